From an optimization exercise on the open Yosys and OpenROAD flow, aimed at small area; shortcuts taken in it are not production practice.
In this exercise RTL edits were held to simulation tests only and were not proved equivalent to the original.
The runs stand in the order in which they began. Some may have run side by side, so a run need not build on the results above it, and the first need not be the original design.
Some runs may be left out. An edit can pass the tests and still lose a function that they never use.
No activity file was given, so power comes from the tool's default toggle rates.

## design/flow/design.v

```verilog
module fsm(
input logic clk,
input logic rst,
input logic put,
input logic right,
input logic left,
input logic col_full,
output logic turn
);
enum logic[2:0] {rec0=3'b000, rec1=3'b001, rec2=3'b010, rec3=3'b011, rec4=3'b100, rec5=3'b101, rec6=3'b110} state;
always_ff@(posedge clk or negedge rst) begin
 if(!rst) begin
     turn<=0;
     state<=rec0;
  end else begin
  case (state)
   rec0: begin
    if (put) begin
     if(col_full==0)begin
     if(turn)begin
       turn<=0;
     end else if(!turn) begin 
     turn<=1;
	  end
     end else if(col_full==1)begin
       turn<=turn;
     end 
       state<=rec0;
    end else if(right) begin
     state<=rec1;
    end else if (left) begin
     state<=rec6;
    end
   end 
   rec1: begin
     if (put) begin
      if(col_full==0)begin
       if(turn)begin
        turn<=0;
       end else if(!turn) begin 
        turn<=1;
		  end
      end else if(col_full==1)begin
       turn<=turn;
     end 
      state<=rec1;
    end else if(right) begin
     state<=rec2;
    end else if (left) begin
     state<=rec0;
    end
   end 
   rec2: begin
   if (put) begin
     if(col_full==0)begin
     if(turn)begin
       turn<=0;
     end else if(!turn) begin 
     turn<=1;
	  end
     end else if(col_full==1)begin
       turn<=turn;
     end 
     state<=rec2;
    end else if(right) begin
     state<=rec2;
    end else if (left) begin
     state<=rec1;
    end
   end 
   rec3: begin
    if (put) begin
  if(col_full==0)begin
     if(turn)begin
       turn<=0;
     end else if(!turn) begin 
     turn<=1;
	  end
     end else if(col_full==1)begin
       turn<=turn;
     end 
        state<=rec3;
    end else if(right) begin
     state<=rec4;
    end else if (left) begin
     state<=rec2;
    end
   end 
   rec4: begin
    if (put) begin
 if(col_full==0)begin
     if(turn)begin
       turn<=0;
     end else if(!turn) begin 
     turn<=1;
	  end
     end else if(col_full==1)begin
       turn<=turn;
     end 
     state<=rec4;
    end else if(right) begin
     state<=rec5;
    end else if (left) begin
     state<=rec3;
    end
   end 
   rec5: begin
    if (put) begin
 if(col_full==0)begin
     if(turn)begin
       turn<=0;
     end else if(!turn) begin 
     turn<=1;
	  end
     end else if(col_full==1)begin
       turn<=turn;
     end 
        state<=rec5;
    end else if(right) begin
     state<=rec6;
    end else if (left) begin
     state<=rec4;
    end
   end 
   rec6: begin
    if (put) begin
  if(col_full==0)begin
     if(turn)begin
       turn<=0;
     end else if(!turn) begin 
     turn<=1;
	  end
     end else if(col_full==1)begin
       turn<=turn;
     end 
     state<=rec6;
    end else if(right) begin
     state<=rec0;
    end else if (left) begin
     state<=rec5;
    end
   end 
endcase
end
end
endmodule
module win(
input logic clk,
input logic rst,
input logic turn,
input logic [0:5][0:6][1:0] panel,
output logic win_a,
output logic win_b
);
int i,j,k,l,m,n,o,p;
always_ff@(posedge clk or negedge rst)
begin 
if(!rst) begin
  win_a <= 0;
  win_b <= 0;
end else begin
 for(i=0; i<=5; i++) begin           
   for(j=0; j<=3; j++) begin   
      if(panel[i][j]==2'b01 && panel[i][j+1]==2'b01 && panel[i][j+2]==2'b01 && panel[i][j+3]==2'b01) begin
              win_a <= 1'b1;
              win_b <= 1'b0;
      end else if(panel[i][j]==2'b10 && panel[i][j+1]==2'b10 && panel[i][j+2]==2'b10 && panel[i][j+3]==2'b10) begin 
              win_a <= 1'b0;
              win_b <= 1'b1;
      end
   end
 end
 for(k=0; k<=2; k++) begin
   for(l=0; l<=6; l++) begin     
      if(panel[k][l]==2'b01 && panel[k+1][l]==2'b01 && panel[k+2][l]==2'b01 && panel[k+3][l]==2'b01) begin
                win_a <= 1'b1;
                win_b <= 1'b0;
      end else if(panel[k][l]==2'b10 && panel[k+1][l]==2'b10 && panel[k+2][l]==2'b10 && panel[k+3][l]==2'b10) begin 
                win_a <= 1'b0;
                win_b <= 1'b1;
      end
   end
 end 
 for(m=0; m<=2; m++) begin
   for(n=0; n<=3; n++) begin   
       if(panel[m+3][n]==2'b01 && panel[m+2][n+1]==2'b01 && panel[m+1][n+2]==2'b01 && panel[m][n+3]==2'b01) begin
                   win_a <= 1'b1;
                   win_b <= 1'b0;
       end else if(panel[m+3][n]==2'b10 && panel[m+2][n+1]==2'b10 && panel[m+1][n+2]==2'b10 && panel[m][n+3]==2'b10) begin 
                   win_a <= 1'b0;
                   win_b <= 1'b1;
       end
   end
 end 
 for(o=0; o<=2; o++) begin
   for(p=0; p<=3; p++) begin 
      if(panel[o][p]==2'b01 && panel[o+1][p+1]==2'b01 && panel[o+2][p+2]==2'b01 && panel[o+3][p+3]==2'b01) begin
                win_a <= 1'b1;
                win_b <= 1'b0;
      end else if(panel[o][p]==2'b10 && panel[o+1][p+1]==2'b10 && panel[o+2][p+2]==2'b10 && panel[o+3][p+3]==2'b10) begin 
                win_a <= 1'b0;
                win_b <= 1'b1;
   end
 end
end 
end
end
endmodule
module state_update(
input logic clk,
input logic rst,
input logic turn,
input logic put,
input logic right,
input logic left,
input logic win_a,
input logic win_b,
output logic [0:5][0:6][1:0] panel,
output logic [0:6] play,
output logic invalid_move,
output logic col_full
);
assign col_full = |(play & {panel[0][0]!=2'b00, panel[0][1]!=2'b00, panel[0][2]!=2'b00, panel[0][3]!=2'b00, panel[0][4]!=2'b00, panel[0][5]!=2'b00, panel[0][6]!=2'b00});
int i,z,j,k,w;
int f,g,c,l,m,n,o,p;
always_ff@(posedge clk or negedge rst)
begin 
  if(!rst) begin
	   for(z=0; z<=5; z++) begin
	     for(i=0; i<=6; i++) begin
		    panel[z][i]<=2'b00;
			 play[i]<=(i==0);
       invalid_move<=0;
			end
	    end
   end else if(put) begin
     invalid_move<=col_full;
     for(i=0; i<=6; i++) begin
       if(play[i]) begin
         if(panel[5][i]==2'b00 && turn==0) begin
            panel[5][i]<=2'b01;
          end else if(panel[5][i]==2'b00 && turn==1) begin
            panel[5][i]<=2'b10;
          end else if(panel[4][i]==2'b00 && turn==0) begin
            panel[4][i]<=2'b01;
          end else if(panel[4][i]==2'b00 && turn==1) begin
            panel[4][i]<=2'b10;       
          end else if(panel[3][i]==2'b00 && turn==0) begin
            panel[3][i]<=2'b01;
          end else if(panel[3][i]==2'b00 && turn==1) begin
            panel[3][i]<=2'b10;  
          end else if(panel[2][i]==2'b00 && turn==0) begin
            panel[2][i]<=2'b01;
          end else if(panel[2][i]==2'b00 && turn==1) begin
            panel[2][i]<=2'b10; 
          end else if(panel[1][i]==2'b00 && turn==0) begin
            panel[1][i]<=2'b01;
          end else if(panel[1][i]==2'b00 && turn==1) begin
            panel[1][i]<=2'b10;    
          end else if(panel[0][i]==2'b00 && turn==0) begin
            panel[0][i]<=2'b01;
          end else if(panel[0][i]==2'b00 && turn==1) begin
            panel[0][i]<=2'b10;
          end
        end
      end
    end else if(right) begin
   for(j=0; j<=5; j++) begin
    if(play[j]) begin
       play[j]<=0;
       play[j+1]<=1;
    end else if (play[6]) begin  
       play[6]<=0;
       play[0]<=1;
    end
  end
 end else if(left)begin
   for(k=1; k<=6; k++) begin
    if(play[k]) begin
       play[k]<=0;
       play[k-1]<=1;
    end else if(play[0]) begin
       play[0]<=0;
       play[6]<=1;
    end
   end
  end else begin
 for(f=0; f<=5; f++) begin           
        for(g=0; g<=3; g++) begin
                if(panel[f][g]==2'b01 && panel[f][g+1]==2'b01 && panel[f][g+2]==2'b01 && panel[f][g+3]==2'b01 && win_a) begin 
                               panel[f][g]<=2'b11;
                               panel[f][g+1]<=2'b11; 
                               panel[f][g+2]<=2'b11; 
                               panel[f][g+3]<=2'b11;                  
                 end else if(panel[f][g]==2'b10 && panel[f][g+1]==2'b10 && panel[f][g+2]==2'b10 && panel[f][g+3]==2'b10 && win_b) begin 
                               panel[f][g]<=2'b11;
                               panel[f][g+1]<=2'b11; 
                               panel[f][g+2]<=2'b11; 
                               panel[f][g+3]<=2'b11; 
                 end
            end
end
        for(c=0; c<=2; c++) begin
        for(l=0; l<=6; l++) begin     
                if(panel[c][l]==2'b01 && panel[c+1][l]==2'b01 && panel[c+2][l]==2'b01 && panel[c+3][l]==2'b01 && win_a) begin
                          panel[c][l]<=2'b11;
                          panel[c+1][l]<=2'b11;
                          panel[c+2][l]<=2'b11;
                          panel[c+3][l]<=2'b11;
                 end else if(panel[c][l]==2'b10 && panel[c+1][l]==2'b10 && panel[c+2][l]==2'b10 && panel[c+3][l]==2'b10 && win_b) begin 
                          panel[c][l]<=2'b11;
                          panel[c+1][l]<=2'b11;
                          panel[c+2][l]<=2'b11;
                          panel[c+3][l]<=2'b11;
                 end
            end
end 
   for(m=0; m<=2; m++) begin
        for(n=0; n<=3; n++) begin   
                if(panel[m+3][n]==2'b01 && panel[m+2][n+1]==2'b01 && panel[m+1][n+2]==2'b01 && panel[m][n+3]==2'b01 && win_a ) begin
                          panel[m+3][n]<=2'b11; 
                          panel[m+2][n+1]<=2'b11;
                          panel[m+1][n+2]<=2'b11;
                          panel[m][n+3]<=2'b11;
                 end else if(panel[m+3][n]==2'b10 && panel[m+2][n+1]==2'b10 && panel[m+1][n+2]==2'b10 && panel[m][n+3]==2'b10 && win_b) begin 
                          panel[m+3][n]<=2'b11; 
                          panel[m+2][n+1]<=2'b11;
                          panel[m+1][n+2]<=2'b11;
                          panel[m][n+3]<=2'b11;
                 end
            end
end 
        for(o=0; o<=2; o++) begin
        for(p=0; p<=3; p++) begin 
                if(panel[o][p]==2'b01 && panel[o+1][p+1]==2'b01 && panel[o+2][p+2]==2'b01 && panel[o+3][p+3]==2'b01 && win_a) begin
                          panel[o][p]<=2'b11;
                          panel[o+1][p+1]<=2'b11;
                          panel[o+2][p+2]<=2'b11;
                          panel[o+3][p+3]<=2'b11;
                 end else if(panel[o][p]==2'b10 && panel[o+1][p+1]==2'b10 && panel[o+2][p+2]==2'b10 && panel[o+3][p+3]==2'b10 && win_b) begin 
                          panel[o][p]<=2'b11;
                          panel[o+1][p+1]<=2'b11;
                          panel[o+2][p+2]<=2'b11;
                          panel[o+3][p+3]<=2'b11;
                 end
            end
end 
end
end
endmodule
module fullpanel(
input logic clk,
input logic rst,
input logic [0:5][0:6][1:0] panel,
output logic full_panel
);
always_ff @(posedge clk or negedge rst)
begin
  if(!rst) begin
     full_panel <= 0;
  end else begin
     if(panel[0][0]!=2'b00 && panel[0][1]!=2'b00 && panel[0][2]!=2'b00 && panel[0][3]!=2'b00 && panel[0][4]!=2'b00 && panel[0][5]!=2'b00 && panel[0][6]!=2'b00) 
     begin
     full_panel <= 1;
  end else full_panel <= 0;
 end
end
endmodule     
module display(
input logic clk,
input logic rst, 
input logic [0:5][0:6][1:0] panel,
input logic [0:6] play,
input logic turn,
output logic hsync,
output logic vsync,
output logic [3:0]red,
output logic [3:0]green,
output logic [3:0]blue
);
logic [9:0] x;                    
logic [9:0] y;                   
logic enable;
always_ff @(posedge clk or negedge rst) 
begin
  if(~rst)begin        
   enable<=0;
  end else enable<= ~enable;
end
  assign vsync = (y>=491 && y<=492) ? 1'b0 : 1'b1;           
  assign hsync = (x>=656 && x<=751) ? 1'b0 : 1'b1;          
always_ff@(posedge clk or negedge rst)
    begin 
      if(~rst)
     begin
      x <= 0;
      y <= 0;
       end else begin
      if(enable) begin 
        if(x==799) begin     
        if(y==523) begin    
          x<=0;
          y<=0;
        end else begin 
          y <= y+1;
          x <= 0; 
            end          
        end else begin 
          y <= y;
          x <= x+1; end
        end 
      end 
  end
int i;   
int j;   
always_ff@(posedge clk or negedge rst)
begin
  if(~rst)begin   
     red <= 0;
     green <= 0;
     blue <= 0;
  end else if(x<640 && y<480) begin    
       red <= 0;
       green <= 0;
       blue <= 0;
       for(i=0; i<=5; i++)begin
        for(j=0; j<=6; j++)begin
          if(panel[i][j]==2'b01 && x>=185+40*j && x<=215+40*j && y>=125+40*i && y<=155+40*i) begin  
               red <= 4'b1111;
               green <= 0;
               blue <= 0;
          end else if(panel[i][j]==2'b10 && x>=185+40*j && x<=215+40*j && y>=125+40*i && y<=155+40*i) begin
               red <= 0;
               green <= 4'b1111;
               blue <= 0;
          end else if(panel[i][j]==2'b11 && x>=185+40*j && x<=215+40*j && y>=125+40*i && y<=155+40*i) begin
               red <= 0;
               green <= 0;
               blue <= 4'b1111;
          end else if(play[j] && turn==0 && x>=185+40*j && x<=215+40*j && y>=400 && y<=420) begin
               red <= 4'b1111;
               green <= 0;
               blue <= 0;
          end else if(play[j] && turn==1 && x>=185+40*j && x<=215+40*j && y>=400 && y<=420) begin
               red <= 0;
               green <= 4'b1111;
               blue <= 0;
          end
        end
      end
    end
end
endmodule
module score4(
input logic clk,
input logic rst,
input logic left,
input logic right,
input logic put,
output logic player,
output logic invalid_move,
output logic win_a,
output logic win_b,
output logic full_panel,
output logic hsync,
output logic vsync,
output logic [3:0] red,  
output logic [3:0] green,
output logic [3:0] blue
);
logic [0:5][0:6][1:0] panel;
logic [0:6] play;
logic col_full;
fsm playing(clk, rst, put, right, left, col_full, player);
win winner(clk, rst, player, panel, win_a, win_b);
state_update up(clk, rst, player, put ,right, left, win_a, win_b, panel, play, invalid_move, col_full);
fullpanel fully(clk, rst, panel, full_panel);
display disp(clk, rst, panel, play, player, hsync, vsync, red, green, blue); 
endmodule
```

## design/flow/run.sh

```bash
#!/bin/bash
# synth_recipe.tcl (not shown) runs the flow's synth.tcl, then flattens the netlist and writes it again
# the make line also repeats each setting of config.mk as NAME=value (left out here)
make -C /OpenROAD-flow-scripts/flow DESIGN_CONFIG=/design/flow/config.mk WORK_HOME=/design/flow/orfs CLKGATE_MAP_FILE= SYNTH_SCRIPT=/design/flow/synth_recipe.tcl finish
```

## design/flow/config.mk

```make
export PLATFORM = sky130hd
export DESIGN_NAME = score4
export DESIGN_NICKNAME = score4
export VERILOG_FILES = /design/flow/design.v
export SDC_FILE = /design/flow/constraint.sdc
export NUM_CORES = 4
export LEC_CHECK = 0
export CAP_MARGIN = 20
export CORE_MARGIN = 2
export CORE_UTILIZATION = 40
export SLEW_MARGIN = 20
```

## design/flow/constraint.sdc

```tcl
create_clock -name core_clock -period 20.0 [get_ports {clk}]
set_input_delay 4.0000 -clock core_clock [delete_from_list [all_inputs] [get_ports {clk}]]
set_output_delay 4.0000 -clock core_clock [all_outputs]
set_load 0.01 [all_outputs]
```

==> results.sh, run 1 <==
export IMPL_ir_drop_mv=0.1235
export IMPL_synth_edf_count=0
export IMPL_finalMaxSlewViolations=0
export IMPL_slew_headroom_pct=6.982
export IMPL_netlist_area_mm2=0.01228
export IMPL_synth_net_count=1688
export IMPL_fin_ws_ns=13.51
export IMPL_synth_cells=1676
export IMPL_place_ws_ns=13.30
export IMPL_reg2reg_from="up.panel[47]"
export IMPL_cts_htree_levels=4
export IMPL_ctsHoldBuffers=0
export IMPL_postSynth_asyncResetShare_pct=100.0
export IMPL_first_global_vias=14950
export IMPL_cts_root_buf="clkbuf_16"
export IMPL_seq_area_frac_synth_pct=25.08
export IMPL_grt_max_degree=75
export IMPL_path_max_fanout=21
export IMPL_rsz0062_at_grt="false"
export IMPL_yosys_area_top_type_share_pct=24.87
export IMPL_fin_crit_sh_pct=32.47
export IMPL_insertion_delay_ns=0.46
export IMPL_drtIter0Drc=3201
export IMPL_maxCapViolCount=0
export IMPL_crit_type="input pin to register"
export IMPL_drcViolationCount=0
export IMPL_fin_tns_setup_ns=0
export IMPL_nets=1636
export IMPL_antenna_found_initial=9
export IMPL_cts_tree="yes"
export IMPL_cts_resized=0
export IMPL_synth_top_cell_by_area="dfrtp_1"
export IMPL_hold_path_class="register to register"
export IMPL_vias_per_cell=7.987
export IMPL_wire_per_inst_um=41.26
export IMPL_rows=64
export IMPL_grt_usage_pct=52.49
export IMPL_hold_violations=0
export IMPL_synth_most_common_cell="nor2_1"
export IMPL_drt_pass1_iterations=9
export IMPL_layout_drive_gt1_share_pct=7.941
export IMPL_worst_path_buf_inv=1
export IMPL_period_needed_ns=6.494
export IMPL_rr_worst_depth=7
export IMPL_max_freq_mhz=154.0
export IMPL_end_kind="register"
export IMPL_wirelength_um=84120
export IMPL_synth_avg_cell_area_um2=7.325
export IMPL_cp_cell_sequence="clkdlybuf4s50_1 > nor2_1 > nand2_1 > a22oi_1 > o21ai_0 > a41oi_1 > o311ai_1 > o21a_1"
export IMPL_timing_critical_path_from="right"
export IMPL_place_congestion=1.141
export IMPL_syn_to_final_growth_pct=9.376
export IMPL_die_area_mm2=0.03211
export IMPL_clk_pin_slew_ns=0.07
export IMPL_io_pins=24
export IMPL_critPathMaxStageDelay_ns=0.74
export IMPL_initial_core_util_pct=40.35
export IMPL_tightest_slew_ns=1.360
export IMPL_p_leak_uw=0.004643
export IMPL_yosys_cell_types_count=86
export IMPL_start_kind="input pin"
export IMPL_critPathTopFamily="compound AO/OA/AOI/OAI gates"
export IMPL_whs_path_depth=1
export IMPL_status="timing/DRC/antenna clean"
export IMPL_hold_end="up.panel[34]"
export IMPL_critPathRequiredTime_ns=20.35
export IMPL_cts_buffer_depth=2
export IMPL_cts_buffers=17
export IMPL_skew_ns=0.01390
export IMPL_ys_top_cells_by_area="dfrtp_1 25%, nand2b_1 5.4%, o21ai_0 5.4%, nor2_1 4.2%, nor2b_1 3.9%"
export IMPL_post_cts_setup_buffers=0
export IMPL_ys_flop_type="dfrtp_1"
export IMPL_ant_nets=0
export IMPL_hpwl_um=63720
export IMPL_die_w_um=179.2
export IMPL_yosysWarningCount=5
export IMPL_numPortBuffers=23
export IMPL_rrSetupSlack_ns=15.52
export IMPL_powerDensity_mw_per_mm2=100.7
export IMPL_synthTopCellsByCount="138 x nor2_1, 132 x o21ai_0, 122 x dfrtp_1"
export IMPL_fp_dieH_um=179.2
export IMPL_hp_start="up.panel[34]"
export IMPL_crit_slowest_cell="clkdlybuf4s50_1"
export IMPL_grt_overflow=0
export IMPL_setup_violations=0
export IMPL_core_area_mm2=0.03043
export IMPL_ys_ff_latch=123
export IMPL_vias=16290
export IMPL_crit_arrival_ns=6.85
export IMPL_grt_pass1_wl_um=115400
export IMPL_cts_sinks=123
export IMPL_r2r_end="winner.win_a"
placed cells by master, fill, tap and decap left out, types with 10 or more instances in the layout:
cell,n
a21oi_1,84
nor2_1,138
a31oi_1,29
o221ai_1,18
and3_1,21
a211oi_1,12
nand3_1,65
nor3_1,53
a211o_1,11
o21ai_0,131
or3_1,23
nand4_1,45
a2111oi_0,10
o31ai_1,24
o21ai_1,10
or4_1,12
a21o_1,32
clkbuf_16,17
clkdlybuf4s50_1,21
o22ai_1,43
buf_4,53
inv_1,26
a22oi_1,17
dfrtp_1,122
mux2_2,10
nand2b_1,106
nand2_1,120
nor4_1,48
nor2b_1,73
o21bai_1,17
nand3b_1,12
o211ai_1,12
logic make-up (layout without fill, tap and decap cells):
| logic type | Yosys count | after routing | synth area share, % |
|---|---|---|---|
| AND/OR/NAND/NOR | 767 | 767 | 33.69 |
| adder cells (fa/ha/maj) | 7 | 7 | 0.7134 |
| other | 0 | 6 | 0 |
| AO/OA/AOI/OAI | 584 | 584 | 32.81 |
| XOR/XNOR | 11 | 11 | 0.7847 |
| flip-flops | 123 | 123 | 25.08 |
| buffers and inverters | 173 | 134 | 5.911 |
| multiplexers | 11 | 11 | 1.009 |
how the worst max path moves through the flow:
stage	end	slack, ns	cells after the start
CTS	vsync	13.62	3
detailed placement	up.panel[78]	13.30	9
floorplan	up.panel[78]	14.24	8
finish	up.panel[46]	13.51	8
global placement	up.panel[78]	13.34	9
global route	up.panel[78]	13.42	9
flip-flops by register name, summed over array words and instances (netlist names):
name and count:
disp.red 1, playing.state 3, up.play 7, fully.full_panel 1, up.invalid_move 1, disp.blue 1, disp.x 10, playing.turn 1
disp.green 1, disp.y 10, winner.win_b 1, winner.win_a 1, up.panel 84, disp.enable 1
per-stage QoR:
| step | total power (µW) | util (%) | instances | hold WS [ns] | instance area [µm²] |
|---|---|---|---|---|---|
| floorplan | 684.4 | - | 1676 | 0.4726 | 12280 |
| CTS | 1275 | 44.02 | 2033 | 0.4814 | 13390 |
| global route | 1350 | 44.09 | 2034 | 0.5050 | 13420 |
| detailed placement | 970.7 | 42.15 | 2001 | 0.4662 | 12830 |
| global placement | 970.8 | 42.07 | 2001 | 0.4573 | 12800 |
| finish | 1353 | 44.13 | 2039 | 0.4886 | 13430 |
power breakdown:
group          internal (µW)  switching (µW)
Combinational            150             442
Clock                    174             140
Sequential               300             148
metal layers:
| metal | vias up | track usage [%] | wire length [µm] |
|---|---|---|---|
| met4 | 8 | 43.18 | 9814 |
| met5 | - | 0 | 54 |
| met3 | 618 | 25.08 | 13620 |
| li1 | 6320 | - | - |
| met2 | 1701 | 72.15 | 32030 |
| met1 | 7639 | 61.33 | 28600 |
worst reg2reg max path, cell delays in order, from the launching register on:
cell	delay (ns)
dfrtp_1	0.69
nand2b_1	0.71
nor4_1	0.31
a2111oi_1	1.20
o21ai_0	0.58
a211o_1	0.42
nor3_1	0.29
o32ai_1	0.14
layout make-up:
type                            instances  area (µm²)
Tap cell                              396       495.5
Timing Repair Buffer                   75       619.3
Fill cell                            3117       17000
Multi-Input combinational cell       1380        8551
Inverter                               27       101.3
Clock buffer                           19       432.9
Sequential cell                       123        3079
Clock inverter                         13       133.9
Antenna cell                            6       15.01
==> inputs of run 2 (changes only) <==
==> design/flow/design.v (replaced) <==
module score4(
input logic clk,
input logic rst,
input logic left,
input logic right,
input logic put,
output logic player,
output logic invalid_move,
output logic win_a,
output logic win_b,
output logic full_panel,
output logic hsync,
output logic vsync,
output logic [3:0] red,
output logic [3:0] green,
output logic [3:0] blue
);
logic [2:0] col;           
logic [1:0] pix;           
logic [1:0] s00, s01, s02, s03, s04, s05, s06;
logic [1:0] s10, s11, s12, s13, s14, s15, s16;
logic [1:0] s20, s21, s22, s23, s24, s25, s26;
logic [1:0] s30, s31, s32, s33, s34, s35, s36;
logic [1:0] s40, s41, s42, s43, s44, s45, s46;
logic [1:0] s50, s51, s52, s53, s54, s55, s56;
wire nz00 = s00[0] | s00[1]; wire a00 = s00[0] & ~s00[1]; wire b00 = s00[1] & ~s00[0];
wire nz01 = s01[0] | s01[1]; wire a01 = s01[0] & ~s01[1]; wire b01 = s01[1] & ~s01[0];
wire nz02 = s02[0] | s02[1]; wire a02 = s02[0] & ~s02[1]; wire b02 = s02[1] & ~s02[0];
wire nz03 = s03[0] | s03[1]; wire a03 = s03[0] & ~s03[1]; wire b03 = s03[1] & ~s03[0];
wire nz04 = s04[0] | s04[1]; wire a04 = s04[0] & ~s04[1]; wire b04 = s04[1] & ~s04[0];
wire nz05 = s05[0] | s05[1]; wire a05 = s05[0] & ~s05[1]; wire b05 = s05[1] & ~s05[0];
wire nz06 = s06[0] | s06[1]; wire a06 = s06[0] & ~s06[1]; wire b06 = s06[1] & ~s06[0];
wire nz10 = s10[0] | s10[1]; wire a10 = s10[0] & ~s10[1]; wire b10 = s10[1] & ~s10[0];
wire nz11 = s11[0] | s11[1]; wire a11 = s11[0] & ~s11[1]; wire b11 = s11[1] & ~s11[0];
wire nz12 = s12[0] | s12[1]; wire a12 = s12[0] & ~s12[1]; wire b12 = s12[1] & ~s12[0];
wire nz13 = s13[0] | s13[1]; wire a13 = s13[0] & ~s13[1]; wire b13 = s13[1] & ~s13[0];
wire nz14 = s14[0] | s14[1]; wire a14 = s14[0] & ~s14[1]; wire b14 = s14[1] & ~s14[0];
wire nz15 = s15[0] | s15[1]; wire a15 = s15[0] & ~s15[1]; wire b15 = s15[1] & ~s15[0];
wire nz16 = s16[0] | s16[1]; wire a16 = s16[0] & ~s16[1]; wire b16 = s16[1] & ~s16[0];
wire nz20 = s20[0] | s20[1]; wire a20 = s20[0] & ~s20[1]; wire b20 = s20[1] & ~s20[0];
wire nz21 = s21[0] | s21[1]; wire a21 = s21[0] & ~s21[1]; wire b21 = s21[1] & ~s21[0];
wire nz22 = s22[0] | s22[1]; wire a22 = s22[0] & ~s22[1]; wire b22 = s22[1] & ~s22[0];
wire nz23 = s23[0] | s23[1]; wire a23 = s23[0] & ~s23[1]; wire b23 = s23[1] & ~s23[0];
wire nz24 = s24[0] | s24[1]; wire a24 = s24[0] & ~s24[1]; wire b24 = s24[1] & ~s24[0];
wire nz25 = s25[0] | s25[1]; wire a25 = s25[0] & ~s25[1]; wire b25 = s25[1] & ~s25[0];
wire nz26 = s26[0] | s26[1]; wire a26 = s26[0] & ~s26[1]; wire b26 = s26[1] & ~s26[0];
wire nz30 = s30[0] | s30[1]; wire a30 = s30[0] & ~s30[1]; wire b30 = s30[1] & ~s30[0];
wire nz31 = s31[0] | s31[1]; wire a31 = s31[0] & ~s31[1]; wire b31 = s31[1] & ~s31[0];
wire nz32 = s32[0] | s32[1]; wire a32 = s32[0] & ~s32[1]; wire b32 = s32[1] & ~s32[0];
wire nz33 = s33[0] | s33[1]; wire a33 = s33[0] & ~s33[1]; wire b33 = s33[1] & ~s33[0];
wire nz34 = s34[0] | s34[1]; wire a34 = s34[0] & ~s34[1]; wire b34 = s34[1] & ~s34[0];
wire nz35 = s35[0] | s35[1]; wire a35 = s35[0] & ~s35[1]; wire b35 = s35[1] & ~s35[0];
wire nz36 = s36[0] | s36[1]; wire a36 = s36[0] & ~s36[1]; wire b36 = s36[1] & ~s36[0];
wire nz40 = s40[0] | s40[1]; wire a40 = s40[0] & ~s40[1]; wire b40 = s40[1] & ~s40[0];
wire nz41 = s41[0] | s41[1]; wire a41 = s41[0] & ~s41[1]; wire b41 = s41[1] & ~s41[0];
wire nz42 = s42[0] | s42[1]; wire a42 = s42[0] & ~s42[1]; wire b42 = s42[1] & ~s42[0];
wire nz43 = s43[0] | s43[1]; wire a43 = s43[0] & ~s43[1]; wire b43 = s43[1] & ~s43[0];
wire nz44 = s44[0] | s44[1]; wire a44 = s44[0] & ~s44[1]; wire b44 = s44[1] & ~s44[0];
wire nz45 = s45[0] | s45[1]; wire a45 = s45[0] & ~s45[1]; wire b45 = s45[1] & ~s45[0];
wire nz46 = s46[0] | s46[1]; wire a46 = s46[0] & ~s46[1]; wire b46 = s46[1] & ~s46[0];
wire nz50 = s50[0] | s50[1]; wire a50 = s50[0] & ~s50[1]; wire b50 = s50[1] & ~s50[0];
wire nz51 = s51[0] | s51[1]; wire a51 = s51[0] & ~s51[1]; wire b51 = s51[1] & ~s51[0];
wire nz52 = s52[0] | s52[1]; wire a52 = s52[0] & ~s52[1]; wire b52 = s52[1] & ~s52[0];
wire nz53 = s53[0] | s53[1]; wire a53 = s53[0] & ~s53[1]; wire b53 = s53[1] & ~s53[0];
wire nz54 = s54[0] | s54[1]; wire a54 = s54[0] & ~s54[1]; wire b54 = s54[1] & ~s54[0];
wire nz55 = s55[0] | s55[1]; wire a55 = s55[0] & ~s55[1]; wire b55 = s55[1] & ~s55[0];
wire nz56 = s56[0] | s56[1]; wire a56 = s56[0] & ~s56[1]; wire b56 = s56[1] & ~s56[0];
wire [6:0] cs;
assign cs[0] = (col == 3'd0);
assign cs[1] = (col == 3'd1);
assign cs[2] = (col == 3'd2);
assign cs[3] = (col == 3'd3);
assign cs[4] = (col == 3'd4);
assign cs[5] = (col == 3'd5);
assign cs[6] = (col == 3'd6);
wire col_full = (cs[0] & nz00) | (cs[1] & nz01) | (cs[2] & nz02) | (cs[3] & nz03) | (cs[4] & nz04) | (cs[5] & nz05) | (cs[6] & nz06);
wire nobtn = ~put & ~right & ~left;
wire hwa = win_a & nobtn;   
wire hwb = win_b & nobtn;
wire pa0 = put & cs[0] & ~player; wire pb0 = put & cs[0] & player;
wire pa1 = put & cs[1] & ~player; wire pb1 = put & cs[1] & player;
wire pa2 = put & cs[2] & ~player; wire pb2 = put & cs[2] & player;
wire pa3 = put & cs[3] & ~player; wire pb3 = put & cs[3] & player;
wire pa4 = put & cs[4] & ~player; wire pb4 = put & cs[4] & player;
wire pa5 = put & cs[5] & ~player; wire pb5 = put & cs[5] & player;
wire pa6 = put & cs[6] & ~player; wire pb6 = put & cs[6] & player;
wire ma0 = a00 & a01 & a02 & a03; wire mb0 = b00 & b01 & b02 & b03; wire q0 = (ma0 & win_a) | (mb0 & win_b);
wire ma1 = a01 & a02 & a03 & a04; wire mb1 = b01 & b02 & b03 & b04; wire q1 = (ma1 & win_a) | (mb1 & win_b);
wire ma2 = a02 & a03 & a04 & a05; wire mb2 = b02 & b03 & b04 & b05; wire q2 = (ma2 & win_a) | (mb2 & win_b);
wire ma3 = a03 & a04 & a05 & a06; wire mb3 = b03 & b04 & b05 & b06; wire q3 = (ma3 & win_a) | (mb3 & win_b);
wire ma4 = a10 & a11 & a12 & a13; wire mb4 = b10 & b11 & b12 & b13; wire q4 = (ma4 & win_a) | (mb4 & win_b);
wire ma5 = a11 & a12 & a13 & a14; wire mb5 = b11 & b12 & b13 & b14; wire q5 = (ma5 & win_a) | (mb5 & win_b);
wire ma6 = a12 & a13 & a14 & a15; wire mb6 = b12 & b13 & b14 & b15; wire q6 = (ma6 & win_a) | (mb6 & win_b);
wire ma7 = a13 & a14 & a15 & a16; wire mb7 = b13 & b14 & b15 & b16; wire q7 = (ma7 & win_a) | (mb7 & win_b);
wire ma8 = a20 & a21 & a22 & a23; wire mb8 = b20 & b21 & b22 & b23; wire q8 = (ma8 & win_a) | (mb8 & win_b);
wire ma9 = a21 & a22 & a23 & a24; wire mb9 = b21 & b22 & b23 & b24; wire q9 = (ma9 & win_a) | (mb9 & win_b);
wire ma10 = a22 & a23 & a24 & a25; wire mb10 = b22 & b23 & b24 & b25; wire q10 = (ma10 & win_a) | (mb10 & win_b);
wire ma11 = a23 & a24 & a25 & a26; wire mb11 = b23 & b24 & b25 & b26; wire q11 = (ma11 & win_a) | (mb11 & win_b);
wire ma12 = a30 & a31 & a32 & a33; wire mb12 = b30 & b31 & b32 & b33; wire q12 = (ma12 & win_a) | (mb12 & win_b);
wire ma13 = a31 & a32 & a33 & a34; wire mb13 = b31 & b32 & b33 & b34; wire q13 = (ma13 & win_a) | (mb13 & win_b);
wire ma14 = a32 & a33 & a34 & a35; wire mb14 = b32 & b33 & b34 & b35; wire q14 = (ma14 & win_a) | (mb14 & win_b);
wire ma15 = a33 & a34 & a35 & a36; wire mb15 = b33 & b34 & b35 & b36; wire q15 = (ma15 & win_a) | (mb15 & win_b);
wire ma16 = a40 & a41 & a42 & a43; wire mb16 = b40 & b41 & b42 & b43; wire q16 = (ma16 & win_a) | (mb16 & win_b);
wire ma17 = a41 & a42 & a43 & a44; wire mb17 = b41 & b42 & b43 & b44; wire q17 = (ma17 & win_a) | (mb17 & win_b);
wire ma18 = a42 & a43 & a44 & a45; wire mb18 = b42 & b43 & b44 & b45; wire q18 = (ma18 & win_a) | (mb18 & win_b);
wire ma19 = a43 & a44 & a45 & a46; wire mb19 = b43 & b44 & b45 & b46; wire q19 = (ma19 & win_a) | (mb19 & win_b);
wire ma20 = a50 & a51 & a52 & a53; wire mb20 = b50 & b51 & b52 & b53; wire q20 = (ma20 & win_a) | (mb20 & win_b);
wire ma21 = a51 & a52 & a53 & a54; wire mb21 = b51 & b52 & b53 & b54; wire q21 = (ma21 & win_a) | (mb21 & win_b);
wire ma22 = a52 & a53 & a54 & a55; wire mb22 = b52 & b53 & b54 & b55; wire q22 = (ma22 & win_a) | (mb22 & win_b);
wire ma23 = a53 & a54 & a55 & a56; wire mb23 = b53 & b54 & b55 & b56; wire q23 = (ma23 & win_a) | (mb23 & win_b);
wire ma24 = a00 & a10 & a20 & a30; wire mb24 = b00 & b10 & b20 & b30; wire q24 = (ma24 & win_a) | (mb24 & win_b);
wire ma25 = a01 & a11 & a21 & a31; wire mb25 = b01 & b11 & b21 & b31; wire q25 = (ma25 & win_a) | (mb25 & win_b);
wire ma26 = a02 & a12 & a22 & a32; wire mb26 = b02 & b12 & b22 & b32; wire q26 = (ma26 & win_a) | (mb26 & win_b);
wire ma27 = a03 & a13 & a23 & a33; wire mb27 = b03 & b13 & b23 & b33; wire q27 = (ma27 & win_a) | (mb27 & win_b);
wire ma28 = a04 & a14 & a24 & a34; wire mb28 = b04 & b14 & b24 & b34; wire q28 = (ma28 & win_a) | (mb28 & win_b);
wire ma29 = a05 & a15 & a25 & a35; wire mb29 = b05 & b15 & b25 & b35; wire q29 = (ma29 & win_a) | (mb29 & win_b);
wire ma30 = a06 & a16 & a26 & a36; wire mb30 = b06 & b16 & b26 & b36; wire q30 = (ma30 & win_a) | (mb30 & win_b);
wire ma31 = a10 & a20 & a30 & a40; wire mb31 = b10 & b20 & b30 & b40; wire q31 = (ma31 & win_a) | (mb31 & win_b);
wire ma32 = a11 & a21 & a31 & a41; wire mb32 = b11 & b21 & b31 & b41; wire q32 = (ma32 & win_a) | (mb32 & win_b);
wire ma33 = a12 & a22 & a32 & a42; wire mb33 = b12 & b22 & b32 & b42; wire q33 = (ma33 & win_a) | (mb33 & win_b);
wire ma34 = a13 & a23 & a33 & a43; wire mb34 = b13 & b23 & b33 & b43; wire q34 = (ma34 & win_a) | (mb34 & win_b);
wire ma35 = a14 & a24 & a34 & a44; wire mb35 = b14 & b24 & b34 & b44; wire q35 = (ma35 & win_a) | (mb35 & win_b);
wire ma36 = a15 & a25 & a35 & a45; wire mb36 = b15 & b25 & b35 & b45; wire q36 = (ma36 & win_a) | (mb36 & win_b);
wire ma37 = a16 & a26 & a36 & a46; wire mb37 = b16 & b26 & b36 & b46; wire q37 = (ma37 & win_a) | (mb37 & win_b);
wire ma38 = a20 & a30 & a40 & a50; wire mb38 = b20 & b30 & b40 & b50; wire q38 = (ma38 & win_a) | (mb38 & win_b);
wire ma39 = a21 & a31 & a41 & a51; wire mb39 = b21 & b31 & b41 & b51; wire q39 = (ma39 & win_a) | (mb39 & win_b);
wire ma40 = a22 & a32 & a42 & a52; wire mb40 = b22 & b32 & b42 & b52; wire q40 = (ma40 & win_a) | (mb40 & win_b);
wire ma41 = a23 & a33 & a43 & a53; wire mb41 = b23 & b33 & b43 & b53; wire q41 = (ma41 & win_a) | (mb41 & win_b);
wire ma42 = a24 & a34 & a44 & a54; wire mb42 = b24 & b34 & b44 & b54; wire q42 = (ma42 & win_a) | (mb42 & win_b);
wire ma43 = a25 & a35 & a45 & a55; wire mb43 = b25 & b35 & b45 & b55; wire q43 = (ma43 & win_a) | (mb43 & win_b);
wire ma44 = a26 & a36 & a46 & a56; wire mb44 = b26 & b36 & b46 & b56; wire q44 = (ma44 & win_a) | (mb44 & win_b);
wire ma45 = a30 & a21 & a12 & a03; wire mb45 = b30 & b21 & b12 & b03; wire q45 = (ma45 & win_a) | (mb45 & win_b);
wire ma46 = a31 & a22 & a13 & a04; wire mb46 = b31 & b22 & b13 & b04; wire q46 = (ma46 & win_a) | (mb46 & win_b);
wire ma47 = a32 & a23 & a14 & a05; wire mb47 = b32 & b23 & b14 & b05; wire q47 = (ma47 & win_a) | (mb47 & win_b);
wire ma48 = a33 & a24 & a15 & a06; wire mb48 = b33 & b24 & b15 & b06; wire q48 = (ma48 & win_a) | (mb48 & win_b);
wire ma49 = a40 & a31 & a22 & a13; wire mb49 = b40 & b31 & b22 & b13; wire q49 = (ma49 & win_a) | (mb49 & win_b);
wire ma50 = a41 & a32 & a23 & a14; wire mb50 = b41 & b32 & b23 & b14; wire q50 = (ma50 & win_a) | (mb50 & win_b);
wire ma51 = a42 & a33 & a24 & a15; wire mb51 = b42 & b33 & b24 & b15; wire q51 = (ma51 & win_a) | (mb51 & win_b);
wire ma52 = a43 & a34 & a25 & a16; wire mb52 = b43 & b34 & b25 & b16; wire q52 = (ma52 & win_a) | (mb52 & win_b);
wire ma53 = a50 & a41 & a32 & a23; wire mb53 = b50 & b41 & b32 & b23; wire q53 = (ma53 & win_a) | (mb53 & win_b);
wire ma54 = a51 & a42 & a33 & a24; wire mb54 = b51 & b42 & b33 & b24; wire q54 = (ma54 & win_a) | (mb54 & win_b);
wire ma55 = a52 & a43 & a34 & a25; wire mb55 = b52 & b43 & b34 & b25; wire q55 = (ma55 & win_a) | (mb55 & win_b);
wire ma56 = a53 & a44 & a35 & a26; wire mb56 = b53 & b44 & b35 & b26; wire q56 = (ma56 & win_a) | (mb56 & win_b);
wire ma57 = a00 & a11 & a22 & a33; wire mb57 = b00 & b11 & b22 & b33; wire q57 = (ma57 & win_a) | (mb57 & win_b);
wire ma58 = a01 & a12 & a23 & a34; wire mb58 = b01 & b12 & b23 & b34; wire q58 = (ma58 & win_a) | (mb58 & win_b);
wire ma59 = a02 & a13 & a24 & a35; wire mb59 = b02 & b13 & b24 & b35; wire q59 = (ma59 & win_a) | (mb59 & win_b);
wire ma60 = a03 & a14 & a25 & a36; wire mb60 = b03 & b14 & b25 & b36; wire q60 = (ma60 & win_a) | (mb60 & win_b);
wire ma61 = a10 & a21 & a32 & a43; wire mb61 = b10 & b21 & b32 & b43; wire q61 = (ma61 & win_a) | (mb61 & win_b);
wire ma62 = a11 & a22 & a33 & a44; wire mb62 = b11 & b22 & b33 & b44; wire q62 = (ma62 & win_a) | (mb62 & win_b);
wire ma63 = a12 & a23 & a34 & a45; wire mb63 = b12 & b23 & b34 & b45; wire q63 = (ma63 & win_a) | (mb63 & win_b);
wire ma64 = a13 & a24 & a35 & a46; wire mb64 = b13 & b24 & b35 & b46; wire q64 = (ma64 & win_a) | (mb64 & win_b);
wire ma65 = a20 & a31 & a42 & a53; wire mb65 = b20 & b31 & b42 & b53; wire q65 = (ma65 & win_a) | (mb65 & win_b);
wire ma66 = a21 & a32 & a43 & a54; wire mb66 = b21 & b32 & b43 & b54; wire q66 = (ma66 & win_a) | (mb66 & win_b);
wire ma67 = a22 & a33 & a44 & a55; wire mb67 = b22 & b33 & b44 & b55; wire q67 = (ma67 & win_a) | (mb67 & win_b);
wire ma68 = a23 & a34 & a45 & a56; wire mb68 = b23 & b34 & b45 & b56; wire q68 = (ma68 & win_a) | (mb68 & win_b);
wire hl00 = nobtn & (q0 | q24 | q57);
wire g00 = nz10 & ~nz00;   
wire hl01 = nobtn & (q0 | q1 | q25 | q58);
wire g01 = nz11 & ~nz01;   
wire hl02 = nobtn & (q0 | q1 | q2 | q26 | q59);
wire g02 = nz12 & ~nz02;   
wire hl03 = nobtn & (q0 | q1 | q2 | q3 | q27 | q45 | q60);
wire g03 = nz13 & ~nz03;   
wire hl04 = nobtn & (q1 | q2 | q3 | q28 | q46);
wire g04 = nz14 & ~nz04;   
wire hl05 = nobtn & (q2 | q3 | q29 | q47);
wire g05 = nz15 & ~nz05;   
wire hl06 = nobtn & (q3 | q30 | q48);
wire g06 = nz16 & ~nz06;   
wire hl10 = nobtn & (q4 | q24 | q31 | q61);
wire g10 = nz20 & ~nz10;   
wire hl11 = nobtn & (q4 | q5 | q25 | q32 | q57 | q62);
wire g11 = nz21 & ~nz11;   
wire hl12 = nobtn & (q4 | q5 | q6 | q26 | q33 | q45 | q58 | q63);
wire g12 = nz22 & ~nz12;   
wire hl13 = nobtn & (q4 | q5 | q6 | q7 | q27 | q34 | q46 | q49 | q59 | q64);
wire g13 = nz23 & ~nz13;   
wire hl14 = nobtn & (q5 | q6 | q7 | q28 | q35 | q47 | q50 | q60);
wire g14 = nz24 & ~nz14;   
wire hl15 = nobtn & (q6 | q7 | q29 | q36 | q48 | q51);
wire g15 = nz25 & ~nz15;   
wire hl16 = nobtn & (q7 | q30 | q37 | q52);
wire g16 = nz26 & ~nz16;   
wire hl20 = nobtn & (q8 | q24 | q31 | q38 | q65);
wire g20 = nz30 & ~nz20;   
wire hl21 = nobtn & (q8 | q9 | q25 | q32 | q39 | q45 | q61 | q66);
wire g21 = nz31 & ~nz21;   
wire hl22 = nobtn & (q8 | q9 | q10 | q26 | q33 | q40 | q46 | q49 | q57 | q62 | q67);
wire g22 = nz32 & ~nz22;   
wire hl23 = nobtn & (q8 | q9 | q10 | q11 | q27 | q34 | q41 | q47 | q50 | q53 | q58 | q63 | q68);
wire g23 = nz33 & ~nz23;   
wire hl24 = nobtn & (q9 | q10 | q11 | q28 | q35 | q42 | q48 | q51 | q54 | q59 | q64);
wire g24 = nz34 & ~nz24;   
wire hl25 = nobtn & (q10 | q11 | q29 | q36 | q43 | q52 | q55 | q60);
wire g25 = nz35 & ~nz25;   
wire hl26 = nobtn & (q11 | q30 | q37 | q44 | q56);
wire g26 = nz36 & ~nz26;   
wire hl30 = nobtn & (q12 | q24 | q31 | q38 | q45);
wire g30 = nz40 & ~nz30;   
wire hl31 = nobtn & (q12 | q13 | q25 | q32 | q39 | q46 | q49 | q65);
wire g31 = nz41 & ~nz31;   
wire hl32 = nobtn & (q12 | q13 | q14 | q26 | q33 | q40 | q47 | q50 | q53 | q61 | q66);
wire g32 = nz42 & ~nz32;   
wire hl33 = nobtn & (q12 | q13 | q14 | q15 | q27 | q34 | q41 | q48 | q51 | q54 | q57 | q62 | q67);
wire g33 = nz43 & ~nz33;   
wire hl34 = nobtn & (q13 | q14 | q15 | q28 | q35 | q42 | q52 | q55 | q58 | q63 | q68);
wire g34 = nz44 & ~nz34;   
wire hl35 = nobtn & (q14 | q15 | q29 | q36 | q43 | q56 | q59 | q64);
wire g35 = nz45 & ~nz35;   
wire hl36 = nobtn & (q15 | q30 | q37 | q44 | q60);
wire g36 = nz46 & ~nz36;   
wire hl40 = nobtn & (q16 | q31 | q38 | q49);
wire g40 = nz50 & ~nz40;   
wire hl41 = nobtn & (q16 | q17 | q32 | q39 | q50 | q53);
wire g41 = nz51 & ~nz41;   
wire hl42 = nobtn & (q16 | q17 | q18 | q33 | q40 | q51 | q54 | q65);
wire g42 = nz52 & ~nz42;   
wire hl43 = nobtn & (q16 | q17 | q18 | q19 | q34 | q41 | q52 | q55 | q61 | q66);
wire g43 = nz53 & ~nz43;   
wire hl44 = nobtn & (q17 | q18 | q19 | q35 | q42 | q56 | q62 | q67);
wire g44 = nz54 & ~nz44;   
wire hl45 = nobtn & (q18 | q19 | q36 | q43 | q63 | q68);
wire g45 = nz55 & ~nz45;   
wire hl46 = nobtn & (q19 | q37 | q44 | q64);
wire g46 = nz56 & ~nz46;   
wire hl50 = nobtn & (q20 | q38 | q53);
wire g50 = ~nz50;   
wire hl51 = nobtn & (q20 | q21 | q39 | q54);
wire g51 = ~nz51;   
wire hl52 = nobtn & (q20 | q21 | q22 | q40 | q55);
wire g52 = ~nz52;   
wire hl53 = nobtn & (q20 | q21 | q22 | q23 | q41 | q56 | q65);
wire g53 = ~nz53;   
wire hl54 = nobtn & (q21 | q22 | q23 | q42 | q66);
wire g54 = ~nz54;   
wire hl55 = nobtn & (q22 | q23 | q43 | q67);
wire g55 = ~nz55;   
wire hl56 = nobtn & (q23 | q44 | q68);
wire g56 = ~nz56;   
logic wa_n, wb_n;
always_comb begin
  wa_n = win_a; wb_n = win_b;
  if (ma0) begin wa_n = 1'b1; wb_n = 1'b0; end else if (mb0) begin wa_n = 1'b0; wb_n = 1'b1; end
  if (ma1) begin wa_n = 1'b1; wb_n = 1'b0; end else if (mb1) begin wa_n = 1'b0; wb_n = 1'b1; end
  if (ma2) begin wa_n = 1'b1; wb_n = 1'b0; end else if (mb2) begin wa_n = 1'b0; wb_n = 1'b1; end
  if (ma3) begin wa_n = 1'b1; wb_n = 1'b0; end else if (mb3) begin wa_n = 1'b0; wb_n = 1'b1; end
  if (ma4) begin wa_n = 1'b1; wb_n = 1'b0; end else if (mb4) begin wa_n = 1'b0; wb_n = 1'b1; end
  if (ma5) begin wa_n = 1'b1; wb_n = 1'b0; end else if (mb5) begin wa_n = 1'b0; wb_n = 1'b1; end
  if (ma6) begin wa_n = 1'b1; wb_n = 1'b0; end else if (mb6) begin wa_n = 1'b0; wb_n = 1'b1; end
  if (ma7) begin wa_n = 1'b1; wb_n = 1'b0; end else if (mb7) begin wa_n = 1'b0; wb_n = 1'b1; end
  if (ma8) begin wa_n = 1'b1; wb_n = 1'b0; end else if (mb8) begin wa_n = 1'b0; wb_n = 1'b1; end
  if (ma9) begin wa_n = 1'b1; wb_n = 1'b0; end else if (mb9) begin wa_n = 1'b0; wb_n = 1'b1; end
  if (ma10) begin wa_n = 1'b1; wb_n = 1'b0; end else if (mb10) begin wa_n = 1'b0; wb_n = 1'b1; end
  if (ma11) begin wa_n = 1'b1; wb_n = 1'b0; end else if (mb11) begin wa_n = 1'b0; wb_n = 1'b1; end
  if (ma12) begin wa_n = 1'b1; wb_n = 1'b0; end else if (mb12) begin wa_n = 1'b0; wb_n = 1'b1; end
  if (ma13) begin wa_n = 1'b1; wb_n = 1'b0; end else if (mb13) begin wa_n = 1'b0; wb_n = 1'b1; end
  if (ma14) begin wa_n = 1'b1; wb_n = 1'b0; end else if (mb14) begin wa_n = 1'b0; wb_n = 1'b1; end
  if (ma15) begin wa_n = 1'b1; wb_n = 1'b0; end else if (mb15) begin wa_n = 1'b0; wb_n = 1'b1; end
  if (ma16) begin wa_n = 1'b1; wb_n = 1'b0; end else if (mb16) begin wa_n = 1'b0; wb_n = 1'b1; end
  if (ma17) begin wa_n = 1'b1; wb_n = 1'b0; end else if (mb17) begin wa_n = 1'b0; wb_n = 1'b1; end
  if (ma18) begin wa_n = 1'b1; wb_n = 1'b0; end else if (mb18) begin wa_n = 1'b0; wb_n = 1'b1; end
  if (ma19) begin wa_n = 1'b1; wb_n = 1'b0; end else if (mb19) begin wa_n = 1'b0; wb_n = 1'b1; end
  if (ma20) begin wa_n = 1'b1; wb_n = 1'b0; end else if (mb20) begin wa_n = 1'b0; wb_n = 1'b1; end
  if (ma21) begin wa_n = 1'b1; wb_n = 1'b0; end else if (mb21) begin wa_n = 1'b0; wb_n = 1'b1; end
  if (ma22) begin wa_n = 1'b1; wb_n = 1'b0; end else if (mb22) begin wa_n = 1'b0; wb_n = 1'b1; end
  if (ma23) begin wa_n = 1'b1; wb_n = 1'b0; end else if (mb23) begin wa_n = 1'b0; wb_n = 1'b1; end
  if (ma24) begin wa_n = 1'b1; wb_n = 1'b0; end else if (mb24) begin wa_n = 1'b0; wb_n = 1'b1; end
  if (ma25) begin wa_n = 1'b1; wb_n = 1'b0; end else if (mb25) begin wa_n = 1'b0; wb_n = 1'b1; end
  if (ma26) begin wa_n = 1'b1; wb_n = 1'b0; end else if (mb26) begin wa_n = 1'b0; wb_n = 1'b1; end
  if (ma27) begin wa_n = 1'b1; wb_n = 1'b0; end else if (mb27) begin wa_n = 1'b0; wb_n = 1'b1; end
  if (ma28) begin wa_n = 1'b1; wb_n = 1'b0; end else if (mb28) begin wa_n = 1'b0; wb_n = 1'b1; end
  if (ma29) begin wa_n = 1'b1; wb_n = 1'b0; end else if (mb29) begin wa_n = 1'b0; wb_n = 1'b1; end
  if (ma30) begin wa_n = 1'b1; wb_n = 1'b0; end else if (mb30) begin wa_n = 1'b0; wb_n = 1'b1; end
  if (ma31) begin wa_n = 1'b1; wb_n = 1'b0; end else if (mb31) begin wa_n = 1'b0; wb_n = 1'b1; end
  if (ma32) begin wa_n = 1'b1; wb_n = 1'b0; end else if (mb32) begin wa_n = 1'b0; wb_n = 1'b1; end
  if (ma33) begin wa_n = 1'b1; wb_n = 1'b0; end else if (mb33) begin wa_n = 1'b0; wb_n = 1'b1; end
  if (ma34) begin wa_n = 1'b1; wb_n = 1'b0; end else if (mb34) begin wa_n = 1'b0; wb_n = 1'b1; end
  if (ma35) begin wa_n = 1'b1; wb_n = 1'b0; end else if (mb35) begin wa_n = 1'b0; wb_n = 1'b1; end
  if (ma36) begin wa_n = 1'b1; wb_n = 1'b0; end else if (mb36) begin wa_n = 1'b0; wb_n = 1'b1; end
  if (ma37) begin wa_n = 1'b1; wb_n = 1'b0; end else if (mb37) begin wa_n = 1'b0; wb_n = 1'b1; end
  if (ma38) begin wa_n = 1'b1; wb_n = 1'b0; end else if (mb38) begin wa_n = 1'b0; wb_n = 1'b1; end
  if (ma39) begin wa_n = 1'b1; wb_n = 1'b0; end else if (mb39) begin wa_n = 1'b0; wb_n = 1'b1; end
  if (ma40) begin wa_n = 1'b1; wb_n = 1'b0; end else if (mb40) begin wa_n = 1'b0; wb_n = 1'b1; end
  if (ma41) begin wa_n = 1'b1; wb_n = 1'b0; end else if (mb41) begin wa_n = 1'b0; wb_n = 1'b1; end
  if (ma42) begin wa_n = 1'b1; wb_n = 1'b0; end else if (mb42) begin wa_n = 1'b0; wb_n = 1'b1; end
  if (ma43) begin wa_n = 1'b1; wb_n = 1'b0; end else if (mb43) begin wa_n = 1'b0; wb_n = 1'b1; end
  if (ma44) begin wa_n = 1'b1; wb_n = 1'b0; end else if (mb44) begin wa_n = 1'b0; wb_n = 1'b1; end
  if (ma45) begin wa_n = 1'b1; wb_n = 1'b0; end else if (mb45) begin wa_n = 1'b0; wb_n = 1'b1; end
  if (ma46) begin wa_n = 1'b1; wb_n = 1'b0; end else if (mb46) begin wa_n = 1'b0; wb_n = 1'b1; end
  if (ma47) begin wa_n = 1'b1; wb_n = 1'b0; end else if (mb47) begin wa_n = 1'b0; wb_n = 1'b1; end
  if (ma48) begin wa_n = 1'b1; wb_n = 1'b0; end else if (mb48) begin wa_n = 1'b0; wb_n = 1'b1; end
  if (ma49) begin wa_n = 1'b1; wb_n = 1'b0; end else if (mb49) begin wa_n = 1'b0; wb_n = 1'b1; end
  if (ma50) begin wa_n = 1'b1; wb_n = 1'b0; end else if (mb50) begin wa_n = 1'b0; wb_n = 1'b1; end
  if (ma51) begin wa_n = 1'b1; wb_n = 1'b0; end else if (mb51) begin wa_n = 1'b0; wb_n = 1'b1; end
  if (ma52) begin wa_n = 1'b1; wb_n = 1'b0; end else if (mb52) begin wa_n = 1'b0; wb_n = 1'b1; end
  if (ma53) begin wa_n = 1'b1; wb_n = 1'b0; end else if (mb53) begin wa_n = 1'b0; wb_n = 1'b1; end
  if (ma54) begin wa_n = 1'b1; wb_n = 1'b0; end else if (mb54) begin wa_n = 1'b0; wb_n = 1'b1; end
  if (ma55) begin wa_n = 1'b1; wb_n = 1'b0; end else if (mb55) begin wa_n = 1'b0; wb_n = 1'b1; end
  if (ma56) begin wa_n = 1'b1; wb_n = 1'b0; end else if (mb56) begin wa_n = 1'b0; wb_n = 1'b1; end
  if (ma57) begin wa_n = 1'b1; wb_n = 1'b0; end else if (mb57) begin wa_n = 1'b0; wb_n = 1'b1; end
  if (ma58) begin wa_n = 1'b1; wb_n = 1'b0; end else if (mb58) begin wa_n = 1'b0; wb_n = 1'b1; end
  if (ma59) begin wa_n = 1'b1; wb_n = 1'b0; end else if (mb59) begin wa_n = 1'b0; wb_n = 1'b1; end
  if (ma60) begin wa_n = 1'b1; wb_n = 1'b0; end else if (mb60) begin wa_n = 1'b0; wb_n = 1'b1; end
  if (ma61) begin wa_n = 1'b1; wb_n = 1'b0; end else if (mb61) begin wa_n = 1'b0; wb_n = 1'b1; end
  if (ma62) begin wa_n = 1'b1; wb_n = 1'b0; end else if (mb62) begin wa_n = 1'b0; wb_n = 1'b1; end
  if (ma63) begin wa_n = 1'b1; wb_n = 1'b0; end else if (mb63) begin wa_n = 1'b0; wb_n = 1'b1; end
  if (ma64) begin wa_n = 1'b1; wb_n = 1'b0; end else if (mb64) begin wa_n = 1'b0; wb_n = 1'b1; end
  if (ma65) begin wa_n = 1'b1; wb_n = 1'b0; end else if (mb65) begin wa_n = 1'b0; wb_n = 1'b1; end
  if (ma66) begin wa_n = 1'b1; wb_n = 1'b0; end else if (mb66) begin wa_n = 1'b0; wb_n = 1'b1; end
  if (ma67) begin wa_n = 1'b1; wb_n = 1'b0; end else if (mb67) begin wa_n = 1'b0; wb_n = 1'b1; end
  if (ma68) begin wa_n = 1'b1; wb_n = 1'b0; end else if (mb68) begin wa_n = 1'b0; wb_n = 1'b1; end
end
always_ff @(posedge clk or negedge rst)
  if (!rst) begin
    s00 <= 2'b00; s01 <= 2'b00; s02 <= 2'b00; s03 <= 2'b00; s04 <= 2'b00; s05 <= 2'b00; s06 <= 2'b00;
    s10 <= 2'b00; s11 <= 2'b00; s12 <= 2'b00; s13 <= 2'b00; s14 <= 2'b00; s15 <= 2'b00; s16 <= 2'b00;
    s20 <= 2'b00; s21 <= 2'b00; s22 <= 2'b00; s23 <= 2'b00; s24 <= 2'b00; s25 <= 2'b00; s26 <= 2'b00;
    s30 <= 2'b00; s31 <= 2'b00; s32 <= 2'b00; s33 <= 2'b00; s34 <= 2'b00; s35 <= 2'b00; s36 <= 2'b00;
    s40 <= 2'b00; s41 <= 2'b00; s42 <= 2'b00; s43 <= 2'b00; s44 <= 2'b00; s45 <= 2'b00; s46 <= 2'b00;
    s50 <= 2'b00; s51 <= 2'b00; s52 <= 2'b00; s53 <= 2'b00; s54 <= 2'b00; s55 <= 2'b00; s56 <= 2'b00;
  end else begin
    s00 <= s00 | {2{hl00}} | {pb0 & g00, pa0 & g00};
    s01 <= s01 | {2{hl01}} | {pb1 & g01, pa1 & g01};
    s02 <= s02 | {2{hl02}} | {pb2 & g02, pa2 & g02};
    s03 <= s03 | {2{hl03}} | {pb3 & g03, pa3 & g03};
    s04 <= s04 | {2{hl04}} | {pb4 & g04, pa4 & g04};
    s05 <= s05 | {2{hl05}} | {pb5 & g05, pa5 & g05};
    s06 <= s06 | {2{hl06}} | {pb6 & g06, pa6 & g06};
    s10 <= s10 | {2{hl10}} | {pb0 & g10, pa0 & g10};
    s11 <= s11 | {2{hl11}} | {pb1 & g11, pa1 & g11};
    s12 <= s12 | {2{hl12}} | {pb2 & g12, pa2 & g12};
    s13 <= s13 | {2{hl13}} | {pb3 & g13, pa3 & g13};
    s14 <= s14 | {2{hl14}} | {pb4 & g14, pa4 & g14};
    s15 <= s15 | {2{hl15}} | {pb5 & g15, pa5 & g15};
    s16 <= s16 | {2{hl16}} | {pb6 & g16, pa6 & g16};
    s20 <= s20 | {2{hl20}} | {pb0 & g20, pa0 & g20};
    s21 <= s21 | {2{hl21}} | {pb1 & g21, pa1 & g21};
    s22 <= s22 | {2{hl22}} | {pb2 & g22, pa2 & g22};
    s23 <= s23 | {2{hl23}} | {pb3 & g23, pa3 & g23};
    s24 <= s24 | {2{hl24}} | {pb4 & g24, pa4 & g24};
    s25 <= s25 | {2{hl25}} | {pb5 & g25, pa5 & g25};
    s26 <= s26 | {2{hl26}} | {pb6 & g26, pa6 & g26};
    s30 <= s30 | {2{hl30}} | {pb0 & g30, pa0 & g30};
    s31 <= s31 | {2{hl31}} | {pb1 & g31, pa1 & g31};
    s32 <= s32 | {2{hl32}} | {pb2 & g32, pa2 & g32};
    s33 <= s33 | {2{hl33}} | {pb3 & g33, pa3 & g33};
    s34 <= s34 | {2{hl34}} | {pb4 & g34, pa4 & g34};
    s35 <= s35 | {2{hl35}} | {pb5 & g35, pa5 & g35};
    s36 <= s36 | {2{hl36}} | {pb6 & g36, pa6 & g36};
    s40 <= s40 | {2{hl40}} | {pb0 & g40, pa0 & g40};
    s41 <= s41 | {2{hl41}} | {pb1 & g41, pa1 & g41};
    s42 <= s42 | {2{hl42}} | {pb2 & g42, pa2 & g42};
    s43 <= s43 | {2{hl43}} | {pb3 & g43, pa3 & g43};
    s44 <= s44 | {2{hl44}} | {pb4 & g44, pa4 & g44};
    s45 <= s45 | {2{hl45}} | {pb5 & g45, pa5 & g45};
    s46 <= s46 | {2{hl46}} | {pb6 & g46, pa6 & g46};
    s50 <= s50 | {2{hl50}} | {pb0 & g50, pa0 & g50};
    s51 <= s51 | {2{hl51}} | {pb1 & g51, pa1 & g51};
    s52 <= s52 | {2{hl52}} | {pb2 & g52, pa2 & g52};
    s53 <= s53 | {2{hl53}} | {pb3 & g53, pa3 & g53};
    s54 <= s54 | {2{hl54}} | {pb4 & g54, pa4 & g54};
    s55 <= s55 | {2{hl55}} | {pb5 & g55, pa5 & g55};
    s56 <= s56 | {2{hl56}} | {pb6 & g56, pa6 & g56};
  end
always_ff @(posedge clk or negedge rst)
  if (!rst) begin
    col <= 3'd0;
    player <= 1'b0;
    invalid_move <= 1'b0;
    win_a <= 1'b0;
    win_b <= 1'b0;
    full_panel <= 1'b0;
  end else begin
    win_a <= wa_n;
    win_b <= wb_n;
    full_panel <= nz00 & nz01 & nz02 & nz03 & nz04 & nz05 & nz06;
    if (put) begin
      invalid_move <= col_full;
      if (!col_full) player <= ~player;
    end else if (right) begin
      col <= (col == 3'd6) ? 3'd0 : col + 3'd1;
    end else if (left) begin
      col <= (col == 3'd0) ? 3'd6 : col - 3'd1;
    end
  end
logic en;
logic [5:0] rx, ry;
logic [4:0] qx, qy;
wire rx_end = rx[5] & rx[2] & rx[1] & rx[0];                   
wire ry_end = ry[5] & ry[2] & ry[1] & ry[0];                   
wire x_end = qx[4] & qx[2] & qx[1] & qx[0] & (rx[4:0] == 5'd14);  
wire y_end = qy[4] & qy[0] & ry[5] & ry[2] & ry[1] & ~ry[0];      
always_ff @(posedge clk or negedge rst)
  if (!rst) begin
    en <= 1'b0;
    rx <= 6'd15; qx <= 5'd3;
    ry <= 6'd35; qy <= 5'd4;
  end else begin
    en <= ~en;
    if (en) begin
      if (x_end) begin
        rx <= 6'd15; qx <= 5'd3;
        if (y_end) begin
          ry <= 6'd35; qy <= 5'd4;
        end else if (ry_end) begin
          ry <= 6'd0; qy <= qy + 5'd1;
        end else
          ry <= ry + 6'd1;
      end else if (rx_end) begin
        rx <= 6'd0; qx <= qx + 5'd1;
      end else
        rx <= rx + 6'd1;
    end
  end
wire rx_ge31 = rx[5] | (&rx[4:0]);
wire ry_ge31 = ry[5] | (&ry[4:0]);
assign hsync = ~((qx == 5'd19 & rx_ge31) | qx == 5'd20 | qx == 5'd21 | (qx == 5'd22 & rx <= 6'd6));
assign vsync = ~(qy == 5'd17 & ry[5:1] == 5'd3);
wire incol = (qx[4:3] == 2'b01) & (qx[2:0] != 3'd7) & ~rx_ge31;
wire inrow = (qy[4:3] == 2'b01) & (qy[2:1] != 2'b11) & ~ry_ge31;
wire inbar = (qy == 5'd14 & ry >= 6'd35) | (qy == 5'd15 & ry <= 6'd15);
logic [1:0] sqv;
always_comb begin
  sqv = 2'b00;
  case (qy[2:0])
    3'd0: case (qx[2:0])
      3'd0: sqv = s00;
      3'd1: sqv = s01;
      3'd2: sqv = s02;
      3'd3: sqv = s03;
      3'd4: sqv = s04;
      3'd5: sqv = s05;
      3'd6: sqv = s06;
      default: sqv = 2'b00;
    endcase
    3'd1: case (qx[2:0])
      3'd0: sqv = s10;
      3'd1: sqv = s11;
      3'd2: sqv = s12;
      3'd3: sqv = s13;
      3'd4: sqv = s14;
      3'd5: sqv = s15;
      3'd6: sqv = s16;
      default: sqv = 2'b00;
    endcase
    3'd2: case (qx[2:0])
      3'd0: sqv = s20;
      3'd1: sqv = s21;
      3'd2: sqv = s22;
      3'd3: sqv = s23;
      3'd4: sqv = s24;
      3'd5: sqv = s25;
      3'd6: sqv = s26;
      default: sqv = 2'b00;
    endcase
    3'd3: case (qx[2:0])
      3'd0: sqv = s30;
      3'd1: sqv = s31;
      3'd2: sqv = s32;
      3'd3: sqv = s33;
      3'd4: sqv = s34;
      3'd5: sqv = s35;
      3'd6: sqv = s36;
      default: sqv = 2'b00;
    endcase
    3'd4: case (qx[2:0])
      3'd0: sqv = s40;
      3'd1: sqv = s41;
      3'd2: sqv = s42;
      3'd3: sqv = s43;
      3'd4: sqv = s44;
      3'd5: sqv = s45;
      3'd6: sqv = s46;
      default: sqv = 2'b00;
    endcase
    3'd5: case (qx[2:0])
      3'd0: sqv = s50;
      3'd1: sqv = s51;
      3'd2: sqv = s52;
      3'd3: sqv = s53;
      3'd4: sqv = s54;
      3'd5: sqv = s55;
      3'd6: sqv = s56;
      default: sqv = 2'b00;
    endcase
    default: sqv = 2'b00;
  endcase
end
wire [1:0] pix_n = (inrow & incol) ? sqv :
                   (inbar & incol & (qx[2:0] == col)) ? {player, ~player} : 2'b00;
always_ff @(posedge clk or negedge rst)
  if (!rst) pix <= 2'b00;
  else pix <= pix_n;
assign red   = {4{pix[0] & ~pix[1]}};
assign green = {4{pix[1] & ~pix[0]}};
assign blue  = {4{pix[1] & pix[0]}};
endmodule
==> design/flow/flow/run.sh (new file) <==
#!/bin/bash
# The standard layout (standard.sh) with three changes, all set through
# ORFS's own variables:
#  - ABC maps the logic with an area-oriented script (flow/abc_area.script),
#  - clock tree synthesis uses small clock buffers and no dummy loads,
#  - the port buffers are the smallest buffer cell.
set -e
rm -rf scripts_mod
cp -r "$FLOW_HOME/scripts" scripts_mod
cp flow/abc_area.script scripts_mod/abc_area.script
export SCRIPTS_DIR="$PWD/scripts_mod"
export CTS_ARGS="-sink_clustering_enable -repair_clock_nets -buf_list {sky130_fd_sc_hd__clkbuf_4 sky130_fd_sc_hd__clkbuf_8} -root_buf sky130_fd_sc_hd__clkbuf_8 -dont_use_dummy_load"
export BUFFER_PORTS_ARGS="-buffer_cell sky130_fd_sc_hd__buf_1"
bash standard.sh > standard.log 2>&1
==> design/flow/flow/abc_area.script (new file) <==
strash
&get -n
&st
&dc2
&dch -f
&nf -a
&put
topo
==> design/flow/standard.sh (new file) <==
#!/bin/bash
# synth_recipe.tcl (not shown) runs the flow's synth.tcl, then flattens the netlist and writes it again
# the make line also repeats each setting of config.mk as NAME=value (left out here)
make -C /OpenROAD-flow-scripts/flow DESIGN_CONFIG=/design/flow/config.mk WORK_HOME=/design/flow/orfs CLKGATE_MAP_FILE= SYNTH_SCRIPT=/design/flow/synth_recipe.tcl "${@:-finish}"
--- a/design/flow/config.mk
+++ b/design/flow/config.mk
@@ -5,6 +5,7 @@
 export SDC_FILE = /design/flow/constraint.sdc
 export NUM_CORES = 4
 export LEC_CHECK = 0
+export ABC_AREA = 1
 export CAP_MARGIN = 20
 export CORE_MARGIN = 2
 export CORE_UTILIZATION = 40
removed: design/flow/run.sh
==> run 2 against run 1 <==
  * First-iteration DRC count fell by 40%
  * Global-route usage fell by 13 points
  * Worst setup slack got worse by 3.7 ns
  * Largest cell class unchanged
==> results.sh, run 2 <==
export IMPL_ys_ff_latch=117
export IMPL_synth_most_common_cell="nor2_1"
export IMPL_tightest_slew_ns=1.146
export IMPL_grt_pass1_wl_um=70710
export IMPL_layout_drive_gt1_share_pct=3.383
export IMPL_initial_core_util_pct=40.89
export IMPL_maxCapViolCount=0
export IMPL_synth_top_cell_by_area="dfrtp_1"
export IMPL_fin_tns_setup_ns=0
export IMPL_skew_ns=0.03775
export IMPL_io_pins=24
export IMPL_clk_pin_slew_ns=0.08
export IMPL_yosys_area_top_type_share_pct=28.83
export IMPL_top_regs="rx: 6 flops, ry: 6 flops"
export IMPL_wirelength_um=48080
export IMPL_netlist_area_mm2=0.009286
export IMPL_core_area_mm2=0.02271
export IMPL_p_leak_uw=0.003561
export IMPL_max_freq_mhz=97.75
export IMPL_antenna_found_initial=2
export IMPL_start_kind="register"
export IMPL_hold_violations=0
export IMPL_critPathMaxStageDelay_ns=0.46
export IMPL_critPathTopFamily="compound AO/OA/AOI/OAI gates"
export IMPL_hpwl_um=37760
export IMPL_cts_root_buf="clkbuf_8"
export IMPL_crit_arrival_ns=10.56
export IMPL_synth_net_count=1255
export IMPL_cts_resized=0
export IMPL_rows=55
export IMPL_ctsHoldBuffers=0
export IMPL_ir_drop_mv=0.1019
export IMPL_cts_htree_levels=4
export IMPL_synth_avg_cell_area_um2=7.568
export IMPL_fp_dieH_um=156.4
export IMPL_grt_usage_pct=39.81
export IMPL_grt_max_degree=68
export IMPL_fin_crit_sh_pct=51.15
export IMPL_seq_area_frac_synth_pct=31.66
export IMPL_worst_path_buf_inv=0
export IMPL_synth_edf_count=0
export IMPL_nets=1301
export IMPL_place_congestion=1.129
export IMPL_cts_tree="yes"
export IMPL_finalMaxSlewViolations=0
export IMPL_critPathRequiredTime_ns=20.33
export IMPL_final_area_mm2=0.01001
export IMPL_numPortBuffers=23
export IMPL_postSynth_asyncResetShare_pct=100.0
export IMPL_status="timing/DRC/antenna clean"
export IMPL_setup_violations=0
export IMPL_most_common_layout_cells="168 x nor2_1, 123 x nor4_1, 108 x nand2_1, 107 x o21ai_0, 106 x dfrtp_1"
export IMPL_mostFrequentLayoutCell="nor2_1"
export IMPL_end_kind="register"
export IMPL_post_cts_setup_buffers=0
export IMPL_cts_sinks=117
export IMPL_syn_to_final_growth_pct=7.815
export IMPL_die_area_mm2=0.02445
export IMPL_crit_slowest_cell="a2111o_1"
export IMPL_placed_area_mm2=0.009776
export IMPL_vias_per_cell=7.206
export IMPL_crit_type="register to register"
export IMPL_cts_buffers=17
export IMPL_drcViolationCount=0
export IMPL_grt_overflow=0
export IMPL_vias=11220
export IMPL_drtIter0Drc=1921
export IMPL_synth_cells=1227
export IMPL_crit_top_cell="a21oi_1"
export IMPL_period_needed_ns=10.23
export IMPL_powerDensity_mw_per_mm2=117.7
export IMPL_ys_flop_type="dfrtp_1"
export IMPL_path_max_fanout=8
export IMPL_yosys_cell_types_count=53
export IMPL_wire_per_inst_um=30.88
export IMPL_die_w_um=156.4
export IMPL_synthTopCellsByCount="168 x nor2_1, 123 x nor4_1, 108 x nand2_1"
export IMPL_yosysWarningCount=1
export IMPL_slew_headroom_pct=22.81
export IMPL_cts_buffer_depth=2
export IMPL_rsz0062_at_grt="false"
export IMPL_ys_top_cells_by_area="dfrtp_1 29%, nor4_1 8.3%, nor2_1 6.8%, o21ai_0 5.8%, nand2b_1 5.1%"
export IMPL_drt_pass1_iterations=7
export IMPL_ant_nets=0
export IMPL_hold_path_class="register to register"
export IMPL_first_global_vias=10670
export IMPL_insertion_delay_ns=0.47
==> run 2: cell count changes in the layout (fill, tap and decap cells not counted), sizes merged, moves of 30 or more <==
cell    previous run  this run
inv               32         0
a21o              32         1
nand2b           106        76
clkinv             4        64
o21ai            141       107
nor2             138       168
nand3             65        27
nor2b             76        11
nor4              51       123
==> run 2: cells by family (layout without fill, tap and decap cells) <==
group                      after synthesis  in the layout  synth area share, %
other                                    0              1                    0
buffers and inverters                   73            117                3.314
muxes                                    2              2               0.2156
and+or+nand+nor                        636            636                34.86
DFF                                    117            117                31.66
xor gates and xnor gates                10             10               0.9431
adders and majority gates               23             23                3.099
AOI/OAI and AO/OA                      366            366                25.91
==> run 2: worst paths after layout <==
| kind | depth (start not counted) | startpoint | slack, ns | endpoint |
|---|---|---|---|---|
| max reg2reg | 66 | s03[1] | 9.77 | win_b |
| min | 2 | ry[1] | 0.50 | ry[1] |
| min reg2reg | 2 | ry[1] | 0.50 | ry[1] |
| max in group asynchronous | 2 | rst | 14.99 | s03[1] |
| min in group asynchronous | 1 | rst | 3.60 | s43[1] |
| max | 66 | s03[1] | 9.77 | win_b |
==> run 2: power breakdown <==
group / internal (µW) / leakage [µW] / switching, µW
Combinational: 147 / 0.00206 / 412
Clock: 74.6 / 0.000122 / 92.3
Sequential: 307 / 0.00138 / 147
Total: 528 / 0.00356 / 651
==> run 2: area by class of cell <==
class	count	area, µm²
flip-flops and latches	117	2942
well taps	285	356.6
fillers	2388	12700
repair buffers	36	187.7
inverters	64	240.2
multi-input cells	1037	6050
diodes	1	2.502
clock buffers	17	234.0
==> run 2: worst min-delay path, delay by kind of cell, from the launching register on <==
| kind | cells | cell delay [ns] |
|---|---|---|
| flops | 1 | 0.40 |
| simple gates | 2 | 0.11 |
==> run 2: through the flow <==
step	total power (µW)	hold WS (ns)	instances	utilization, %	setup slack (ns)
6_report	1178	0.4966	1557	44.09	9.770
2_1_floorplan	713.1	0.4612	1227	-	12.00
4_1_cts	1137	0.5033	1556	44.08	10.19
5_1_grt	1227	0.5193	1556	44.08	8.769
3_3_place_gp	978.4	0.4789	1539	43.05	10.53
3_5_place_dp	969.0	0.4834	1539	43.05	10.29
==> run 2: routing by layer <==
metal / vias to the layer above / routed length, µm / track usage (%)
met5: - / 12 / 0.4141
met4: 2 / 3125 / 21.89
met3: 219 / 6609 / 15.81
met2: 888 / 19830 / 57.27
met1: 5315 / 18500 / 50.82
li1: 4795 / - / -
==> inputs of run 3 (changes only) <==
==> design/flow/run.sh (new file) <==
#!/bin/bash
# synth_recipe.tcl (not shown) runs the flow's synth.tcl, then flattens the netlist and writes it again
# the make line also repeats each setting of config.mk as NAME=value (left out here)
make -C /OpenROAD-flow-scripts/flow DESIGN_CONFIG=/design/flow/config.mk WORK_HOME=/design/flow/orfs CLKGATE_MAP_FILE= SYNTH_SCRIPT=/design/flow/synth_recipe.tcl finish
--- a/design/flow/config.mk
+++ b/design/flow/config.mk
@@ -6,7 +6,9 @@
 export NUM_CORES = 4
 export LEC_CHECK = 0
 export ABC_AREA = 1
+export ABC_CLOCK_PERIOD_IN_PS = 20000
 export CAP_MARGIN = 20
 export CORE_MARGIN = 2
 export CORE_UTILIZATION = 40
+export CTS_BUF_LIST = sky130_fd_sc_hd__clkbuf_4 sky130_fd_sc_hd__clkbuf_8
 export SLEW_MARGIN = 20
removed: design/flow/flow/run.sh
removed: design/flow/flow/abc_area.script
removed: design/flow/standard.sh
==> run 3 against run 2 <==
  * Worst setup slack better by 1.3 ns
  * Still clean
  * Fmax is 14% higher
  * Largest power group unchanged
  * Hold slack worse by 0.019 ns
  * Largest cell class unchanged
  * Sequential cell count stayed put
  * Combinational power is 15% higher
  * Clock skew is 0.014 ns lower
  * Non-clock buffer count is 5 lower
==> results.sh, run 3 <==
export IMPL_status="timing/DRC/antenna clean"
export IMPL_slew_headroom_pct=24.05
export IMPL_crit_slowest_cell="nor2_1"
export IMPL_core_area_mm2=0.02425
export IMPL_critPathTopFamily="simple AND/OR/NAND/NOR gates"
export IMPL_grt_overflow=0
export IMPL_die_area_mm2=0.02589
export IMPL_synth_net_count=1534
export IMPL_yosys_area_top_type_share_pct=27.19
export IMPL_seq_area_frac_synth_pct=29.86
export IMPL_p_leak_uw=0.005279
export IMPL_insertion_delay_ns=0.48
export IMPL_synth_most_common_cell="nand2_1"
export IMPL_fp_dieH_um=160.9
export IMPL_hpwl_um=42990
export IMPL_skew_ns=0.02351
export IMPL_worstSetupPathDepth=133
export IMPL_grt_max_degree=67
export IMPL_synthAdderAreaFrac_pct=2.922
export IMPL_die_w_um=160.9
export IMPL_setup_violations=0
export IMPL_io_pins=24
export IMPL_netlist_area_mm2=0.009847
export IMPL_critPathMaxStageDelay_ns=0.53
export IMPL_cts_buffers=17
export IMPL_seq_area_mm2=0.002940
export IMPL_crit_type="register to register"
export IMPL_finalMaxSlewViolations=0
export IMPL_tightest_slew_ns=1.131
export IMPL_initial_core_util_pct=40.61
export IMPL_worst_path_buf_inv=1
export IMPL_drtIter0Drc=1698
export IMPL_first_global_vias=11430
export IMPL_layout_drive_gt1_share_pct=7.752
export IMPL_cts_resized=0
export IMPL_path_max_fanout=4
export IMPL_syn_to_final_growth_pct=9.720
export IMPL_whs_path_depth=2
export IMPL_cts_tree="yes"
export IMPL_p_total_uw=1315
export IMPL_vias=12100
export IMPL_vias_per_cell=6.499
export IMPL_rrSetupSlack_ns=11.04
export IMPL_synthTopCellsByCount="324 x nand2_1, 186 x inv_1, 178 x nor2_1"
export IMPL_synth_cells=1506
export IMPL_wire_per_inst_um=28.58
export IMPL_rr_worst_depth=133
export IMPL_ir_drop_mv=0.08442
export IMPL_synth_compound_area_share_pct=20.48
export IMPL_yosysWarningCount=1
export IMPL_place_congestion=1.168
export IMPL_max_freq_mhz=111.6
export IMPL_post_cts_setup_buffers=0
export IMPL_clk_pin_slew_ns=0.09
export IMPL_maxCapViolCount=0
export IMPL_cts_htree_levels=4
export IMPL_crit_top_cell="nand2_1"
export IMPL_yosys_cell_types_count=51
export IMPL_drt_pass1_iterations=6
export IMPL_ant_nets=0
export IMPL_synth_top_cell_by_area="dfrtp_1"
export IMPL_placed_area_mm2=0.01038
export IMPL_final_area_mm2=0.01080
export IMPL_crit_arrival_ns=9.33
export IMPL_grt_usage_pct=40.97
export IMPL_drcViolationCount=0
export IMPL_synth_xor_area_share_pct=0.4447
export IMPL_antenna_found_initial=3
export IMPL_ys_ff_latch=117
export IMPL_start_kind="register"
export IMPL_synth_avg_cell_area_um2=6.538
export IMPL_ys_top_cells_by_area="dfrtp_1 27%, nand2_1 12%, inv_1 7.1%, nor2_1 6.8%, nand3_1 6.0%"
export IMPL_cts_sinks=117
export IMPL_top_regs="rx: 6 flops, ry: 6 flops"
export IMPL_hold_path_class="register to register"
export IMPL_ys_flop_type="dfrtp_1"
export IMPL_synth_top_family_by_area="simple AND/OR/NAND/NOR gates"
export IMPL_fin_tns_setup_ns=0
export IMPL_ctsHoldBuffers=0
export IMPL_critPathRequiredTime_ns=20.37
export IMPL_grt_pass1_wl_um=77130
export IMPL_end_kind="register"
export IMPL_period_needed_ns=8.958
export IMPL_rsz0062_at_grt="false"
export IMPL_synth_simple_gate_area_share_pct=35.97
export IMPL_synthMuxAreaShare_pct=0
export IMPL_synth_edf_count=0
export IMPL_most_common_layout_cells="324 x nand2_1, 185 x inv_1, 178 x nor2_1, 119 x nand3_1, 107 x dfrtp_1"
export IMPL_powerDensity_mw_per_mm2=121.7
export IMPL_wirelength_um=53220
export IMPL_cts_root_buf="clkbuf_8"
export IMPL_rows=57
export IMPL_fin_crit_sh_pct=44.79
export IMPL_numPortBuffers=23
export IMPL_postSynth_asyncResetShare_pct=100.0
export IMPL_multiInputGateArea_mm2=0.005902
export IMPL_mostFrequentLayoutCell="nand2_1"
export IMPL_nets=1550
export IMPL_cts_buffer_depth=2
export IMPL_fillerInstances=2610
export IMPL_hold_violations=0
-- run 3: cell types whose count changed after synthesis, moves of 29 or more --
cell and change:
a211oi_1 +29, a22o_1 -29, clkinv_1 -61, inv_1 +186, nand2_1 +216, nand2b_1 -76
nand3_1 +92, nand4_1 +49, nor4_1 -105, o21ai_0 -59, o22ai_1 +63, or3_1 -33
-- run 3: kinds of logic after synthesis --
kind of cell / after synthesis
AOI/OAI and AO/OA: 322
xor gates and xnor gates: 5
adders and majority gates: 23
buffers and inverters: 251
DFF: 117
and+or+nand+nor: 788
-- run 3: final cells by class --
cell class,count,area share [%]
tap,324,3.752
clock inverter,14,1.540
multi-input combinational,1138,54.63
antenna,3,0.06948
inverter,217,7.840
sequential,117,27.21
timing repair buffer,31,2.664
clock buffer,18,2.293
-- run 3: final timing paths --
kind,startpoint,to
min in group asynchronous,rst,s45[1]
max in group asynchronous,rst,s50[1]
setup / recovery,s02[0],win_b
hold reg to reg,ry[1],ry[1]
setup reg to reg,s02[0],win_b
hold / removal,ry[1],ry[1]
-- run 3: where the power goes --
group          internal (µW)  total (µW)  switching [µW]
logic                    152         639             487
registers                310         429             119
clock network            118         246             128
total                    581        1310             734
-- run 3: worst min-delay path, cell delays in order, from the launching register on --
cell and delay [ns]:
dfstp_2 0.38, nand2_1 0.06, nand2_1 0.04
-- run 3: metrics by stage --
step           worst slack, ns  std cells  utilization [%]  hold slack, ns
3_3_place_gp             11.37       1827            42.79          0.4716
2_1_floorplan            13.26       1506                -          0.4530
4_1_cts                  11.46       1859            44.50          0.4798
6_report                 11.04       1862            44.56          0.4776
5_1_grt                  9.808       1859            44.53          0.5118
3_5_place_dp             11.52       1827            42.79          0.4672
-- run 3: layer usage --
metal,share of wire (%),track usage (%),vias to the layer above
met1,39,52.52,5682
met5,0.041,0,-
li1,-,-,5267
met2,42,61.57,911
met4,7.1,23.70,4
met3,11,11.85,238
==> inputs of run 4 (changes only) <==
--- a/design/flow/design.v
+++ b/design/flow/design.v
@@ -238,77 +238,110 @@
 wire hl56 = nobtn & (q23 | q44 | q68);
 wire g56 = ~nz56;   
 logic wa_n, wb_n;
+wire ga0 = ma0 | ma1 | ma2 | ma3; wire gb0 = mb0 | mb1 | mb2 | mb3;
+wire ga1 = ma4 | ma5 | ma6 | ma7; wire gb1 = mb4 | mb5 | mb6 | mb7;
+wire ga2 = ma8 | ma9 | ma10 | ma11; wire gb2 = mb8 | mb9 | mb10 | mb11;
+wire ga3 = ma12 | ma13 | ma14 | ma15; wire gb3 = mb12 | mb13 | mb14 | mb15;
+wire ga4 = ma16 | ma17 | ma18 | ma19; wire gb4 = mb16 | mb17 | mb18 | mb19;
+wire ga5 = ma20 | ma21 | ma22 | ma23; wire gb5 = mb20 | mb21 | mb22 | mb23;
+wire ga6 = ma24; wire gb6 = mb24;
+wire ga7 = ma25; wire gb7 = mb25;
+wire ga8 = ma26; wire gb8 = mb26;
+wire ga9 = ma27; wire gb9 = mb27;
+wire ga10 = ma28; wire gb10 = mb28;
+wire ga11 = ma29; wire gb11 = mb29;
+wire ga12 = ma30; wire gb12 = mb30;
+wire ga13 = ma31; wire gb13 = mb31;
+wire ga14 = ma32; wire gb14 = mb32;
+wire ga15 = ma33; wire gb15 = mb33;
+wire ga16 = ma34; wire gb16 = mb34;
+wire ga17 = ma35; wire gb17 = mb35;
+wire ga18 = ma36; wire gb18 = mb36;
+wire ga19 = ma37; wire gb19 = mb37;
+wire ga20 = ma38; wire gb20 = mb38;
+wire ga21 = ma39; wire gb21 = mb39;
+wire ga22 = ma40; wire gb22 = mb40;
+wire ga23 = ma41; wire gb23 = mb41;
+wire ga24 = ma42; wire gb24 = mb42;
+wire ga25 = ma43; wire gb25 = mb43;
+wire ga26 = ma44; wire gb26 = mb44;
+wire ga27 = ma45; wire gb27 = mb45;
+wire ga28 = ma46; wire gb28 = mb46;
+wire ga29 = ma47; wire gb29 = mb47;
+wire ga30 = ma48; wire gb30 = mb48;
+wire ga31 = ma49; wire gb31 = mb49;
+wire ga32 = ma50; wire gb32 = mb50;
+wire ga33 = ma51; wire gb33 = mb51;
+wire ga34 = ma52; wire gb34 = mb52;
+wire ga35 = ma53; wire gb35 = mb53;
+wire ga36 = ma54; wire gb36 = mb54;
+wire ga37 = ma55; wire gb37 = mb55;
+wire ga38 = ma56; wire gb38 = mb56;
+wire ga39 = ma57; wire gb39 = mb57;
+wire ga40 = ma58; wire gb40 = mb58;
+wire ga41 = ma59; wire gb41 = mb59;
+wire ga42 = ma60; wire gb42 = mb60;
+wire ga43 = ma61; wire gb43 = mb61;
+wire ga44 = ma62; wire gb44 = mb62;
+wire ga45 = ma63; wire gb45 = mb63;
+wire ga46 = ma64; wire gb46 = mb64;
+wire ga47 = ma65; wire gb47 = mb65;
+wire ga48 = ma66; wire gb48 = mb66;
+wire ga49 = ma67; wire gb49 = mb67;
+wire ga50 = ma68; wire gb50 = mb68;
 always_comb begin
   wa_n = win_a; wb_n = win_b;
-  if (ma0) begin wa_n = 1'b1; wb_n = 1'b0; end else if (mb0) begin wa_n = 1'b0; wb_n = 1'b1; end
-  if (ma1) begin wa_n = 1'b1; wb_n = 1'b0; end else if (mb1) begin wa_n = 1'b0; wb_n = 1'b1; end
-  if (ma2) begin wa_n = 1'b1; wb_n = 1'b0; end else if (mb2) begin wa_n = 1'b0; wb_n = 1'b1; end
-  if (ma3) begin wa_n = 1'b1; wb_n = 1'b0; end else if (mb3) begin wa_n = 1'b0; wb_n = 1'b1; end
-  if (ma4) begin wa_n = 1'b1; wb_n = 1'b0; end else if (mb4) begin wa_n = 1'b0; wb_n = 1'b1; end
-  if (ma5) begin wa_n = 1'b1; wb_n = 1'b0; end else if (mb5) begin wa_n = 1'b0; wb_n = 1'b1; end
-  if (ma6) begin wa_n = 1'b1; wb_n = 1'b0; end else if (mb6) begin wa_n = 1'b0; wb_n = 1'b1; end
-  if (ma7) begin wa_n = 1'b1; wb_n = 1'b0; end else if (mb7) begin wa_n = 1'b0; wb_n = 1'b1; end
-  if (ma8) begin wa_n = 1'b1; wb_n = 1'b0; end else if (mb8) begin wa_n = 1'b0; wb_n = 1'b1; end
-  if (ma9) begin wa_n = 1'b1; wb_n = 1'b0; end else if (mb9) begin wa_n = 1'b0; wb_n = 1'b1; end
-  if (ma10) begin wa_n = 1'b1; wb_n = 1'b0; end else if (mb10) begin wa_n = 1'b0; wb_n = 1'b1; end
-  if (ma11) begin wa_n = 1'b1; wb_n = 1'b0; end else if (mb11) begin wa_n = 1'b0; wb_n = 1'b1; end
-  if (ma12) begin wa_n = 1'b1; wb_n = 1'b0; end else if (mb12) begin wa_n = 1'b0; wb_n = 1'b1; end
-  if (ma13) begin wa_n = 1'b1; wb_n = 1'b0; end else if (mb13) begin wa_n = 1'b0; wb_n = 1'b1; end
-  if (ma14) begin wa_n = 1'b1; wb_n = 1'b0; end else if (mb14) begin wa_n = 1'b0; wb_n = 1'b1; end
-  if (ma15) begin wa_n = 1'b1; wb_n = 1'b0; end else if (mb15) begin wa_n = 1'b0; wb_n = 1'b1; end
-  if (ma16) begin wa_n = 1'b1; wb_n = 1'b0; end else if (mb16) begin wa_n = 1'b0; wb_n = 1'b1; end
-  if (ma17) begin wa_n = 1'b1; wb_n = 1'b0; end else if (mb17) begin wa_n = 1'b0; wb_n = 1'b1; end
-  if (ma18) begin wa_n = 1'b1; wb_n = 1'b0; end else if (mb18) begin wa_n = 1'b0; wb_n = 1'b1; end
-  if (ma19) begin wa_n = 1'b1; wb_n = 1'b0; end else if (mb19) begin wa_n = 1'b0; wb_n = 1'b1; end
-  if (ma20) begin wa_n = 1'b1; wb_n = 1'b0; end else if (mb20) begin wa_n = 1'b0; wb_n = 1'b1; end
-  if (ma21) begin wa_n = 1'b1; wb_n = 1'b0; end else if (mb21) begin wa_n = 1'b0; wb_n = 1'b1; end
-  if (ma22) begin wa_n = 1'b1; wb_n = 1'b0; end else if (mb22) begin wa_n = 1'b0; wb_n = 1'b1; end
-  if (ma23) begin wa_n = 1'b1; wb_n = 1'b0; end else if (mb23) begin wa_n = 1'b0; wb_n = 1'b1; end
-  if (ma24) begin wa_n = 1'b1; wb_n = 1'b0; end else if (mb24) begin wa_n = 1'b0; wb_n = 1'b1; end
-  if (ma25) begin wa_n = 1'b1; wb_n = 1'b0; end else if (mb25) begin wa_n = 1'b0; wb_n = 1'b1; end
-  if (ma26) begin wa_n = 1'b1; wb_n = 1'b0; end else if (mb26) begin wa_n = 1'b0; wb_n = 1'b1; end
-  if (ma27) begin wa_n = 1'b1; wb_n = 1'b0; end else if (mb27) begin wa_n = 1'b0; wb_n = 1'b1; end
-  if (ma28) begin wa_n = 1'b1; wb_n = 1'b0; end else if (mb28) begin wa_n = 1'b0; wb_n = 1'b1; end
-  if (ma29) begin wa_n = 1'b1; wb_n = 1'b0; end else if (mb29) begin wa_n = 1'b0; wb_n = 1'b1; end
-  if (ma30) begin wa_n = 1'b1; wb_n = 1'b0; end else if (mb30) begin wa_n = 1'b0; wb_n = 1'b1; end
-  if (ma31) begin wa_n = 1'b1; wb_n = 1'b0; end else if (mb31) begin wa_n = 1'b0; wb_n = 1'b1; end
-  if (ma32) begin wa_n = 1'b1; wb_n = 1'b0; end else if (mb32) begin wa_n = 1'b0; wb_n = 1'b1; end
-  if (ma33) begin wa_n = 1'b1; wb_n = 1'b0; end else if (mb33) begin wa_n = 1'b0; wb_n = 1'b1; end
-  if (ma34) begin wa_n = 1'b1; wb_n = 1'b0; end else if (mb34) begin wa_n = 1'b0; wb_n = 1'b1; end
-  if (ma35) begin wa_n = 1'b1; wb_n = 1'b0; end else if (mb35) begin wa_n = 1'b0; wb_n = 1'b1; end
-  if (ma36) begin wa_n = 1'b1; wb_n = 1'b0; end else if (mb36) begin wa_n = 1'b0; wb_n = 1'b1; end
-  if (ma37) begin wa_n = 1'b1; wb_n = 1'b0; end else if (mb37) begin wa_n = 1'b0; wb_n = 1'b1; end
-  if (ma38) begin wa_n = 1'b1; wb_n = 1'b0; end else if (mb38) begin wa_n = 1'b0; wb_n = 1'b1; end
-  if (ma39) begin wa_n = 1'b1; wb_n = 1'b0; end else if (mb39) begin wa_n = 1'b0; wb_n = 1'b1; end
-  if (ma40) begin wa_n = 1'b1; wb_n = 1'b0; end else if (mb40) begin wa_n = 1'b0; wb_n = 1'b1; end
-  if (ma41) begin wa_n = 1'b1; wb_n = 1'b0; end else if (mb41) begin wa_n = 1'b0; wb_n = 1'b1; end
-  if (ma42) begin wa_n = 1'b1; wb_n = 1'b0; end else if (mb42) begin wa_n = 1'b0; wb_n = 1'b1; end
-  if (ma43) begin wa_n = 1'b1; wb_n = 1'b0; end else if (mb43) begin wa_n = 1'b0; wb_n = 1'b1; end
-  if (ma44) begin wa_n = 1'b1; wb_n = 1'b0; end else if (mb44) begin wa_n = 1'b0; wb_n = 1'b1; end
-  if (ma45) begin wa_n = 1'b1; wb_n = 1'b0; end else if (mb45) begin wa_n = 1'b0; wb_n = 1'b1; end
-  if (ma46) begin wa_n = 1'b1; wb_n = 1'b0; end else if (mb46) begin wa_n = 1'b0; wb_n = 1'b1; end
-  if (ma47) begin wa_n = 1'b1; wb_n = 1'b0; end else if (mb47) begin wa_n = 1'b0; wb_n = 1'b1; end
-  if (ma48) begin wa_n = 1'b1; wb_n = 1'b0; end else if (mb48) begin wa_n = 1'b0; wb_n = 1'b1; end
-  if (ma49) begin wa_n = 1'b1; wb_n = 1'b0; end else if (mb49) begin wa_n = 1'b0; wb_n = 1'b1; end
-  if (ma50) begin wa_n = 1'b1; wb_n = 1'b0; end else if (mb50) begin wa_n = 1'b0; wb_n = 1'b1; end
-  if (ma51) begin wa_n = 1'b1; wb_n = 1'b0; end else if (mb51) begin wa_n = 1'b0; wb_n = 1'b1; end
-  if (ma52) begin wa_n = 1'b1; wb_n = 1'b0; end else if (mb52) begin wa_n = 1'b0; wb_n = 1'b1; end
-  if (ma53) begin wa_n = 1'b1; wb_n = 1'b0; end else if (mb53) begin wa_n = 1'b0; wb_n = 1'b1; end
-  if (ma54) begin wa_n = 1'b1; wb_n = 1'b0; end else if (mb54) begin wa_n = 1'b0; wb_n = 1'b1; end
-  if (ma55) begin wa_n = 1'b1; wb_n = 1'b0; end else if (mb55) begin wa_n = 1'b0; wb_n = 1'b1; end
-  if (ma56) begin wa_n = 1'b1; wb_n = 1'b0; end else if (mb56) begin wa_n = 1'b0; wb_n = 1'b1; end
-  if (ma57) begin wa_n = 1'b1; wb_n = 1'b0; end else if (mb57) begin wa_n = 1'b0; wb_n = 1'b1; end
-  if (ma58) begin wa_n = 1'b1; wb_n = 1'b0; end else if (mb58) begin wa_n = 1'b0; wb_n = 1'b1; end
-  if (ma59) begin wa_n = 1'b1; wb_n = 1'b0; end else if (mb59) begin wa_n = 1'b0; wb_n = 1'b1; end
-  if (ma60) begin wa_n = 1'b1; wb_n = 1'b0; end else if (mb60) begin wa_n = 1'b0; wb_n = 1'b1; end
-  if (ma61) begin wa_n = 1'b1; wb_n = 1'b0; end else if (mb61) begin wa_n = 1'b0; wb_n = 1'b1; end
-  if (ma62) begin wa_n = 1'b1; wb_n = 1'b0; end else if (mb62) begin wa_n = 1'b0; wb_n = 1'b1; end
-  if (ma63) begin wa_n = 1'b1; wb_n = 1'b0; end else if (mb63) begin wa_n = 1'b0; wb_n = 1'b1; end
-  if (ma64) begin wa_n = 1'b1; wb_n = 1'b0; end else if (mb64) begin wa_n = 1'b0; wb_n = 1'b1; end
-  if (ma65) begin wa_n = 1'b1; wb_n = 1'b0; end else if (mb65) begin wa_n = 1'b0; wb_n = 1'b1; end
-  if (ma66) begin wa_n = 1'b1; wb_n = 1'b0; end else if (mb66) begin wa_n = 1'b0; wb_n = 1'b1; end
-  if (ma67) begin wa_n = 1'b1; wb_n = 1'b0; end else if (mb67) begin wa_n = 1'b0; wb_n = 1'b1; end
-  if (ma68) begin wa_n = 1'b1; wb_n = 1'b0; end else if (mb68) begin wa_n = 1'b0; wb_n = 1'b1; end
+  if (ga0) begin wa_n = 1'b1; wb_n = 1'b0; end else if (gb0) begin wa_n = 1'b0; wb_n = 1'b1; end
+  if (ga1) begin wa_n = 1'b1; wb_n = 1'b0; end else if (gb1) begin wa_n = 1'b0; wb_n = 1'b1; end
+  if (ga2) begin wa_n = 1'b1; wb_n = 1'b0; end else if (gb2) begin wa_n = 1'b0; wb_n = 1'b1; end
+  if (ga3) begin wa_n = 1'b1; wb_n = 1'b0; end else if (gb3) begin wa_n = 1'b0; wb_n = 1'b1; end
+  if (ga4) begin wa_n = 1'b1; wb_n = 1'b0; end else if (gb4) begin wa_n = 1'b0; wb_n = 1'b1; end
+  if (ga5) begin wa_n = 1'b1; wb_n = 1'b0; end else if (gb5) begin wa_n = 1'b0; wb_n = 1'b1; end
+  if (ga6) begin wa_n = 1'b1; wb_n = 1'b0; end else if (gb6) begin wa_n = 1'b0; wb_n = 1'b1; end
+  if (ga7) begin wa_n = 1'b1; wb_n = 1'b0; end else if (gb7) begin wa_n = 1'b0; wb_n = 1'b1; end
+  if (ga8) begin wa_n = 1'b1; wb_n = 1'b0; end else if (gb8) begin wa_n = 1'b0; wb_n = 1'b1; end
+  if (ga9) begin wa_n = 1'b1; wb_n = 1'b0; end else if (gb9) begin wa_n = 1'b0; wb_n = 1'b1; end
+  if (ga10) begin wa_n = 1'b1; wb_n = 1'b0; end else if (gb10) begin wa_n = 1'b0; wb_n = 1'b1; end
+  if (ga11) begin wa_n = 1'b1; wb_n = 1'b0; end else if (gb11) begin wa_n = 1'b0; wb_n = 1'b1; end
+  if (ga12) begin wa_n = 1'b1; wb_n = 1'b0; end else if (gb12) begin wa_n = 1'b0; wb_n = 1'b1; end
+  if (ga13) begin wa_n = 1'b1; wb_n = 1'b0; end else if (gb13) begin wa_n = 1'b0; wb_n = 1'b1; end
+  if (ga14) begin wa_n = 1'b1; wb_n = 1'b0; end else if (gb14) begin wa_n = 1'b0; wb_n = 1'b1; end
+  if (ga15) begin wa_n = 1'b1; wb_n = 1'b0; end else if (gb15) begin wa_n = 1'b0; wb_n = 1'b1; end
+  if (ga16) begin wa_n = 1'b1; wb_n = 1'b0; end else if (gb16) begin wa_n = 1'b0; wb_n = 1'b1; end
+  if (ga17) begin wa_n = 1'b1; wb_n = 1'b0; end else if (gb17) begin wa_n = 1'b0; wb_n = 1'b1; end
+  if (ga18) begin wa_n = 1'b1; wb_n = 1'b0; end else if (gb18) begin wa_n = 1'b0; wb_n = 1'b1; end
+  if (ga19) begin wa_n = 1'b1; wb_n = 1'b0; end else if (gb19) begin wa_n = 1'b0; wb_n = 1'b1; end
+  if (ga20) begin wa_n = 1'b1; wb_n = 1'b0; end else if (gb20) begin wa_n = 1'b0; wb_n = 1'b1; end
+  if (ga21) begin wa_n = 1'b1; wb_n = 1'b0; end else if (gb21) begin wa_n = 1'b0; wb_n = 1'b1; end
+  if (ga22) begin wa_n = 1'b1; wb_n = 1'b0; end else if (gb22) begin wa_n = 1'b0; wb_n = 1'b1; end
+  if (ga23) begin wa_n = 1'b1; wb_n = 1'b0; end else if (gb23) begin wa_n = 1'b0; wb_n = 1'b1; end
+  if (ga24) begin wa_n = 1'b1; wb_n = 1'b0; end else if (gb24) begin wa_n = 1'b0; wb_n = 1'b1; end
+  if (ga25) begin wa_n = 1'b1; wb_n = 1'b0; end else if (gb25) begin wa_n = 1'b0; wb_n = 1'b1; end
+  if (ga26) begin wa_n = 1'b1; wb_n = 1'b0; end else if (gb26) begin wa_n = 1'b0; wb_n = 1'b1; end
+  if (ga27) begin wa_n = 1'b1; wb_n = 1'b0; end else if (gb27) begin wa_n = 1'b0; wb_n = 1'b1; end
+  if (ga28) begin wa_n = 1'b1; wb_n = 1'b0; end else if (gb28) begin wa_n = 1'b0; wb_n = 1'b1; end
+  if (ga29) begin wa_n = 1'b1; wb_n = 1'b0; end else if (gb29) begin wa_n = 1'b0; wb_n = 1'b1; end
+  if (ga30) begin wa_n = 1'b1; wb_n = 1'b0; end else if (gb30) begin wa_n = 1'b0; wb_n = 1'b1; end
+  if (ga31) begin wa_n = 1'b1; wb_n = 1'b0; end else if (gb31) begin wa_n = 1'b0; wb_n = 1'b1; end
+  if (ga32) begin wa_n = 1'b1; wb_n = 1'b0; end else if (gb32) begin wa_n = 1'b0; wb_n = 1'b1; end
+  if (ga33) begin wa_n = 1'b1; wb_n = 1'b0; end else if (gb33) begin wa_n = 1'b0; wb_n = 1'b1; end
+  if (ga34) begin wa_n = 1'b1; wb_n = 1'b0; end else if (gb34) begin wa_n = 1'b0; wb_n = 1'b1; end
+  if (ga35) begin wa_n = 1'b1; wb_n = 1'b0; end else if (gb35) begin wa_n = 1'b0; wb_n = 1'b1; end
+  if (ga36) begin wa_n = 1'b1; wb_n = 1'b0; end else if (gb36) begin wa_n = 1'b0; wb_n = 1'b1; end
+  if (ga37) begin wa_n = 1'b1; wb_n = 1'b0; end else if (gb37) begin wa_n = 1'b0; wb_n = 1'b1; end
+  if (ga38) begin wa_n = 1'b1; wb_n = 1'b0; end else if (gb38) begin wa_n = 1'b0; wb_n = 1'b1; end
+  if (ga39) begin wa_n = 1'b1; wb_n = 1'b0; end else if (gb39) begin wa_n = 1'b0; wb_n = 1'b1; end
+  if (ga40) begin wa_n = 1'b1; wb_n = 1'b0; end else if (gb40) begin wa_n = 1'b0; wb_n = 1'b1; end
+  if (ga41) begin wa_n = 1'b1; wb_n = 1'b0; end else if (gb41) begin wa_n = 1'b0; wb_n = 1'b1; end
+  if (ga42) begin wa_n = 1'b1; wb_n = 1'b0; end else if (gb42) begin wa_n = 1'b0; wb_n = 1'b1; end
+  if (ga43) begin wa_n = 1'b1; wb_n = 1'b0; end else if (gb43) begin wa_n = 1'b0; wb_n = 1'b1; end
+  if (ga44) begin wa_n = 1'b1; wb_n = 1'b0; end else if (gb44) begin wa_n = 1'b0; wb_n = 1'b1; end
+  if (ga45) begin wa_n = 1'b1; wb_n = 1'b0; end else if (gb45) begin wa_n = 1'b0; wb_n = 1'b1; end
+  if (ga46) begin wa_n = 1'b1; wb_n = 1'b0; end else if (gb46) begin wa_n = 1'b0; wb_n = 1'b1; end
+  if (ga47) begin wa_n = 1'b1; wb_n = 1'b0; end else if (gb47) begin wa_n = 1'b0; wb_n = 1'b1; end
+  if (ga48) begin wa_n = 1'b1; wb_n = 1'b0; end else if (gb48) begin wa_n = 1'b0; wb_n = 1'b1; end
+  if (ga49) begin wa_n = 1'b1; wb_n = 1'b0; end else if (gb49) begin wa_n = 1'b0; wb_n = 1'b1; end
+  if (ga50) begin wa_n = 1'b1; wb_n = 1'b0; end else if (gb50) begin wa_n = 1'b0; wb_n = 1'b1; end
 end
 always_ff @(posedge clk or negedge rst)
   if (!rst) begin
==> design/flow/flow/run.sh (new file) <==
#!/bin/bash
# The standard layout (standard.sh) with these changes, all made through
# ORFS's own variables:
#  - ABC maps the logic with an area-oriented script (flow/abc_area.script),
#  - Yosys does not extract half/full adders before ABC (ADDER_MAP_FILE empty),
#    so ABC maps the counters' logic itself,
#  - clock tree synthesis uses clkbuf_8 buffers and no dummy loads,
#  - the port buffers are the smallest buffer cell.
set -e
rm -rf scripts_mod
cp -r "$FLOW_HOME/scripts" scripts_mod
cp flow/abc_area.script scripts_mod/abc_area.script
export SCRIPTS_DIR="$PWD/scripts_mod"
export ADDER_MAP_FILE=
export CTS_ARGS="-sink_clustering_enable -repair_clock_nets -buf_list {sky130_fd_sc_hd__clkbuf_4 sky130_fd_sc_hd__clkbuf_8} -root_buf sky130_fd_sc_hd__clkbuf_8 -dont_use_dummy_load"
export BUFFER_PORTS_ARGS="-buffer_cell sky130_fd_sc_hd__buf_1"
bash standard.sh > standard.log 2>&1
==> design/flow/flow/abc_area.script (new file) <==
strash
&get -n
&st
&dc2
&dch -f
&nf -a -F 20 -A 20 -E 100
&put
topo
==> design/flow/standard.sh (new file) <==
#!/bin/bash
# synth_recipe.tcl (not shown) runs the flow's synth.tcl, then flattens the netlist and writes it again
# the make line also repeats each setting of config.mk as NAME=value (left out here)
make -C /OpenROAD-flow-scripts/flow DESIGN_CONFIG=/design/flow/config.mk WORK_HOME=/design/flow/orfs CLKGATE_MAP_FILE= SYNTH_SCRIPT=/design/flow/synth_recipe.tcl "${@:-finish}"
==> design/flow/config.mk (replaced) <==
export PLATFORM = sky130hd
export DESIGN_NAME = score4
export DESIGN_NICKNAME = score4
export VERILOG_FILES = /design/flow/design.v
export SDC_FILE = /design/flow/constraint.sdc
export NUM_CORES = 4
export LEC_CHECK = 0
export ABC_AREA = 1
export CAP_MARGIN = 20
export CORE_MARGIN = 2
export CORE_UTILIZATION = 40
export SLEW_MARGIN = 20
removed: design/flow/run.sh
==> run 4 against run 3 <==
  * First-iteration DRC count grew 6.4%
  * Sequential cell count stayed put
  * Clock-buffer cell count decreased by 1
  * Area after synthesis down 11%
==> results.sh, run 4 <==
export IMPL_cts_htree_levels=4
export IMPL_insertion_delay_ns=0.46
export IMPL_fillerInstances=2190
export IMPL_grt_overflow=0
export IMPL_wirelength_um=47260
export IMPL_postSynth_asyncResetShare_pct=100.0
export IMPL_wire_per_inst_um=32.30
export IMPL_fp_dieH_um=152.4
export IMPL_critPathMaxStageDelay_ns=0.54
export IMPL_synth_avg_cell_area_um2=7.803
export IMPL_crit_type="register to register"
export IMPL_synth_most_common_cell="nor2_1"
export IMPL_fin_crit_sh_pct=43.86
export IMPL_seq_area_frac_synth_pct=33.38
export IMPL_top_layer="met4"
export IMPL_synth_top_cell_by_area="dfrtp_1"
export IMPL_p_leak_uw=0.003382
export IMPL_nets=1189
export IMPL_status="timing/DRC/antenna clean"
export IMPL_skew_ns=0.04453
export IMPL_tightest_slew_ns=0.9734
export IMPL_syn_to_final_growth_pct=8.877
export IMPL_yosys_cell_types_count=52
export IMPL_mostFrequentLayoutCell="nor2_1"
export IMPL_start_kind="register"
export IMPL_most_common_layout_cells="140 x nor2_1, 123 x nor4_1, 105 x dfrtp_1, 96 x nand2_1, 63 x a22oi_1"
export IMPL_initial_core_util_pct=40.62
export IMPL_multiInputGateArea_mm2=0.005578
export IMPL_cts_tree="yes"
export IMPL_io_pins=24
export IMPL_vias_per_cell=7.554
export IMPL_wl_met2_um=19780
export IMPL_ant_nets=0
export IMPL_whs_path_depth=1
export IMPL_top_regs="rx: 6 flops, ry: 6 flops"
export IMPL_cts_sinks=117
export IMPL_synth_edf_count=0
export IMPL_end_kind="register"
export IMPL_netlist_area_mm2=0.008810
export IMPL_seq_area_mm2=0.002943
export IMPL_antenna_found_initial=2
export IMPL_synth_cells=1129
export IMPL_numPortBuffers=23
export IMPL_ys_top_cells_by_area="dfrtp_1 30%, nor4_1 8.7%, nor2_1 6.0%, a22oi_1 5.4%, nand2b_1 4.1%"
export IMPL_ys_ff_latch=117
export IMPL_ys_flop_type="dfrtp_1"
export IMPL_cts_resized=0
export IMPL_maxCapViolCount=0
export IMPL_finalMaxSlewViolations=0
export IMPL_clk_pin_slew_ns=0.09
export IMPL_cts_buffer_depth=2
export IMPL_crit_arrival_ns=9.06
export IMPL_powerDensity_mw_per_mm2=109.3
export IMPL_rr_worst_depth=55
export IMPL_ir_drop_mv=0.08506
export IMPL_period_needed_ns=8.773
export IMPL_slew_headroom_pct=34.51
export IMPL_first_global_vias=10300
export IMPL_hold_violations=0
export IMPL_path_max_fanout=10
export IMPL_ctsHoldBuffers=0
export IMPL_critPathRequiredTime_ns=20.29
export IMPL_grt_usage_pct=39.93
export IMPL_die_w_um=152.4
export IMPL_wl_met1_um=18100
export IMPL_drtIter0Drc=1807
export IMPL_layout_drive_gt1_share_pct=4.484
export IMPL_cts_buffers=17
export IMPL_yosys_area_top_type_share_pct=30.39
export IMPL_crit_slowest_cell="or4_1"
export IMPL_core_area_mm2=0.02169
export IMPL_drcViolationCount=0
export IMPL_fin_tns_setup_ns=0
export IMPL_place_congestion=1.056
export IMPL_synthTopCellsByCount="140 x nor2_1, 123 x nor4_1, 107 x dfrtp_1"
export IMPL_grt_max_degree=70
export IMPL_die_area_mm2=0.02323
export IMPL_vias=11050
export IMPL_rsz0062_at_grt="false"
export IMPL_drt_pass1_iterations=8
export IMPL_synth_net_count=1134
export IMPL_post_cts_setup_buffers=0
export IMPL_holdWs_ns=0.5071
export IMPL_yosysWarningCount=1
export IMPL_grt_pass1_wl_um=69060
export IMPL_wl_met3_um=6049
export IMPL_hpwl_um=36280
export IMPL_crit_top_cell="a21oi_1"
export IMPL_setup_violations=0
export IMPL_max_freq_mhz=114.0
export IMPL_rows=54
export IMPL_hold_path_class="register to register"
export IMPL_cts_root_buf="clkbuf_8"
## run 4: metal layers
metal  global-route usage (%)  up-vias
met5                        0        -
met4                    22.87        0
met3                    11.23      232
met2                    58.97      934
met1                    52.51     5277
li1                         -     4608
## run 4: final timing paths
check	slack (ns)	start	endpoint
max	11.23	s12[1]	win_a
max in group asynchronous	14.99	rst	s34[1]
min reg2reg	0.51	rx[1]	rx[1]
max reg2reg	11.23	s12[1]	win_a
min in group asynchronous	3.62	rst	s03[0]
min	0.51	rx[1]	rx[1]
## run 4: kinds of logic after synthesis
family                    after synthesis  synth area share, %
AOI/OAI and AO/OA                     342                27.35
and+or+nand+nor                       590                34.91
xor gates and xnor gates               10               0.9942
buffers and inverters                  70                3.366
DFF                                   117                33.38
## run 4: area by class of cell
type / count / share of cell area (%)
Timing Repair Buffer: 45 / 2.661
Clock buffer: 17 / 2.439
Antenna cell: 1 / 0.02609
Multi-Input combinational cell: 942 / 58.15
Tap cell: 280 / 3.652
Inverter: 61 / 2.387
Sequential cell: 117 / 30.68
## run 4: power by group
group | switching, µW | total [µW] | internal, µW
sequential | 130 | 426 | 296
combinational | 335 | 455 | 120
clock | 92.4 | 167 | 74.7
total | 557 | 1050 | 491
## run 4: stage by stage
stage	cell area, µm²	instances	setup WS, ns	total power (µW)	utilization (%)
detailed placement	9355	1445	11.46	851.5	43.13
global placement	9355	1445	11.53	855.0	43.13
global route	9589	1462	10.42	1080	44.21
CTS	9589	1462	11.36	1018	44.21
finish	9592	1463	11.23	1048	44.23
floorplan	8810	1129	13.21	630.4	-
## run 4: critical path, delay by kind of cell (launching register included)
family | cells | cell delay [ns]
flops | 1 | 0.44
simple gates | 5 | 1.36
compound gates | 50 | 6.80

## re-timing with driven ports
In the flow no input, the clock included, has a driving cell. The finished layouts below were timed again as built, in two steps. Step 1, drivers: a clkbuf_16 drives clk and a buf_2 each remaining input, both assumed. Step 2, shift: input delay + t, output delay - t, t = (earliest + latest rising clock arrival at the registers) / 2. This alone moves slack from input paths to output paths. a / b / c = no drivers / after step 1 / after step 2; a / b = the first two.
run	t, ns	setup slack, ns	clock arrival spread, ns
run 1	0.509	13.506 / 13.504 / 13.029	0.014 / 0.014
run 2	0.492	9.770 / 9.770 / 9.770	0.037 / 0.038
run 3	0.521	11.042 / 11.042 / 11.042	0.024 / 0.024
run 4	0.481	11.227 / 11.227 / 11.227	0.045 / 0.045
After both steps every run listed still meets setup and hold. For run 1, which loses most, drivers alone change the setup slack by -0.002 ns; drivers and shift together by -0.477 ns.
